Background: an optimization exercise with open tools, aiming at small area. Do not read the settings as production practice.
At most, simulation tests tie the RTL to the original design; equivalence was not proved.
The runs stand in the order in which they began. Some may have run side by side, so a run need not build on the results above it, and the first need not be the original design.
The series may have gaps, and a smaller design here may also do less where the tests do not look.
The RTL of runs 2 and 3 was laid out without a check of its function.
Power figures rest on the tool's default switching activity, not on a simulated workload.

## flow/run.sh

```bash
#!/bin/bash
# synth_recipe.tcl (not shown) runs the flow's synth.tcl, then flattens the netlist and writes it again
# the make line also repeats each setting of config.mk as NAME=value (left out here)
make -C /OpenROAD-flow-scripts/flow DESIGN_CONFIG=/design/flow/config.mk WORK_HOME=/design/flow/orfs CLKGATE_MAP_FILE= SYNTH_SCRIPT=/design/flow/synth_recipe.tcl finish
```

## flow/config.mk

```make
export PLATFORM = sky130hd
export DESIGN_NAME = tinycpu
export DESIGN_NICKNAME = tinycpu
export VERILOG_FILES = /design/flow/design.v
export SDC_FILE = /design/flow/constraint.sdc
export NUM_CORES = 8
export LEC_CHECK = 0
export CAP_MARGIN = 20
export CORE_MARGIN = 2
export CORE_UTILIZATION = 25
export SETUP_SLACK_MARGIN = 0.6
export SLEW_MARGIN = 20
```

## flow/constraint.sdc

```tcl
create_clock -name core_clock -period 15.0 [get_ports {clk}]
set_input_delay 3.0000 -clock core_clock [delete_from_list [all_inputs] [get_ports {clk}]]
set_output_delay 3.0000 -clock core_clock [all_outputs]
set_load 0.01 [all_outputs]
```

## flow/design.v

```verilog
`timescale 1ns / 1ps
module decode(
    input [31:0] instruction,   
    output [6:0] op,            
    output [6:0] func7,         
    output [2:0] func3,         
    output [4:0] rs1,           
    output [4:0] rs2,           
    output [4:0] rd,            
    output [11:0] load_immediate,   
    output [11:0] save_immediate    
);
    assign op = instruction[6:0];                          
    assign func7 = instruction[31:25];                    
    assign func3 = instruction[14:12];                    
    assign rs1 = instruction[19:15];                      
    assign rs2 = instruction[24:20];                      
    assign rd = instruction[11:7];                        
    assign load_immediate = instruction[31:20];           
    assign save_immediate = {instruction[31:25], instruction[11:7]};   
endmodule
`timescale 1ns / 1ps
module control(
    input [6:0] Op,
    input [6:0] Funct7,
    input [2:0] Funct3,
    input zero,
    output regWrite,
    output memWrite,
    output [5:0] EXTOp,
    output [4:0] ALUOp,
    output ALUSrc,
    output [2:0] dataMemoryType,
    output writeDataSelection  
);
wire rtype  = ~Op[6]&Op[5]&Op[4]&~Op[3]&~Op[2]&Op[1]&Op[0];  
wire i_add=rtype&~Funct7[6]&~Funct7[5]&~Funct7[4]&~Funct7[3]&~Funct7[2]&~Funct7[1]&~Funct7[0]&~Funct3[2]&~Funct3[1]&~Funct3[0];  
wire i_sub=rtype&~Funct7[6]&Funct7[5]&~Funct7[4]&~Funct7[3]&~Funct7[2]&~Funct7[1]&~Funct7[0]&~Funct3[2]&~Funct3[1]&~Funct3[0];  
wire itype_l  = ~Op[6]&~Op[5]&~Op[4]&~Op[3]&~Op[2]&Op[1]&Op[0];  
wire i_lb=itype_l&~Funct3[2]& ~Funct3[1]& ~Funct3[0];  
wire i_lh=itype_l&~Funct3[2]& ~Funct3[1]& Funct3[0];   
wire i_lw=itype_l&~Funct3[2]& Funct3[1]& ~Funct3[0];   
wire itype_r  = ~Op[6]&~Op[5]&Op[4]&~Op[3]&~Op[2]&Op[1]&Op[0];  
wire i_addi  =  itype_r& ~Funct3[2]& ~Funct3[1]& ~Funct3[0];  
wire stype  = ~Op[6]&Op[5]&~Op[4]&~Op[3]&~Op[2]&Op[1]&Op[0]   ; 
wire i_sw   = stype&~Funct3[2]&Funct3[1]&Funct3[0];  
wire i_sb=stype& ~Funct3[2]& ~Funct3[1]&~Funct3[0];
wire i_sh=stype&& ~Funct3[2]&~Funct3[1]&Funct3[0];
assign regWrite   = rtype | itype_r|itype_l  ;  
assign memWrite   = stype;               
assign ALUSrc     = itype_r | stype | itype_l ;  
assign writeDataSelection = itype_l;   
assign ALUOp[0]= i_add  | i_addi|stype|itype_l ;
assign ALUOp[1]= i_add  | i_addi|stype|itype_l ;
assign ALUOp[2]=0;
assign ALUOp[3]=0;
assign ALUOp[4]=0;
assign EXTOp[0] =  stype;
assign EXTOp[1] =  itype_l | itype_r ; 
assign EXTOp[2]=0;
assign EXTOp[4]=0;
assign EXTOp[5]=0;
assign EXTOp[3]    =    0; 
assign dataMemoryType[2:1]=2'b00;
assign dataMemoryType[0]=i_lh | i_sh | i_lb | i_sb;
endmodule
`timescale 1ns / 1ps
module immediate_generate(
    input [4:0] i_immediate_shift_amount,
    input [11:0] i_immediate,
    input [11:0] s_immediate,
    input [11:0] b_immediate,
    input [19:0] u_immediate,
    input [19:0] j_immediate,
    input [5:0] EXTOp,
    output reg[31:0] immediate
    );
        always @(*) begin
        case (EXTOp)
            6'b000010:  
                immediate <= {{20{i_immediate[11]}}, i_immediate[11:0]};  
            6'b000001:  
                immediate <= {{20{s_immediate[11]}}, s_immediate[11:0]};  
            6'b000100:  
                immediate <= {{19{b_immediate[11]}}, b_immediate[11:0], 1'b0};  
            6'b000101:  
                immediate <= {u_immediate[19:0], 12'b0};  
            6'b000110:  
                immediate <= {{11{j_immediate[19]}}, j_immediate[19:0], 1'b0};  
            default:
                immediate <= 32'b0;  
        endcase
    end
endmodule
module alu(
    input signed [31:0] operandA, operandB,   
    input [4:0] ALUOp,                       
    output reg signed [31:0] result,         
    output reg Zero                          
);
always @(*) begin
    case (ALUOp)
        5'b00011:  begin  
            result = operandA + operandB;
        end
        default: result = 32'b0;  
    endcase
    Zero = (result == 0) ? 1'b1 : 1'b0;
end
endmodule
`timescale 1ns / 1ps
module RegisterFile(
    input clk,
    input reset,
    input enable,
    input RegisterFileWrite,
    input [4:0] rs1, rs2, rd,
    input [31:0] WriteData,
    output [31:0] rs1_data, rs2_data
);
reg [31:0] register[31:0];
genvar ith_register;
generate
    for (ith_register = 0; ith_register < 32; ith_register = ith_register + 1) begin : g_reg
        always @(posedge clk or negedge reset) begin
            if (!reset)
                register[ith_register] <= ith_register;
            else if (enable && RegisterFileWrite && rd == ith_register)
                register[ith_register] <= WriteData;
        end
    end
endgenerate
assign rs1_data = (rs1 == 5'b0) ? 32'b0 : register[rs1];
assign rs2_data = (rs2 == 5'b0) ? 32'b0 : register[rs2];
endmodule
`timescale 1ns / 1ps
module dataMemory    (
    input clk,
    input rstn,
    input dataMemoryWrite,
    input [4:0] address,
    input [31:0] dataIn,
    input [2:0] dataMemoryType,
    output reg[31:0]dataOut
);
reg [7:0]data[31:0];
wire [4:0] address1 = address + 5'd1;
wire [4:0] address2 = address + 5'd2;
wire [4:0] address3 = address + 5'd3;
genvar ith_register;
generate
    for (ith_register = 0; ith_register < 32; ith_register = ith_register + 1) begin : g_byte
        always@ (posedge clk or negedge rstn)begin
            if(!rstn)
                data[ith_register]<=8'b0;
            else if(dataMemoryWrite)
            begin
            case(dataMemoryType)
            3'b011: if (address == ith_register) data[ith_register]<=dataIn[7:0];
            3'b001: begin
                if (address == ith_register) data[ith_register]<=dataIn[7:0];
                else if (address1 == ith_register) data[ith_register]<=dataIn[15:8];
            end
            3'b000: begin
                if (address == ith_register) data[ith_register]<=dataIn[7:0];
                else if (address1 == ith_register) data[ith_register]<=dataIn[15:8];
                else if (address2 == ith_register) data[ith_register]<=dataIn[23:16];
                else if (address3 == ith_register) data[ith_register]<=dataIn[31:24];
            end
            default: ;
            endcase
            end
        end
    end
endgenerate
always@(*)
begin
    case(dataMemoryType)
    3'b011: begin
    dataOut={{24{data[address][7]}}, data[address][7:0]};
    end
    3'b001: begin
        dataOut={16'b0,data[address1][7:0],data[address][7:0]};
    end
    default: begin
        dataOut={data[address3][7:0],data[address2][7:0],data[address1][7:0],data[address][7:0]};
    end
    endcase
end
endmodule
`timescale 1ns / 1ps
module tinycpu(
    input         clk,
    input         rstn,           
    input         stall,          
    input  [31:0] instr,          
    output [5:0]  imem_addr,      
    output        rf_we,          
    output [4:0]  rf_waddr,
    output [31:0] rf_wdata,
    output        dm_we,          
    output        dm_half,        
    output [4:0]  dm_addr,
    output [31:0] dm_wdata
    );
reg [5:0] rom_addr;
always @(posedge clk or negedge rstn) begin
    if (!rstn)
        rom_addr <= 6'd0;
    else if (!stall)
        rom_addr <= rom_addr + 1'b1;
end
wire [6:0] op;
wire [6:0] func7;
wire [2:0] func3;
wire [4:0] rs1;
wire [4:0] rs2;
wire [4:0] rd;
wire [11:0] load_immediate;
wire [11:0] save_immediate;
wire regWrite;
wire memWrite;
wire [5:0] EXTOp;
wire [4:0] ALUOp;
wire ALUSrc;
wire [2:0] dataMemoryType;
wire writeDataSelection;
wire [31:0] immediate;
wire [31:0] rs1_data;
wire [31:0] rs2_data;
wire signed [31:0] aluOutput;
wire Zero;
wire [31:0] dataMemory_dataOut;
wire [31:0] WriteData;
decode decoder(.instruction(instr),.op(op),.func7(func7),.func3(func3),.rs1(rs1),.rs2(rs2),.rd(rd),.load_immediate(load_immediate),.save_immediate(save_immediate));
control control_signal(.Op(op),.Funct7(func7),.Funct3(func3),.zero(Zero),.regWrite(regWrite),.memWrite(memWrite),.EXTOp(EXTOp),.ALUOp(ALUOp),.ALUSrc(ALUSrc),.dataMemoryType(dataMemoryType),.writeDataSelection(writeDataSelection));
immediate_generate gen(.i_immediate_shift_amount(5'b0),.i_immediate(instr[31:20]),.s_immediate({instr[31:25],instr[11:7]}),.b_immediate({instr[31],instr[7],instr[30:25],instr[11:8]}),.u_immediate(20'b0),.j_immediate(20'b0),.EXTOp(EXTOp),.immediate(immediate));
assign WriteData = writeDataSelection ? dataMemory_dataOut : aluOutput;
RegisterFile myRegisterFile(
    .clk(clk),
    .reset(rstn),
    .enable(~stall),
    .RegisterFileWrite(regWrite),
    .rs1(rs1),
    .rs2(rs2),
    .rd(rd),
    .WriteData(WriteData),
    .rs1_data(rs1_data),
    .rs2_data(rs2_data)
);
wire [31:0] operandA, operandB;
assign operandA = rs1_data;
assign operandB = (ALUSrc) ? immediate : rs2_data;
alu myAlu(
    .operandA(operandA),
    .operandB(operandB),
    .ALUOp(ALUOp),
    .result(aluOutput),
    .Zero(Zero)
);
dataMemory myDataMemory(
    .clk(clk),
    .rstn(rstn),
    .dataMemoryWrite(memWrite & ~stall),
    .address(aluOutput[4:0]),
    .dataIn(rs2_data),
    .dataMemoryType(dataMemoryType),
    .dataOut(dataMemory_dataOut)
);
assign imem_addr = rom_addr;
assign rf_we     = regWrite;
assign rf_waddr  = rd;
assign rf_wdata  = WriteData;
assign dm_we     = memWrite;
assign dm_half   = dataMemoryType[0];
assign dm_addr   = aluOutput[4:0];
assign dm_wdata  = rs2_data;
endmodule
```

==> results of run 1 <==
==> cells in the final DEF (no fill, tap or decap), drive strengths merged, types with 107 or more instances in the layout <==
master / count
nand2: 1222
a211oi: 236
buf: 1087
nor2: 939
mux2i: 301
a31oi: 173
nand3: 232
a21oi: 679
a22oi: 745
clkdlybuf4s50: 107
clkbuf: 208
dfrtp: 1174
a221oi: 175
nor3: 165
nand4: 186
a22o: 221
o21ai: 940
==> what timing repair did <==
action	CTS	global route
pin swaps	1	3
endpoints found under the setup margin	16	19
buffers inserted	4	2
resized for setup	9	12
hold buffers	0	0
==> layer usage <==
layer  GRT usage, %  vias up  wire length (um)
met1           54.6    47487            272000
met2           54.0     9178            254000
li1               -    35979                 -
met4           27.9       65             57800
met5          0.915        -               915
met3           19.2     2519             98700
==> cell usage after synthesis, types with 33 or more instances <==
cell and n:
nand2_1 1220, dfrtp_1 1174, nor2_1 937, o21ai_0 814, clkbuf_1 779, a22oi_1 744
a21oi_1 669, mux2i_1 301, a211oi_1 234, nand3_1 231, a22o_1 221, nand4_1 186
a221oi_1 175, a31oi_1 173, nor3_1 163, o21ai_1 126, a222oi_1 96, dfstp_2 80
buf_2 63, mux2_2 59, nor4_1 59, and3_1 53, buf_1 50, inv_1 45
and2_1 38, ha_1 38, o31ai_1 37, o221ai_1 33
==> registers in the layout, summed over array words and instances (netlist names) <==
register / cells
myDataMemory.data: 256
myRegisterFile.register: 992
rom_addr: 6
==> critical path, delay by kind of cell <==
kind,cells,cell delay [ns]
adders and majority gates,3,1.27
AOI/OAI and AO/OA,6,1.28
buffers and inverters,10,2.79
xor gates and xnor gates,2,0.71
and+or+nand+nor,9,2.22
==> cell type report <==
cell class / instances / area, um^2
clock inverter: 61 / 817
timing repair buffer: 1201 / 10700
multi-input combinational: 7075 / 43700
sequential: 1254 / 31500
clock buffer: 207 / 4330
tap: 4120 / 5150
antenna: 102 / 255
inverter: 50 / 190
fill: 32480 / 211000
==> logic make-up (layout without fill, tap and decap cells) <==
family,after synthesis,after routing,synth area share [%]
AND/OR/NAND/NOR,3011,3011,17.0
buffers and inverters,957,1519,4.84
multiplexers,362,362,4.81
adder cells (fa/ha/maj),39,39,0.642
flip-flops,1254,1254,40.8
XOR/XNOR,42,42,0.585
other,0,102,0
AO/OA/AOI/OAI,3621,3621,31.4
==> worst max path at each step <==
stage	endpoint	slack (ns)	cells past startpoint
2_1_floorplan	rf_wdata[15]	0.91	35
3_3_place_gp	rf_wdata[19]	0.18	31
3_5_place_dp	rf_wdata[19]	0.26	31
4_1_cts	rf_wdata[22]	0.61	28
5_1_grt	rf_wdata[15]	0.56	32
6_report	rf_wdata[19]	0.66	30
==> through the flow <==
step	total power [W]	worst slack, ns
6_report	0.00817	0.662
5_1_grt	0.00830	0.564
4_1_cts	0.00812	0.612
3_5_place_dp	0.00419	0.259
3_3_place_gp	0.00419	0.176
2_1_floorplan	0.00374	0.906
==> where the power goes <==
group / internal, W / switching [W] / total [W]
Clock: 0.00232 / 0.00167 / 0.00399
Sequential: 0.00341 / 0.0000466 / 0.00346
Combinational: 0.000178 / 0.000539 / 0.000717
Total: 0.00591 / 0.00226 / 0.00817
==> flow_summary.json, run 1 <==
{
  "antenna_found_initial": 134,
  "setup_violations": 0,
  "clock_sinks": 1254,
  "worstSetupPathType": "in2out",
  "slowest_stage": "dlygate4sd2_1",
  "cap_viol_max_count": 0,
  "ys_dominant_reg_cell": "dfrtp_1",
  "rr_endpoint": "myRegisterFile.register[14][22]$_DFFE_PN0P_",
  "tightest_slew_ns": 1.32,
  "leakage_nw": 40.2,
  "routed_wirelength_um": 683000,
  "final_nets": 9809,
  "clkLatencyLatePin_ns": 0.94,
  "rrSetupSlack_ns": 7.35,
  "top_level_ports": 118,
  "hp-start": "rom_addr[5]$_DFFE_PN0N_",
  "r2r.worst_path.cells": 26,
  "crit_path_max_incr_delay_ns": 0.76,
  "fp.dieW_um": 560,
  "utilization_pct": 31.4,
  "drtAntennaViolNets": 0,
  "worst_ep_required_time_ns": 12.00,
  "post-route-min-period_ns": 14.34,
  "power_density_nw_per_um2": 84.6,
  "overflow": 0,
  "ys_seq_elements": 1254,
  "track_usage_pct": 41.8,
  "critical_path.most_common_cell": "buf_4",
  "placed_cell_area_um2": 91100,
  "finalCritPeriodShare_pct": 95.6,
  "setup.worst_path.start": "instr[21]",
  "async_reset_ff_share_pct": 100,
  "finalHoldViolations": 0,
  "dieArea_um2": 313000,
  "setup.worst_path.end_class": "output port",
  "rsz0062_at_grt": "false",
  "whs_endpoint": "rom_addr[5]$_DFFE_PN0N_",
  "area_growth_pct": 25.1,
  "dpl.cell_count": 13694,
  "synth_fp_nets": 9360,
  "startpoint_type": "primary input",
  "start_util_pct": 25.1,
  "drt-pass1-iter-count": 12,
  "synth_top_cell_area_share_pct": 38.0,
  "wire_per_inst_um": 48.5,
  "gp_congestion": 1.19,
  "fin_cells": 14070,
  "htreeDepth": 4,
  "cts_tree": "yes",
  "finClkSkew_ns": 0.140,
  "synthCells": 9286,
  "drc": 0,
  "min_path_type": "reg2reg",
  "crit_path_max_fanout": 15,
  "setup_tns_ns": 0,
  "clock-root-buffer": "clkbuf_16",
  "reg2reg_from": "myRegisterFile.register[6][0]$_DFFE_PN0P_",
  "cts_buffer_depth": 4,
  "synth_edf_count": 0,
  "cts_buffers": 153,
  "synthTopCellsByArea": "dfrtp_1 (38%), a22oi_1 (7.2%), nand2_1 (5.9%), o21ai_0 (5.3%), nor2_1 (4.6%)",
  "avgSynthCellArea_um2": 8.32,
  "cts.reportedPaths.clkPinSlew_ns": 0.07,
  "synthDistinctLibCells": 108,
  "first_global_vias": 84541,
  "ys_seq_area_share_pct": 40.8,
  "critPathArrivalTime_ns": 11.34,
  "final_cell_area_um2": 96600,
  "layout-drive-gt1-share_pct": 18.4,
  "coreArea_um2": 308000,
  "fmax_ghz": 0.0697,
  "holdWs_ns": 0.476,
  "yosysTopAreaCell": "dfrtp_1",
  "std_cell_rows": 204,
  "grt_pass1_wl_um": 876000,
  "holdPathStages": 1,
  "slew_violations": 0,
  "worst_slew_margin_rel_pct": 11.8,
  "port_buffers": 117,
  "die_height_um": 560,
  "yosysWarnings": 7,
  "num_vias": 95228,
  "dp_hpwl_um": 496000,
  "outcome": "no timing/DRC/antenna violations",
  "first_iter_violations": 18695,
  "routed_via_density": 6.77,
  "grt_max_degree": 155,
  "peakVddDrop_mv": 0.0848,
  "netlist_area_um2": 77200
}
==> inputs of run 2 (changes only) <==
==> flow/design.v (replaced) <==
`timescale 1ns / 1ps
module tinycpu(
    input         clk,
    input         rstn,           
    input         stall,          
    input  [31:0] instr,          
    output [5:0]  imem_addr,      
    output        rf_we,          
    output [4:0]  rf_waddr,
    output [31:0] rf_wdata,
    output        dm_we,          
    output        dm_half,        
    output [4:0]  dm_addr,
    output [31:0] dm_wdata
    );
integer i, j;
reg [5:0] pc;
always @(posedge clk or negedge rstn) begin
    if (!rstn)
        pc <= 6'd0;
    else if (!stall)
        pc <= pc + 1'b1;
end
wire [6:0] op  = instr[6:0];
wire [2:0] f3  = instr[14:12];
wire [6:0] f7  = instr[31:25];
wire [4:0] rd  = instr[11:7];
wire [4:0] rs1 = instr[19:15];
wire [4:0] rs2 = instr[24:20];
wire low_ok = ~op[6] & ~op[3] & ~op[2] & op[1] & op[0];
wire is_r   = low_ok &  op[5] &  op[4];
wire is_i   = low_ok & ~op[5] &  op[4];
wire is_l   = low_ok & ~op[5] & ~op[4];
wire is_s   = low_ok &  op[5] & ~op[4];
wire half   = ~f3[2] & ~f3[1];
reg  [31:0] r [1:31];
reg  [31:1] v;                  
wire [31:0] wdata;
wire        rf_wen = rf_we & ~stall;
genvar g;
generate
    for (g = 1; g < 32; g = g + 1) begin : g_reg
        wire we_g = rf_wen & (rd == g);
        always @(posedge clk)
            if (we_g) r[g] <= wdata;
        always @(posedge clk or negedge rstn)
            if (!rstn)
                v[g] <= 1'b0;
            else if (we_g)
                v[g] <= 1'b1;
    end
endgenerate
reg  [31:0] rs1_data, rs2_data;
reg  [31:1] sel1, sel2;
always @(*) begin
    for (i = 1; i < 32; i = i + 1) begin
        sel1[i] = (rs1 == i) & v[i];
        sel2[i] = (rs2 == i) & v[i];
    end
    rs1_data = 32'b0;
    rs2_data = 32'b0;
    for (i = 1; i < 32; i = i + 1) begin
        rs1_data = rs1_data | ({32{sel1[i]}} & r[i]);
        rs2_data = rs2_data | ({32{sel2[i]}} & r[i]);
    end
    rs1_data[4:0] = rs1_data[4:0] | (rs1 & {5{~|sel1}});
    rs2_data[4:0] = rs2_data[4:0] | (rs2 & {5{~|sel2}});
end
wire [31:0] imm = {{20{instr[31]}}, instr[31:25], op[5] ? instr[11:7] : instr[24:20]};
wire [31:0] opb = (op[5] & op[4]) ? rs2_data : imm;
wire [31:0] sum = rs1_data + opb;
reg  [7:0] m [0:31];
wire [4:0] a  = sum[4:0];
wire [1:0] s  = a[1:0];
wire [2:0] wb = a[4:2];
reg  [2:0] c  [0:3];            
reg  [1:0] k  [0:3];            
reg  [7:0] z  [0:3];            
reg  [7:0] st [0:3];            
reg  [7:0] ld [0:3];            
always @(*) begin
    for (j = 0; j < 4; j = j + 1) begin
        c[j] = wb + (j < s);
        k[j] = j - s;
        z[j] = m[{c[j], j[1:0]}];
        st[j] = rs2_data[8*k[j] +: 8];
    end
    for (j = 0; j < 4; j = j + 1)
        ld[j] = z[(s + j) & 3];
end
wire dm_wen = is_s & ~stall;
generate
    for (g = 0; g < 32; g = g + 1) begin : g_byte
        wire we_g = dm_wen & (c[g % 4] == g / 4) & (~k[g % 4][1] | ~half);
        always @(posedge clk or negedge rstn)
            if (!rstn)
                m[g] <= 8'b0;
            else if (we_g)
                m[g] <= st[g % 4];
    end
endgenerate
wire [31:0] load_data = {half ? 16'b0 : {ld[3], ld[2]}, ld[1], ld[0]};
wire add_ok = (f3 == 3'b000) & (~op[5] | (f7 == 7'b0));
assign wdata = ~op[4] ? load_data : (add_ok ? sum : 32'b0);
assign imem_addr = pc;
assign rf_we     = is_r | is_i | is_l;
assign rf_waddr  = rd;
assign rf_wdata  = wdata;
assign dm_we     = is_s;
assign dm_half   = half;
assign dm_addr   = a;
assign dm_wdata  = rs2_data;
endmodule
==> run 2 against run 1 <==
Core utilization decreased by 1.8 points. Sequential power increased by 16%. Largest power group is now registers. Non-clock buffer count down 832. Hold slack got worse by 0.0086 ns. Critical path type unchanged. Highest routed layer unchanged. Global-route usage fell by 18 points. Largest cell class is now flip-flops and latches.
==> flow_summary.json, run 2 <==
{
  "outcome": "no timing/DRC/antenna violations",
  "wire_per_inst_um": 37.8,
  "setup_tns_ns": 0,
  "worst_ep_required_time_ns": 12.00,
  "setup.worst_path.end_class": "output port",
  "cts.reportedPaths.clkPinSlew_ns": 0.05,
  "largest_reg_flops": 992,
  "dp_hpwl_um": 177000,
  "synth_top_cell_area_share_pct": 49.4,
  "drt-pass1-iter-count": 14,
  "num_vias": 51452,
  "coreArea_um2": 240000,
  "antenna_found_initial": 27,
  "htreeDepth": 4,
  "hp-start": "pc[5]$_DFFE_PN0N_",
  "yosysWarnings": 8,
  "setup_violations": 0,
  "ys_seq_elements": 1285,
  "setup_ws_ns": 0.650,
  "first_iter_violations": 11368,
  "slew_violations": 0,
  "peakVddDrop_mv": 0.118,
  "ys_top_cells_by_count": "edfxtp_1 (992), a22oi_1 (589), clkbuf_1 (302)",
  "worst_slew_margin_rel_pct": 17.0,
  "finClkSkew_ns": 0.0684,
  "die_height_um": 495,
  "rr_endpoint": "r[8][11]$_DFFE_PP_",
  "critPathArrivalTime_ns": 11.35,
  "avgSynthCellArea_um2": 13.4,
  "leakage_nw": 24.8,
  "tightest_slew_ns": 1.24,
  "first_global_vias": 47828,
  "finalHoldViolations": 0,
  "finalCritPeriodShare_pct": 95.7,
  "layout-drive-gt1-share_pct": 20.4,
  "post-route-min-period_ns": 14.35,
  "worstSetupPathType": "in2out",
  "area_growth_pct": 17.6,
  "preCtsSetupSlack_ns": 0.267,
  "synthDistinctLibCells": 84,
  "routed_wirelength_um": 300000,
  "power_w": 0.00891,
  "startpoint_type": "primary input",
  "cap_viol_max_count": 0,
  "start_util_pct": 25.1,
  "drtAntennaViolNets": 0,
  "synth_top_family_by_area": "compound AO/OA/AOI/OAI gates",
  "yosysTopAreaCell": "edfxtp_1",
  "ys_dominant_reg_cell": "edfxtp_1",
  "synthTopCellsByArea": "edfxtp_1 (49%), dfrtp_1 (12%), a22oi_1 (7.3%), mux2_2 (5.3%), a22o_1 (2.4%)",
  "largest_registers": "r x992, m x256, v x31",
  "grt_max_degree": 105,
  "overflow": 0,
  "synthMuxAreaShare_pct": 7.19,
  "drc": 0,
  "cts_buffer_depth": 3,
  "routed_via_density": 6.49,
  "cts_tree": "yes",
  "synth_simple_gate_area_share_pct": 8.45,
  "top_level_ports": 118,
  "r2r.worst_path.cells": 22,
  "crit_path_max_fanout": 10,
  "grt_pass1_wl_um": 402000,
  "port_buffers": 117,
  "synth_fp_nets": 4592,
  "ys_seq_area_share_pct": 61.5,
  "reg2reg_from": "v[3]$_DFFE_PN0P_",
  "clock-root-buffer": "clkbuf_16",
  "top_register": "r",
  "synth_compound_area_share_pct": 18.1,
  "whs_endpoint": "pc[5]$_DFFE_PN0N_",
  "yosysMostFrequentCell": "edfxtp_1",
  "cts_buffers": 137,
  "fmax_ghz": 0.0697,
  "critical_path.most_common_cell": "ha_1",
  "dieArea_um2": 245000,
  "netlist_area_um2": 60300,
  "track_usage_pct": 23.5,
  "std_cell_rows": 180,
  "gp_congestion": 1.04,
  "crit_chain": "clkdlybuf4s50_1 > buf_4 > nor2b_2 > and3_2 > nor4_1 > nand4_1 > nor2_2 > a2111o_1 > mux2i_1 > o21ai_0 > fa_1 > ha_1 > ha_1 > ha_1 > xnor2_1 > xnor2_1 > nor2_1 > a222oi_1 > a31oi_1 > a221oi_1 > o22ai_2 > clkdlybuf4s50_1",
  "rsz0062_at_grt": "false",
  "synthCells": 4510,
  "holdPathStages": 1,
  "cts_hold_buf": 0,
  "synth_xor_area_share_pct": 0.722,
  "crit_path_max_incr_delay_ns": 0.82,
  "rrSetupSlack_ns": 7.18,
  "power_density_nw_per_um2": 126,
  "slowest_stage": "xnor2_1",
  "async_reset_ff_share_pct": 22.8,
  "min_path_type": "reg2reg",
  "fp.dieW_um": 495,
  "final_cell_mix": "edfxtp_1 (992), a22oi_1 (589), dfrtp_1 (293)",
  "clkLatencyLatePin_ns": 0.83,
  "synthAdderAreaFrac_pct": 0.987,
  "final_nets": 4696,
  "clock_sinks": 1285,
  "final_common_cell": "edfxtp_1",
  "synth_edf_count": 992
}
run 2: worst max-delay path, delay by kind of cell:
kind	cells	cell delay, ns
and+or+nand+nor	6	1.67
buffers and inverters	3	1.67
adders and majority gates	4	1.47
AOI/OAI and AO/OA	6	2.43
xor gates and xnor gates	2	1.01
muxes	1	0.09
run 2: repair_timing:
item,in CTS,in global routing
resized for setup,9,16
endpoints found under the setup margin,25,29
gates cloned,0,0
pin swaps,0,1
setup buffers,0,2
run 2: where the power goes:
part	switching, W	internal [W]	total, W
logic	0.000931	0.000374	0.00131
clock network	0.00151	0.00206	0.00358
registers	0.0000157	0.00401	0.00403
total	0.00246	0.00645	0.00891
run 2: cell families after synthesis:
logic type / Yosys count
mux: 356
buf+inv: 436
xor+xnor: 45
flops: 1285
simple gates: 948
compound gates: 1393
fa+ha+maj: 47
run 2: stage by stage:
| stage | area, um^2 | hold slack [ns] | std cells | util [%] |
|---|---|---|---|---|
| after detailed placement | 66100 | 0.467 | 7658 | 27.5 |
| after floorplan | 60300 | 0.446 | 4510 | - |
| after CTS | 70900 | 0.477 | 7911 | 29.5 |
| after global routing | 70900 | 0.512 | 7913 | 29.5 |
| after global placement | 66100 | 0.461 | 7658 | 27.5 |
| final | 71000 | 0.468 | 7927 | 29.5 |
run 2: worst max-delay path by stage:
stage               startpoint  slack (ns)      endpoint
floorplan            instr[24]        0.98  rf_wdata[21]
global placement     instr[24]        0.24  rf_wdata[21]
detailed placement   instr[24]        0.27  rf_wdata[29]
CTS                  instr[20]        0.62  rf_wdata[14]
global route         instr[23]        0.61  rf_wdata[19]
finish               instr[23]        0.65  rf_wdata[11]
run 2: metal layers:
metal	wire length (um)	global-route usage [%]
met4	25300	14.6
met1	99900	28.1
met3	53200	11.5
met2	121000	33.4
met5	384	0.548
run 2: layout make-up:
class | count | area [um^2]
antenna | 14 | 35.0
inverter | 32 | 120
tap | 3185 | 3990
sequential | 1285 | 37100
clock buffer | 172 | 3740
clock inverter | 81 | 960
timing repair buffer | 369 | 3090
fill | 23918 | 169000
multi-input combinational | 2789 | 21900
==> inputs of run 3 (changes only) <==
--- a/flow/design.v
+++ b/flow/design.v
@@ -70,6 +70,7 @@
 wire [31:0] opb = (op[5] & op[4]) ? rs2_data : imm;
 wire [31:0] sum = rs1_data + opb;
 reg  [7:0] m [0:31];
+reg  [31:0] mv;                 
 wire [4:0] a  = sum[4:0];
 wire [1:0] s  = a[1:0];
 wire [2:0] wb = a[4:2];
@@ -82,7 +83,9 @@
     for (j = 0; j < 4; j = j + 1) begin
         c[j] = wb + (j < s);
         k[j] = j - s;
-        z[j] = m[{c[j], j[1:0]}];
+        z[j] = 8'b0;
+        for (i = 0; i < 8; i = i + 1)
+            z[j] = z[j] | ({8{(c[j] == i) & mv[4*i+j]}} & m[4*i+j]);
         st[j] = rs2_data[8*k[j] +: 8];
     end
     for (j = 0; j < 4; j = j + 1)
@@ -92,11 +95,14 @@
 generate
     for (g = 0; g < 32; g = g + 1) begin : g_byte
         wire we_g = dm_wen & (c[g % 4] == g / 4) & (~k[g % 4][1] | ~half);
+        always @(posedge clk)
+            if (we_g)
+                m[g] <= st[g % 4];
         always @(posedge clk or negedge rstn)
             if (!rstn)
-                m[g] <= 8'b0;
+                mv[g] <= 1'b0;
             else if (we_g)
-                m[g] <= st[g % 4];
+                mv[g] <= 1'b1;
     end
 endgenerate
 wire [31:0] load_data = {half ? 16'b0 : {ld[3], ld[2]}, ld[1], ld[0]};
--- a/flow/config.mk
+++ b/flow/config.mk
@@ -7,6 +7,6 @@
 export LEC_CHECK = 0
 export CAP_MARGIN = 20
 export CORE_MARGIN = 2
-export CORE_UTILIZATION = 25
-export SETUP_SLACK_MARGIN = 0.6
+export CORE_UTILIZATION = 50
+export SETUP_SLACK_MARGIN = 0.2
 export SLEW_MARGIN = 20
==> run 3 against run 2 <==
Clock power shrank 2%. Combinational power shrank 36%. Total power shrank 4.8%. Highest routed layer unchanged.
==> flow_summary.json, run 3 <==
{
  "htreeDepth": 4,
  "setup_ws_ns": 0.231,
  "die_height_um": 345,
  "fp.dieW_um": 345,
  "avgSynthCellArea_um2": 14.3,
  "ys_dominant_reg_cell": "edfxtp_1",
  "synth_fp_nets": 4148,
  "dp_hpwl_um": 165000,
  "drtAntennaViolNets": 0,
  "first_iter_violations": 11100,
  "p_clk_share_pct": 41.5,
  "grt_pass1_wl_um": 372000,
  "leakage_nw": 21.6,
  "yosysTopAreaCell": "edfxtp_1",
  "ys_seq_area_share_pct": 67.3,
  "p_int_w": 0.00640,
  "worst_slew_margin_rel_pct": 20.2,
  "clkLatencyLatePin_ns": 0.80,
  "track_usage_pct": 45.5,
  "setup.worst_path.end_class": "output port",
  "std_cell_rows": 125,
  "finalCritPeriodShare_pct": 98.5,
  "p_comb_share_pct": 9.8,
  "start_util_pct": 50.3,
  "clock-root-buffer": "clkbuf_16",
  "layout-drive-gt1-share_pct": 15.7,
  "largest_registers": "r x992, m x256, mv x32",
  "peakVddDrop_mv": 0.136,
  "final_nets": 4305,
  "outcome": "no timing/DRC/antenna violations",
  "synthDistinctLibCells": 93,
  "final_cell_mix": "edfxtp_1 (1248), a22oi_1 (579), buf_4 (234)",
  "antenna_found_initial": 16,
  "top_register": "r",
  "use_met1_pct": 54.2,
  "finClkSkew_ns": 0.0429,
  "overflow": 0,
  "top_level_ports": 118,
  "routed_via_density": 8.12,
  "preCtsSetupSlack_ns": 0.496,
  "setup_tns_ns": 0,
  "cts_buffers": 140,
  "synth_top_cell_area_share_pct": 64.3,
  "use_met2_pct": 64.6,
  "power.switching_w": 0.00209,
  "largest_reg_flops": 992,
  "area_growth_pct": 14.7,
  "setup_violations": 0,
  "ys_seq_elements": 1317,
  "cts_buffer_depth": 3,
  "post-route-min-period_ns": 14.77,
  "met3_usage_pct": 22.0,
  "power_density_nw_per_um2": 127,
  "ys_top_cells_by_count": "edfxtp_1 (1248), a22oi_1 (580), clkbuf_1 (276)",
  "coreArea_um2": 116000,
  "num_vias": 47651,
  "rsz0062_at_grt": "false",
  "wire_per_inst_um": 47.3,
  "slew_violations": 0,
  "cts_tree": "yes",
  "finalHoldViolations": 0,
  "yosysWarnings": 8,
  "cts.reportedPaths.clkPinSlew_ns": 0.06,
  "routed_wirelength_um": 278000,
  "critPathArrivalTime_ns": 11.77,
  "synth_edf_count": 1248,
  "yosysMostFrequentCell": "edfxtp_1",
  "async_reset_ff_share_pct": 5.24,
  "final_common_cell": "edfxtp_1",
  "first_global_vias": 44447,
  "switching_share_pct": 24.6,
  "tightest_slew_ns": 1.20,
  "cap_viol_max_count": 0,
  "power_frac_seq_pct": 48.7,
  "gp_congestion": 1.04,
  "grt_busiest_layer": "met2",
  "min_path_type": "reg2reg",
  "grt_max_degree": 47,
  "netlist_area_um2": 58300,
  "drc": 0,
  "startpoint_type": "primary input",
  "clock_sinks": 1317,
  "drt-pass1-iter-count": 12,
  "worst_ep_required_time_ns": 12.00,
  "synthTopCellsByArea": "edfxtp_1 (64%), a22oi_1 (7.5%), a221oi_1 (3.0%), dfrtp_1 (3.0%), a22o_1 (2.7%)",
  "synthCells": 4067,
  "dieArea_um2": 119000,
  "fmax_ghz": 0.0677,
  "port_buffers": 117,
  "worstSetupPathType": "in2out",
  "crit_path_max_fanout": 12
}
[run 3: cell count changes in the layout (fill, tap and decap cells not counted), sizes merged, moves of 25 or more]
cell / previous run / this run
a221oi: 163 / 202
a32oi: 6 / 33
dfrtp: 293 / 69
edfxtp: 992 / 1248
mux2: 282 / 17
mux4: 34 / 8
nand2: 123 / 95
nor2: 152 / 97
o21ai: 49 / 24
or2: 41 / 71
[run 3: kinds of logic (layout without fill, tap and decap cells)]
kind of cell	count (synthesis)	count (layout)	synth area share, %
DFF	1317	1317	67.3
and+or+nand+nor	872	872	8.39
AOI/OAI and AO/OA	1356	1356	18.6
other	0	12	0
adders and majority gates	46	46	1.00
buffers and inverters	354	622	2.36
xor gates and xnor gates	35	35	0.646
muxes	87	87	1.70
[run 3: stage by stage]
stage | power, W | area (um^2) | utilization (%) | cells | hold WS (ns)
2_1_floorplan | 0.00464 | 58300 | - | 4067 | 0.430
3_3_place_gp | 0.00500 | 62200 | 53.7 | 5606 | 0.442
3_5_place_dp | 0.00501 | 62200 | 53.7 | 5606 | 0.445
4_1_cts | 0.00845 | 66800 | 57.7 | 5859 | 0.462
5_1_grt | 0.00866 | 66900 | 57.7 | 5860 | 0.477
6_report | 0.00849 | 66900 | 57.7 | 5871 | 0.457
[run 3: final cells by class]
cell class / count / area [um^2]
Fill cell: 8994 / 49000
Sequential cell: 1317 / 39200
Multi-Input combinational cell: 2396 / 18100
Clock buffer: 174 / 3740
Timing Repair Buffer: 352 / 2960
Tap cell: 1524 / 1910
Clock inverter: 79 / 830
Inverter: 17 / 63.8
Antenna cell: 12 / 30.0
[run 3: final timing paths]
path / from / slack, ns / cells after the start / endpoint
min in group asynchronous: rstn / 2.15 / 1 / mv[20]$_DFFE_PN0P_
hold reg to reg: mv[21]$_DFFE_PN0P_ / 0.46 / 1 / mv[21]$_DFFE_PN0P_
setup / recovery: instr[23] / 0.23 / 26 / rf_wdata[15]
max in group asynchronous: rstn / 11.79 / 2 / v[9]$_DFFE_PN0P_
setup reg to reg: v[25]$_DFFE_PN0P_ / 7.13 / 24 / r[1][15]$_DFFE_PP_
hold / removal: mv[21]$_DFFE_PN0P_ / 0.46 / 1 / mv[21]$_DFFE_PN0P_
[run 3: power groups by stage]
stage               combinational (W)  clock, W  sequential [W]
detailed placement           0.000801         0         0.00421
floorplan                    0.000430         0         0.00421
global route                 0.000867   0.00366         0.00413
CTS                          0.000803   0.00351         0.00413
global placement             0.000795         0         0.00421
finish                       0.000836   0.00352         0.00413
[run 3: metal layers]
layer / up-vias / part of all wire, %
li1: 17538 / -
met1: 23100 / 32
met2: 5387 / 41
met3: 1606 / 17
met4: 20 / 9.3
met5: - / 0.059
[run 3: worst max-delay path, stage by stage]
cell             delay, ns
clkdlybuf4s50_1       0.77
nor2b_1               0.46
and3_2                0.33
buf_4                 0.22
a22o_1                0.21
a221oi_1              0.43
nand4_1               0.17
a2111o_1              0.35
mux2_2                0.27
mux2_2                0.31
ha_1                  0.27
fa_1                  0.58
xnor2_1               0.19
buf_4                 0.22
inv_1                 0.08
ha_1                  0.31
nor2b_1               0.17
o22ai_1               0.36
and2_1                0.25
nor3b_1               0.06
buf_4                 0.17
a221o_1               0.34
or4_4                 0.48
a221o_1               0.38
a221o_1               0.71
clkdlybuf4s50_1       0.62
[run 3: repair_timing]
item,4_1_cts,5_1_grt
resized for setup,0,4
hold buffers,0,0
setup buffers,0,0
endpoints found under the setup margin,0,2
==> inputs of run 4 (changes only) <==
==> flow/design.v (replaced) <==
`timescale 1ns / 1ps
module alu_add(input [31:0] a, input [31:0] b, output [31:0] s);
    wire [31:0] g0 = a & b;
    wire [31:0] p0 = a ^ b;
    reg  [31:0] G, P;
    integer i, d;
    always @(*) begin
        G = g0;
        P = p0;
        for (d = 1; d < 32; d = d * 2)
            for (i = 2 * d - 1; i < 32; i = i + 2 * d) begin
                G[i] = G[i] | (P[i] & G[i - d]);
                P[i] = P[i] & P[i - d];
            end
        for (d = 8; d >= 1; d = d / 2)
            for (i = 3 * d - 1; i < 32; i = i + 2 * d) begin
                G[i] = G[i] | (P[i] & G[i - d]);
                P[i] = P[i] & P[i - d];
            end
    end
    assign s = p0 ^ {G[30:0], 1'b0};
endmodule
`timescale 1ns / 1ps
module sel31(input [31:1] s, input [31:1] d, output y);
    wire [10:0] n;
    genvar i;
    generate
        for (i = 0; i < 10; i = i + 1) begin : g_a
            c_a222oi u (.a1(s[3*i+1]), .a2(d[3*i+1]), .b1(s[3*i+2]), .b2(d[3*i+2]),
                        .c1(s[3*i+3]), .c2(d[3*i+3]), .y(n[i]));
        end
    endgenerate
    c_nand2 u10 (.a(s[31]), .b(d[31]), .y(n[10]));
    wire p0, p1, p2;
    c_nand4 w0 (.a(n[0]), .b(n[1]), .c(n[2]), .d(n[3]), .y(p0));
    c_nand4 w1 (.a(n[4]), .b(n[5]), .c(n[6]), .d(n[7]), .y(p1));
    c_nand3 w2 (.a(n[8]), .b(n[9]), .c(n[10]), .y(p2));
    c_or3   w3 (.a(p0), .b(p1), .c(p2), .y(y));
endmodule
module sel32(input [31:0] s, input [31:0] d, output y);
    wire [10:0] n;
    genvar i;
    generate
        for (i = 0; i < 10; i = i + 1) begin : g_a
            c_a222oi u (.a1(s[3*i]), .a2(d[3*i]), .b1(s[3*i+1]), .b2(d[3*i+1]),
                        .c1(s[3*i+2]), .c2(d[3*i+2]), .y(n[i]));
        end
    endgenerate
    wire n11;
    c_nand2 u10 (.a(s[30]), .b(d[30]), .y(n[10]));
    c_nand2 u11 (.a(s[31]), .b(d[31]), .y(n11));
    wire p0, p1, p2;
    c_nand4 w0 (.a(n[0]), .b(n[1]), .c(n[2]), .d(n[3]), .y(p0));
    c_nand4 w1 (.a(n[4]), .b(n[5]), .c(n[6]), .d(n[7]), .y(p1));
    c_nand4 w2 (.a(n[8]), .b(n[9]), .c(n[10]), .d(n11), .y(p2));
    c_or3   w3 (.a(p0), .b(p1), .c(p2), .y(y));
endmodule
module sel8(input [7:0] s, input [7:0] d, output y);
    wire n0, n1, n2, n3;
    c_a222oi u0 (.a1(s[0]), .a2(d[0]), .b1(s[1]), .b2(d[1]), .c1(s[2]), .c2(d[2]), .y(n0));
    c_a222oi u1 (.a1(s[3]), .a2(d[3]), .b1(s[4]), .b2(d[4]), .c1(s[5]), .c2(d[5]), .y(n1));
    c_nand2  u2 (.a(s[6]), .b(d[6]), .y(n2));
    c_nand2  u3 (.a(s[7]), .b(d[7]), .y(n3));
    c_nand4  w  (.a(n0), .b(n1), .c(n2), .d(n3), .y(y));
endmodule
module sel4(input [3:0] s, input [3:0] d, output y);
    assign y = |(s & d);
endmodule
module wb_bit(input [3:0] rs, input [3:0] rd, input as, input ad, output y);
    assign y = |(rs & rd) | (as & ad);
endmodule
module c_a222oi(input a1, a2, b1, b2, c1, c2, output y);
    assign y = ~((a1 & a2) | (b1 & b2) | (c1 & c2));
endmodule
module c_nand2(input a, b, output y);
    assign y = ~(a & b);
endmodule
module c_nand3(input a, b, c, output y);
    assign y = ~(a & b & c);
endmodule
module c_nand4(input a, b, c, d, output y);
    assign y = ~(a & b & c & d);
endmodule
module c_or3(input a, b, c, output y);
    assign y = a | b | c;
endmodule
`timescale 1ns / 1ps
module tinycpu(
    input         clk,
    input         rstn,           
    input         stall,          
    input  [31:0] instr,          
    output [5:0]  imem_addr,      
    output        rf_we,          
    output [4:0]  rf_waddr,
    output [31:0] rf_wdata,
    output        dm_we,          
    output        dm_half,        
    output [4:0]  dm_addr,
    output [31:0] dm_wdata
    );
integer i, j;
genvar g, b;
reg [5:0] pc;
always @(posedge clk or negedge rstn) begin
    if (!rstn)
        pc <= 6'd0;
    else if (!stall)
        pc <= pc + 1'b1;
end
wire [6:0] op  = instr[6:0];
wire [2:0] f3  = instr[14:12];
wire [6:0] f7  = instr[31:25];
wire [4:0] rd  = instr[11:7];
wire [4:0] rs1 = instr[19:15];
wire [4:0] rs2 = instr[24:20];
wire low_ok = ~op[6] & ~op[3] & ~op[2] & op[1] & op[0];
wire is_r   = low_ok &  op[5] &  op[4];
wire is_i   = low_ok & ~op[5] &  op[4];
wire is_l   = low_ok & ~op[5] & ~op[4];
wire is_s   = low_ok &  op[5] & ~op[4];
wire half   = ~f3[2] & ~f3[1];
reg  [31:0] r [1:31];
reg  [31:1] v;                  
wire [31:0] wdata;
wire        rf_wen = rf_we & ~stall;
generate
    for (g = 1; g < 32; g = g + 1) begin : g_reg
        wire we_g = rf_wen & (rd == g);
        always @(posedge clk)
            if (we_g) r[g] <= wdata;
        always @(posedge clk or negedge rstn)
            if (!rstn)
                v[g] <= 1'b0;
            else if (we_g)
                v[g] <= 1'b1;
    end
endgenerate
reg  [31:1] sel1, sel2;
always @(*)
    for (i = 1; i < 32; i = i + 1) begin
        sel1[i] = (rs1 == i) & v[i];
        sel2[i] = (rs2 == i) & v[i];
    end
wire none1 = ~|sel1;
wire none2 = ~|sel2;
wire [31:0] rs1_data, rs2_data;
generate
    for (b = 0; b < 32; b = b + 1) begin : g_rp
        wire [31:1] col;
        for (g = 1; g < 32; g = g + 1) begin : g_c
            assign col[g] = r[g][b];
        end
        if (b < 5) begin : g_lo
            sel32 p1 (.s({sel1, none1}), .d({col, rs1[b]}), .y(rs1_data[b]));
            sel32 p2 (.s({sel2, none2}), .d({col, rs2[b]}), .y(rs2_data[b]));
        end else begin : g_hi
            sel31 p1 (.s(sel1), .d(col), .y(rs1_data[b]));
            sel31 p2 (.s(sel2), .d(col), .y(rs2_data[b]));
        end
    end
endgenerate
wire [31:0] imm = {{20{instr[31]}}, instr[31:25], op[5] ? instr[11:7] : instr[24:20]};
wire [31:0] opb = (op[5] & op[4]) ? rs2_data : imm;
wire [31:0] sum;
alu_add adder (.a(rs1_data), .b(opb), .s(sum));
reg  [7:0] m [0:31];
reg  [31:0] mv;                 
wire [4:0] a  = sum[4:0];
wire [1:0] s  = a[1:0];
wire [2:0] wb = a[4:2];
reg  [7:0] wsel;                
reg  [7:0] cs [0:3];            
reg  [3:0] kk [0:3];            
always @(*) begin
    for (i = 0; i < 8; i = i + 1)
        wsel[i] = (wb == i);
    for (j = 0; j < 4; j = j + 1) begin
        cs[j] = (j < s) ? {wsel[6:0], wsel[7]} : wsel;
        for (i = 0; i < 4; i = i + 1)
            kk[j][i] = (((j - s) & 3) == i);
    end
end
reg  [7:0] zs [0:3];
always @(*)
    for (j = 0; j < 4; j = j + 1)
        for (i = 0; i < 8; i = i + 1)
            zs[j][i] = cs[j][i] & mv[4*i+j];
wire [7:0] z [0:3];
generate
    for (g = 0; g < 4; g = g + 1) begin : g_z
        for (b = 0; b < 8; b = b + 1) begin : g_zb
            sel8 u (.s(zs[g]),
                    .d({m[28+g][b], m[24+g][b], m[20+g][b], m[16+g][b],
                        m[12+g][b], m[8+g][b], m[4+g][b], m[g][b]}),
                    .y(z[g][b]));
        end
    end
endgenerate
wire [7:0] st [0:3];
generate
    for (g = 0; g < 4; g = g + 1) begin : g_st
        for (b = 0; b < 8; b = b + 1) begin : g_stb
            sel4 u (.s(kk[g]),
                    .d({rs2_data[24+b], rs2_data[16+b], rs2_data[8+b], rs2_data[b]}),
                    .y(st[g][b]));
        end
    end
endgenerate
wire dm_wen = is_s & ~stall;
generate
    for (g = 0; g < 32; g = g + 1) begin : g_byte
        wire we_g = dm_wen & cs[g % 4][g / 4] & (kk[g % 4][0] | kk[g % 4][1] | ~half);
        always @(posedge clk)
            if (we_g)
                m[g] <= st[g % 4];
        always @(posedge clk or negedge rstn)
            if (!rstn)
                mv[g] <= 1'b0;
            else if (we_g)
                mv[g] <= 1'b1;
    end
endgenerate
wire add_ok = op[4] & (f3 == 3'b000) & (~op[5] | (f7 == 7'b0));
reg  [3:0] rot [0:3];
always @(*)
    for (i = 0; i < 4; i = i + 1)
        for (j = 0; j < 4; j = j + 1)
            rot[i][j] = ~op[4] & kk[j][i] & (i < 2 | ~half);
generate
    for (b = 0; b < 32; b = b + 1) begin : g_wb
        wb_bit u (.rs(rot[b / 8]),
                  .rd({z[3][b % 8], z[2][b % 8], z[1][b % 8], z[0][b % 8]}),
                  .as(add_ok), .ad(sum[b]), .y(wdata[b]));
    end
endgenerate
assign imem_addr = pc;
assign rf_we     = is_r | is_i | is_l;
assign rf_waddr  = rd;
assign rf_wdata  = wdata;
assign dm_we     = is_s;
assign dm_half   = half;
assign dm_addr   = a;
assign dm_wdata  = rs2_data;
endmodule
--- a/flow/config.mk
+++ b/flow/config.mk
@@ -8,5 +8,10 @@
 export CAP_MARGIN = 20
 export CORE_MARGIN = 2
 export CORE_UTILIZATION = 50
+export CTS_BUF_LIST = sky130_fd_sc_hd__clkbuf_4 sky130_fd_sc_hd__clkbuf_8
+export CTS_CLUSTER_DIAMETER = 40
+export CTS_CLUSTER_SIZE = 10
 export SETUP_SLACK_MARGIN = 0.2
 export SLEW_MARGIN = 20
+export SYNTH_HIERARCHICAL = 1
+export SYNTH_MINIMUM_KEEP_SIZE = 0
==> run 4 against run 3 <==
Sequential cell count unchanged. Sequential power is 2% lower. Still clean on timing, DRC and antenna. Clock-buffer cell count grew 41. Cell count down 11%. Global-route usage is 5.4 points lower. Sequential share of layout area grew 4.4 points. Highest routed layer unchanged.
==> flow_summary.json, run 4 <==
{
  "outcome": "no timing/DRC/antenna violations",
  "drc": 0,
  "reg2reg_from": "v[26]$_DFFE_PN0P_",
  "clock-root-buffer": "clkbuf_8",
  "critPathArrivalTime_ns": 11.49,
  "ys_dominant_reg_cell": "edfxtp_1",
  "rrSetupSlack_ns": 7.23,
  "port_buffers": 117,
  "rr_endpoint": "r[10][25]$_DFFE_PP_",
  "coreArea_um2": 107000,
  "ys_seq_elements": 1317,
  "synth_edf_count": 1248,
  "synth_fp_nets": 3377,
  "yosysMostFrequentCell": "edfxtp_1",
  "holdPathStages": 1,
  "routed_via_density": 8.01,
  "avgSynthCellArea_um2": 16.5,
  "finalHoldViolations": 0,
  "synthTopCellsByArea": "edfxtp_1 (69%), a222oi_1 (14%), dfrtp_1 (3.2%), nand4_1 (2.0%), nand2_1 (1.6%)",
  "grt_pass1_wl_um": 310000,
  "startpoint_type": "primary input",
  "final_common_cell": "edfxtp_1",
  "wire_per_inst_um": 43.3,
  "layout-drive-gt1-share_pct": 14.6,
  "netlist_area_um2": 54200,
  "synthDistinctLibCells": 65,
  "routed_wirelength_um": 228000,
  "setup.worst_path.end_class": "output port",
  "gp_congestion": 1.01,
  "postCtsSetupBuffers": 0,
  "power_density_nw_per_um2": 118,
  "worst_slew_margin_rel_pct": 15.3,
  "rsz0062_at_grt": "false",
  "power_w": 0.00731,
  "final_cell_mix": "edfxtp_1 (1248), a222oi_1 (736), nand2_1 (238)",
  "tightest_slew_ns": 1.27,
  "setup_tns_ns": 0,
  "cts_buffer_depth": 3,
  "setup.worst_path.start": "instr[21]",
  "std_cell_rows": 120,
  "dp_hpwl_um": 139000,
  "crit_path_max_fanout": 28,
  "setup_violations": 0,
  "hp-start": "mv[18]$_DFFE_PN0P_",
  "top_register": "r",
  "yosysTopAreaCell": "edfxtp_1",
  "antenna_found_initial": 14,
  "cap_viol_max_count": 0,
  "crit_path_max_incr_delay_ns": 0.81,
  "async_reset_ff_share_pct": 5.24,
  "post-route-min-period_ns": 14.49,
  "seqCellArea_um2": 39200,
  "r2r.worst_path.cells": 25,
  "htreeDepth": 4,
  "dieArea_um2": 111000,
  "grt_max_degree": 70,
  "dpl.cell_count": 4952,
  "fmax_ghz": 0.0690,
  "overflow": 0,
  "multi_input_area_um2": 15000,
  "cts.reportedPaths.clkPinSlew_ns": 0.07,
  "n_fill_cell": 8259,
  "yosysWarnings": 20,
  "peakVddDrop_mv": 0.0811,
  "worstSetupPathType": "in2out",
  "cts_buffers": 178,
  "synth_top_cell_area_share_pct": 69.1,
  "fp.dieW_um": 333,
  "leakage_nw": 22.1,
  "crit_end": "rf_wdata[25]",
  "ys_top_cells_by_count": "edfxtp_1 (1248), a222oi_1 (736), nand2_1 (238)",
  "synthCells": 3292,
  "area_growth_pct": 14.6,
  "largest_reg_flops": 992,
  "min_path_type": "reg2reg",
  "first_iter_violations": 11391,
  "die_height_um": 333,
  "clock_sinks": 1317,
  "first_global_vias": 40588,
  "slew_violations": 0,
  "worst_ep_required_time_ns": 12.00,
  "cts_tree": "yes",
  "slowest_stage": "clkdlybuf4s50_1",
  "ys_seq_area_share_pct": 72.3,
  "drt-pass1-iter-count": 15,
  "fin_cells": 5253,
  "top_level_ports": 118,
  "track_usage_pct": 40.0,
  "holdWs_ns": 0.454,
  "clkLatencyLatePin_ns": 0.90,
  "finClkSkew_ns": 0.0661,
  "largest_registers": "r x992, m x256, mv x32",
  "finalCritPeriodShare_pct": 96.6,
  "drtAntennaViolNets": 0,
  "final_nets": 3814,
  "num_vias": 42074,
  "start_util_pct": 50.5
}
[run 4: changes by cell type after synthesis, moves of 90 or more]
cell,previous run,this run
nand2_1,93,238
a221oi_1,202,3
nand4_1,87,177
nand3_1,221,59
clkbuf_1,276,24
a222oi_1,64,736
a22o_1,179,6
a22oi_1,580,98
[run 4: kinds of logic after synthesis]
kind of cell / Yosys count / share of synthesized area (%)
flops: 1317 / 72.3
compound gates: 966 / 16.7
simple gates: 837 / 8.29
buf+inv: 79 / 0.620
fa+ha+maj: 50 / 1.37
xor+xnor: 24 / 0.388
mux: 19 / 0.369
[run 4: per-layer routing]
| layer | global-route usage (%) | part of all wire [%] |
|---|---|---|
| met2 | 58.2 | 43 |
| met1 | 51.8 | 33 |
| met3 | 13.3 | 16 |
| met4 | 25.8 | 7.2 |
| met5 | 0 | 0.035 |
[run 4: power breakdown]
group | total, W | internal (W) | switching (W)
combinational | 0.000465 | 0.000134 | 0.000331
sequential | 0.00406 | 0.00404 | 0.0000155
clock | 0.00279 | 0.00139 | 0.00140
total | 0.00731 | 0.00557 | 0.00174
[run 4: per-stage QoR]
stage	setup slack [ns]	cell area [um^2]	utilization [%]
after CTS	0.582	62100	57.9
after global placement	0.721	58600	54.6
after floorplan	2.53	54200	-
final	0.510	62200	57.9
after detailed placement	0.611	58600	54.6
after global routing	0.230	62200	57.9
[run 4: how the worst min path moves through the flow]
stage / to
5_1_grt: mv[17]$_DFFE_PN0P_
4_1_cts: mv[18]$_DFFE_PN0P_
6_report: mv[18]$_DFFE_PN0P_
2_1_floorplan: mv[17]$_DFFE_PN0P_
3_5_place_dp: mv[18]$_DFFE_PN0P_
3_3_place_gp: mv[17]$_DFFE_PN0P_
[run 4: worst max-delay path: cells and delay by family]
family / cells / cell delay (ns)
simple gates: 9 / 3.47
compound gates: 9 / 2.11
buf+inv: 5 / 1.93
fa+ha+maj: 2 / 0.79
mux: 1 / 0.16
[run 4: final cells by class]
| cell class | instances | share of cell area, % |
|---|---|---|
| Sequential cell | 1317 | 63.1 |
| Multi-Input combinational cell | 1896 | 24.1 |
| Clock buffer | 215 | 4.47 |
| Timing Repair Buffer | 298 | 4.09 |
| Tap cell | 1403 | 2.82 |
| Clock inverter | 80 | 1.20 |
| Inverter | 38 | 0.229 |
| Antenna cell | 6 | 0.0242 |
[run 4: Yosys stat by module, one instance, submodules excluded, a selection]
module | copies in the design | area [um^2] | flops+latches | cells
alu_add | 1 | 1380 | 0 | 160
c_a222oi | 704 | 10.0 | 0 | 1
c_nand2 | 138 | 3.75 | 0 | 1
c_nand3 | 54 | 5.00 | 0 | 1
c_nand4 | 170 | 6.26 | 0 | 1
c_or3 | 64 | 6.26 | 0 | 1
sel4 | 32 | 18.8 | 0 | 3
tinycpu | 1 | 42300 | 1317 | 1810
wb_bit | 32 | 21.3 | 0 | 3
[run 4: repair_timing]
action,in CTS,in global routing
hold buffers,0,0
setup endpoints to repair,0,5
resized for setup,0,1
==> inputs of run 5 (changes only) <==
--- a/flow/config.mk
+++ b/flow/config.mk
@@ -8,9 +8,9 @@
 export CAP_MARGIN = 20
 export CORE_MARGIN = 2
 export CORE_UTILIZATION = 50
-export CTS_BUF_LIST = sky130_fd_sc_hd__clkbuf_4 sky130_fd_sc_hd__clkbuf_8
-export CTS_CLUSTER_DIAMETER = 40
-export CTS_CLUSTER_SIZE = 10
+export CTS_BUF_LIST = sky130_fd_sc_hd__clkbuf_8
+export CTS_CLUSTER_DIAMETER = 50
+export CTS_CLUSTER_SIZE = 14
 export SETUP_SLACK_MARGIN = 0.2
 export SLEW_MARGIN = 20
 export SYNTH_HIERARCHICAL = 1
==> run 5 against run 4 <==
Still clean. Area after synthesis is the same. Clock-buffer cell count shrank 71. Hold slack gained 0.0014 ns. Critical endpoint unchanged.
==> flow_summary.json, run 5 <==
{
  "setup.worst_path.start": "instr[21]",
  "top_level_ports": 118,
  "rsz0062_at_grt": "false",
  "startpoint_type": "primary input",
  "grt_max_degree": 70,
  "synthMuxAreaShare_pct": 0.369,
  "dp_hpwl_um": 139000,
  "ys_seq_elements": 1317,
  "crit_path_max_fanout": 28,
  "drtAntennaViolNets": 0,
  "cts_buffer_depth": 3,
  "die_height_um": 333,
  "outcome": "no timing/DRC/antenna violations",
  "leakage_nw": 21.8,
  "setup.worst_path.end_class": "output port",
  "cts_tree": "yes",
  "cap_viol_max_count": 0,
  "netlist_area_um2": 54200,
  "slew_violations": 0,
  "cts.reportedPaths.clkPinSlew_ns": 0.08,
  "synth_top_cell_area_share_pct": 69.1,
  "synth_top_family_by_area": "compound AO/OA/AOI/OAI gates",
  "yosysTopAreaCell": "edfxtp_1",
  "worst_ep_required_time_ns": 12.00,
  "cts_buffers": 136,
  "routed_via_density": 8.10,
  "synth_simple_gate_area_share_pct": 8.29,
  "ys_top_cells_by_count": "edfxtp_1 (1248), a222oi_1 (736), nand2_1 (238)",
  "wire_per_inst_um": 43.6,
  "dpl.cell_count": 4952,
  "cts_hold_buf": 0,
  "yosysWarnings": 20,
  "peakVddDrop_mv": 0.100,
  "overflow": 0,
  "first_iter_violations": 11101,
  "yosysMostFrequentCell": "edfxtp_1",
  "synth_compound_area_share_pct": 16.7,
  "synthTopCellsByArea": "edfxtp_1 (69%), a222oi_1 (14%), dfrtp_1 (3.2%), nand4_1 (2.0%), nand2_1 (1.6%)",
  "tightest_slew_ns": 1.27,
  "critPathArrivalTime_ns": 11.44,
  "finalHoldViolations": 0,
  "gp_congestion": 1.01,
  "std_cell_rows": 120,
  "post-route-min-period_ns": 14.44,
  "ys_seq_area_share_pct": 72.3,
  "clock_sinks": 1317,
  "wl_met2_um": 96500,
  "power_density_nw_per_um2": 114,
  "clkLatencyLatePin_ns": 0.88,
  "async_reset_ff_share_pct": 5.24,
  "synthDistinctLibCells": 65,
  "setup_violations": 0,
  "synthCells": 3292,
  "layout-drive-gt1-share_pct": 12.9,
  "fmax_ghz": 0.0693,
  "first_global_vias": 40106,
  "finalCritPeriodShare_pct": 96.3,
  "start_util_pct": 50.5,
  "htreeDepth": 4,
  "met3_length_um": 35300,
  "final_common_cell": "edfxtp_1",
  "setup_tns_ns": 0,
  "drc": 0,
  "met1Wirelength_um": 77500,
  "largest_registers": "r x992, m x256, mv x32",
  "largest_reg_flops": 992,
  "drt-pass1-iter-count": 13,
  "num_vias": 42046,
  "dieArea_um2": 111000,
  "final_nets": 3772,
  "min_path_type": "reg2reg",
  "synthAdderAreaFrac_pct": 1.37,
  "avgSynthCellArea_um2": 16.5,
  "top_register": "r",
  "synth_xor_area_share_pct": 0.388,
  "worstSetupPathType": "in2out",
  "coreArea_um2": 107000,
  "hp-start": "mv[18]$_DFFE_PN0P_",
  "area_growth_pct": 13.4,
  "routed_wirelength_um": 226000,
  "highest_layer": "met5",
  "clock-root-buffer": "clkbuf_8",
  "ys_dominant_reg_cell": "edfxtp_1",
  "antenna_found_initial": 10,
  "fin_cells": 5189,
  "synth_fp_nets": 3377,
  "grt_pass1_wl_um": 308000,
  "reg2reg_from": "v[26]$_DFFE_PN0P_",
  "worst_slew_margin_rel_pct": 15.6,
  "synth_edf_count": 1248,
  "track_usage_pct": 39.8,
  "fp.dieW_um": 333,
  "finClkSkew_ns": 0.0506,
  "final_cell_mix": "edfxtp_1 (1248), a222oi_1 (736), nand2_1 (238)",
  "port_buffers": 117
}
==> run 5: cell counts after synthesis <==
No cell type changed its count.
==> run 5: cell type report <==
type / count / area [um^2]
Inverter: 38 / 143
Multi-Input combinational cell: 1896 / 15000
Sequential cell: 1317 / 39200
Fill cell: 8305 / 45800
Timing Repair Buffer: 298 / 2540
Tap cell: 1403 / 1760
Clock buffer: 144 / 1980
Clock inverter: 86 / 883
Antenna cell: 7 / 17.5
==> run 5: worst max-delay path, stage by stage <==
cell and delay, ns:
clkdlybuf4s50_1 0.84, nor2b_1 0.62, nor4bb_1 0.38, a211o_1 0.15, a211o_1 0.11, nor4_2 0.09, a222oi_1 0.41, nand4_1 0.20
or3_1 0.41, mux2i_1 0.14, a21oi_1 0.10, ha_1 0.21, fa_1 0.41, a21o_1 0.20, a21oi_1 0.18, fa_1 0.47
inv_1 0.14, buf_12 0.19, or3_1 0.17, o21ai_0 0.17, and2_1 0.32, a222oi_1 0.41, nand4_1 0.53, a22oi_1 0.37
nand2_1 0.37, buf_4 0.28, clkdlybuf4s50_1 0.50
==> run 5: metrics by stage <==
stage | area [um^2] | total power [W] | hold slack [ns] | worst slack, ns | utilization, %
after floorplan | 54200 | 0.00435 | 0.420 | 2.53 | -
after global placement | 58600 | 0.00458 | 0.438 | 0.721 | 54.6
after detailed placement | 58600 | 0.00459 | 0.440 | 0.611 | 54.6
after CTS | 61500 | 0.00700 | 0.458 | 0.582 | 57.3
after global routing | 61500 | 0.00718 | 0.476 | 0.229 | 57.3
final | 61500 | 0.00700 | 0.455 | 0.561 | 57.3
==> run 5: path summary, 6_finish.rpt <==
path	slack (ns)	endpoint	cells past startpoint
setup reg to reg	7.24	r[26][20]$_DFFE_PP_	25
setup / recovery	0.56	rf_wdata[25]	27
min in group asynchronous	2.24	mv[16]$_DFFE_PN0P_	1
max in group asynchronous	12.02	v[8]$_DFFE_PN0P_	1
hold / removal	0.46	mv[18]$_DFFE_PN0P_	1
hold reg to reg	0.46	mv[18]$_DFFE_PN0P_	1
==> run 5: report_power, final <==
group          switching (W)  internal [W]  leakage (nW)
Combinational       0.000332      0.000134          6.60
Clock                0.00132       0.00116          1.50
Sequential         0.0000153       0.00404          13.7
==> run 5: per-layer routing <==
metal	up-vias	global-route usage, %
li1	15994	-
met5	-	0
met1	20942	52.4
met3	811	11.9
met4	6	25.6
met2	4293	57.8
==> run 5: timing repair <==
item / 4_1_cts / 5_1_grt
endpoints found under the setup margin: 0 / 6
gates resized for setup: 0 / 1
setup buffers: 0 / 0
==> run 5: cells by family after synthesis <==
group                      after synthesis
and+or+nand+nor                        837
muxes                                   19
adders and majority gates               50
buffers and inverters                   79
xor gates and xnor gates                24
AOI/OAI and AO/OA                      966
DFF                                   1317
==> run 5: modules after synthesis (local to each module, per instance), excerpt <==
module    cells  area [um^2]
c_nand3       1         5.00
c_nand4       1         6.26
c_nand2       1         3.75
wb_bit        3         21.3
c_a222oi      1         10.0
alu_add     160         1380
tinycpu    1810        42300
c_or3         1         6.26
sel4          3         18.8
==> inputs of run 6 (changes only) <==
--- a/flow/design.v
+++ b/flow/design.v
@@ -221,17 +221,17 @@
                 mv[g] <= 1'b1;
     end
 endgenerate
-wire add_ok = op[4] & (f3 == 3'b000) & (~op[5] | (f7 == 7'b0));
+wire alu_ok = (is_r & (f3 == 3'b000) & (f7 == 7'b0)) | (is_i & (f3 == 3'b000)) | is_s;
 reg  [3:0] rot [0:3];
 always @(*)
     for (i = 0; i < 4; i = i + 1)
         for (j = 0; j < 4; j = j + 1)
-            rot[i][j] = ~op[4] & kk[j][i] & (i < 2 | ~half);
+            rot[i][j] = is_l & kk[j][i] & (i < 2 | ~half);
 generate
     for (b = 0; b < 32; b = b + 1) begin : g_wb
         wb_bit u (.rs(rot[b / 8]),
                   .rd({z[3][b % 8], z[2][b % 8], z[1][b % 8], z[0][b % 8]}),
-                  .as(add_ok), .ad(sum[b]), .y(wdata[b]));
+                  .as(alu_ok), .ad(sum[b]), .y(wdata[b]));
     end
 endgenerate
 assign imem_addr = pc;
@@ -239,7 +239,7 @@
 assign rf_waddr  = rd;
 assign rf_wdata  = wdata;
 assign dm_we     = is_s;
-assign dm_half   = half;
-assign dm_addr   = a;
+assign dm_half   = (is_l | is_s) & half;
+assign dm_addr   = a & {5{alu_ok | is_l}};
 assign dm_wdata  = rs2_data;
 endmodule
==> flow/flow/run.sh (new file) <==
#!/bin/bash
# Own layout flow: the standard ORFS layout (standard.sh, which runs the
# standard synthesis unchanged) with a leaner clock tree (no dummy loads, sink
# clusters of up to 25 flip-flops on clkbuf_16) and the smallest buffer on the
# ports. The full output of the flow goes to flow.log in this folder; ORFS keeps
# each step's own log under orfs/logs/.
set -euo pipefail
export CTS_ARGS="-sink_clustering_enable -repair_clock_nets -dont_use_dummy_load -buf_list sky130_fd_sc_hd__clkbuf_16 -sink_clustering_size 25 -sink_clustering_max_diameter 80"
export BUFFER_PORTS_ARGS="-buffer_cell sky130_fd_sc_hd__buf_1"
bash standard.sh > flow.log 2>&1
==> flow/standard.sh (new file) <==
#!/bin/bash
# synth_recipe.tcl (not shown) runs the flow's synth.tcl, then flattens the netlist and writes it again
# the make line also repeats each setting of config.mk as NAME=value (left out here)
make -C /OpenROAD-flow-scripts/flow DESIGN_CONFIG=/design/flow/config.mk WORK_HOME=/design/flow/orfs CLKGATE_MAP_FILE= SYNTH_SCRIPT=/design/flow/synth_recipe.tcl "${@:-finish}"
--- a/flow/config.mk
+++ b/flow/config.mk
@@ -7,10 +7,7 @@
 export LEC_CHECK = 0
 export CAP_MARGIN = 20
 export CORE_MARGIN = 2
-export CORE_UTILIZATION = 50
-export CTS_BUF_LIST = sky130_fd_sc_hd__clkbuf_8
-export CTS_CLUSTER_DIAMETER = 50
-export CTS_CLUSTER_SIZE = 14
+export CORE_UTILIZATION = 60
 export SETUP_SLACK_MARGIN = 0.2
 export SLEW_MARGIN = 20
 export SYNTH_HIERARCHICAL = 1
removed: flow/run.sh
==> run 6 against run 5 <==
First-iteration DRC count increased by 2.3%. Via count about the same. Combinational power decreased by 36%. Routed wire length decreased by 3.5%. Synthesized cell count increased by 0.82%. Cell count decreased by 7.3%. Total power decreased by 13%. Hold slack improved by 0.010 ns. Largest cell class unchanged.
==> flow_summary.json, run 6 <==
{
  "rrSetupSlack_ns": 6.87,
  "leakage_nw": 20.9,
  "cts_hold_buf": 0,
  "cts_tree": "yes",
  "yosysWarnings": 20,
  "yosysTopAreaCell": "edfxtp_1",
  "multi_input_area_um2": 15200,
  "power_density_nw_per_um2": 103,
  "final_nets": 3710,
  "antenna_found_initial": 16,
  "largest_reg_flops": 992,
  "cts.reportedPaths.clkPinSlew_ns": 0.08,
  "ys_top_cells_by_count": "edfxtp_1 (1248), a222oi_1 (737), nand2_1 (242)",
  "post_cts_resized": 0,
  "dp_hpwl_um": 134000,
  "rsz0062_at_grt": "false",
  "clkLatencyLatePin_ns": 0.75,
  "tightest_slew_ns": 1.25,
  "synth_edf_count": 1248,
  "std_cell_rows": 110,
  "gp_congestion": 1.08,
  "startpoint_type": "primary input",
  "min_path_type": "reg2reg",
  "synthDistinctLibCells": 66,
  "holdPathStages": 1,
  "dieArea_um2": 93200,
  "layout-drive-gt1-share_pct": 9.27,
  "worst_ep_required_time_ns": 12.00,
  "post-route-min-period_ns": 14.19,
  "setup_violations": 0,
  "finalCritPeriodShare_pct": 94.6,
  "port_buffers": 117,
  "synth_top_cell_area_share_pct": 68.8,
  "num_vias": 42051,
  "track_usage_pct": 46.0,
  "setup.worst_path.end_class": "output port",
  "critPathArrivalTime_ns": 11.19,
  "final_cell_mix": "edfxtp_1 (1248), a222oi_1 (737), nand2_1 (242)",
  "cts_buffers": 61,
  "ys_seq_elements": 1317,
  "reg2reg_from": "v[18]$_DFFE_PN0P_",
  "finalHoldViolations": 0,
  "top_register": "r",
  "cap_viol_max_count": 0,
  "top_level_ports": 118,
  "ys_dominant_reg_cell": "edfxtp_1",
  "fmax_ghz": 0.0705,
  "coreArea_um2": 90000,
  "worst_slew_margin_rel_pct": 16.5,
  "crit_path_max_fanout": 22,
  "synth_fp_nets": 3404,
  "clock_sinks": 1317,
  "setup_tns_ns": 0,
  "outcome": "no timing/DRC/antenna violations",
  "grt_pass1_wl_um": 300000,
  "grt_max_degree": 70,
  "yosysMostFrequentCell": "edfxtp_1",
  "routed_wirelength_um": 218000,
  "start_util_pct": 60.5,
  "overflow": 0,
  "ys_seq_area_share_pct": 72.0,
  "netlist_area_um2": 54400,
  "first_global_vias": 39909,
  "whs_endpoint": "mv[1]$_DFFE_PN0P_",
  "htreeDepth": 2,
  "slew_violations": 0,
  "async_reset_ff_share_pct": 5.24,
  "drt-pass1-iter-count": 15,
  "drc": 0,
  "avgSynthCellArea_um2": 16.4,
  "power_w": 0.00611,
  "drtAntennaViolNets": 0,
  "seqCellArea_um2": 39200,
  "finClkSkew_ns": 0.0800,
  "routed_via_density": 8.75,
  "first_iter_violations": 11360,
  "setup.worst_path.start": "instr[20]",
  "die_height_um": 305,
  "synthCells": 3319,
  "wire_per_inst_um": 45.4,
  "fp.dieW_um": 305,
  "final_common_cell": "edfxtp_1",
  "cts_buffer_depth": 3,
  "n_fill_cell": 6295,
  "worstSetupPathType": "in2out",
  "r2r.worst_path.cells": 20,
  "peakVddDrop_mv": 0.107,
  "rr_endpoint": "r[13][21]$_DFFE_PP_",
  "synthTopCellsByArea": "edfxtp_1 (69%), a222oi_1 (14%), dfrtp_1 (3.2%), nand4_1 (2.0%), nand2_1 (1.7%)",
  "area_growth_pct": 8.96,
  "postCtsSetupBuffers": 0,
  "clock-root-buffer": "clkbuf_16",
  "largest_registers": "r x992, m x256, mv x32",
  "hp-start": "mv[1]$_DFFE_PN0P_"
}
run 6: changes by cell type in the layout (fill, tap and decap cells not counted), sizes merged, moves of 6 or more:
cell | before | now
and2 | 34 | 28
clkinvlp | 8 | 0
bufinv | 14 | 0
nor2 | 70 | 77
buf | 182 | 295
or2 | 31 | 14
o21bai | 33 | 52
clkinv | 34 | 0
clkbuf | 144 | 61
inv | 68 | 33
nand3 | 59 | 67
clkdlybuf4s50 | 116 | 0
run 6: how the worst max path moves through the flow:
stage / to / slack (ns)
2_1_floorplan: rf_wdata[0] / 2.62
3_3_place_gp: rf_wdata[21] / 1.39
3_5_place_dp: rf_wdata[21] / 1.23
4_1_cts: rf_wdata[29] / 1.25
5_1_grt: rf_wdata[31] / 0.74
6_report: rf_wdata[21] / 0.81
run 6: layout make-up:
class | instances | area share [%]
diodes | 9 | 0.0380
flip-flops and latches | 1317 | 66.1
well taps | 1176 | 2.48
repair buffers | 295 | 3.02
inverters | 33 | 0.209
clock buffers | 61 | 2.57
multi-input cells | 1917 | 25.6
run 6: layer usage:
layer | wire (um) | vias up | GRT usage (%)
met5 | 57 | - | 0.258
met4 | 19700 | 6 | 31.8
met3 | 38900 | 1045 | 16.8
met2 | 91900 | 4723 | 66.6
met1 | 67800 | 20431 | 58.1
li1 | - | 15846 | -
run 6: critical path, stage by stage:
cell and delay, ns:
buf_1 0.70, nor3_1 0.23, and3_2 0.39, a2111oi_4 0.30, nand3_1 0.14, a2111oi_2 0.73
a222oi_1 0.28, nand4_1 0.24, or3_1 0.48, mux2i_1 0.14, a21oi_1 0.22, fa_1 0.26
inv_1 0.07, fa_1 0.46, inv_1 0.71, xnor2_1 0.30, and3_1 0.37, a222oi_1 0.52
nand4_1 0.47, a222oi_1 0.49, nand2_1 0.40, buf_1 0.25
run 6: cell families after synthesis:
family,count (synthesis),synth area share [%]
AO/OA/AOI/OAI,994,17.1
XOR/XNOR,24,0.386
adder cells (fa/ha/maj),50,1.37
buffers and inverters,85,0.692
flip-flops,1317,72.0
multiplexers,19,0.370
AND/OR/NAND/NOR,830,8.11
run 6: through the flow:
stage               std cells  setup WS (ns)  util (%)  hold WS (ns)  instance area (um^2)
floorplan                3319           2.62         -         0.420                 54400
global placement         4738           1.39      64.2         0.433                 57800
detailed placement       4738           1.23      64.2         0.436                 57800
CTS                      4799           1.25      65.9         0.458                 59300
global route             4799          0.739      65.9         0.475                 59300
finish                   4808          0.809      65.9         0.466                 59300
run 6: Yosys stat by module (local to each module, per instance), a selection:
module,area (um^2),times used,cells
sel4,18.8,32,3
wb_bit,21.3,32,3
c_nand4,6.26,170,1
alu_add,1380,1,157
tinycpu,42500,1,1840
c_or3,6.26,64,1
c_a222oi,10.0,704,1
run 6: where the power goes:
group | leakage (nW) | switching (W) | total, W | internal, W
sequential | 13.9 | 0.0000143 | 0.00401 | 0.00399
clock | 0.752 | 0.00108 | 0.00181 | 0.000722
combinational | 6.24 | 0.000217 | 0.000299 | 0.0000813
==> inputs of run 7 (changes only) <==
--- a/flow/design.v
+++ b/flow/design.v
@@ -68,6 +68,18 @@
 endmodule
 module wb_bit(input [3:0] rs, input [3:0] rd, input as, input ad, output y);
     assign y = |(rs & rd) | (as & ad);
+endmodule
+module hold #(parameter W = 32) (input [W-1:0] q, input we, input wen, input [W-1:0] w,
+                                 output [W-1:0] d);
+    genvar i;
+    generate
+        for (i = 0; i < W; i = i + 1) begin : g_b
+            c_a22o u (.a1(q[i]), .a2(wen), .b1(w[i]), .b2(we), .y(d[i]));
+        end
+    endgenerate
+endmodule
+module c_a22o(input a1, a2, b1, b2, output y);
+    assign y = (a1 & a2) | (b1 & b2);
 endmodule
 module c_a222oi(input a1, a2, b1, b2, c1, c2, output y);
     assign y = ~((a1 & a2) | (b1 & b2) | (c1 & c2));
@@ -127,8 +139,10 @@
 generate
     for (g = 1; g < 32; g = g + 1) begin : g_reg
         wire we_g = rf_wen & (rd == g);
+        wire [31:0] next_g;
+        hold #(32) h (.q(r[g]), .we(we_g), .wen(~we_g), .w(wdata), .d(next_g));
         always @(posedge clk)
-            if (we_g) r[g] <= wdata;
+            r[g] <= next_g;
         always @(posedge clk or negedge rstn)
             if (!rstn)
                 v[g] <= 1'b0;
@@ -211,9 +225,10 @@
 generate
     for (g = 0; g < 32; g = g + 1) begin : g_byte
         wire we_g = dm_wen & cs[g % 4][g / 4] & (kk[g % 4][0] | kk[g % 4][1] | ~half);
+        wire [7:0] next_g;
+        hold #(8) h (.q(m[g]), .we(we_g), .wen(~we_g), .w(st[g % 4]), .d(next_g));
         always @(posedge clk)
-            if (we_g)
-                m[g] <= st[g % 4];
+            m[g] <= next_g;
         always @(posedge clk or negedge rstn)
             if (!rstn)
                 mv[g] <= 1'b0;
==> run 7 against run 6 <==
Register-to-register slack worse by 0.21 ns. Clock-buffer cell count increased by 5. Maximum frequency down 1.4%. Synthesized cell count is 40% higher. Sequential cell count did not move. Cell count grew 28%. Still clean on timing, DRC and antenna.
==> flow_summary.json, run 7 <==
{
  "first_iter_violations": 13498,
  "grt_pass1_wl_um": 351000,
  "routed_wirelength_um": 249000,
  "gp_congestion": 1.05,
  "antenna_found_initial": 26,
  "cap_viol_max_count": 0,
  "num_vias": 53796,
  "reg2reg_from": "v[20]$_DFFE_PN0P_",
  "cts_buffers": 66,
  "crit_path_max_fanout": 25,
  "slew_violations": 0,
  "largest_reg_flops": 992,
  "finalCritPeriodShare_pct": 95.9,
  "die_height_um": 302,
  "overflow": 0,
  "drc": 0,
  "setup.worst_path.start": "instr[21]",
  "worst_ep_required_time_ns": 12.00,
  "final_cell_mix": "a22o_1 (1249), dfxtp_1 (1248), a222oi_1 (736)",
  "top_register": "r",
  "setup_ws_ns": 0.609,
  "first_global_vias": 49180,
  "hp-start": "mv[6]$_DFFE_PN0P_",
  "start_util_pct": 60.4,
  "synthDistinctLibCells": 71,
  "grt_max_degree": 50,
  "rsz0062_at_grt": "false",
  "layout-drive-gt1-share_pct": 6.76,
  "netlist_area_um2": 53200,
  "finClkSkew_ns": 0.0745,
  "holdWs_ns": 0.453,
  "rrSetupSlack_ns": 6.66,
  "avgSynthCellArea_um2": 11.4,
  "yosysWarnings": 20,
  "fmax_ghz": 0.0695,
  "largest_registers": "r x992, m x256, mv x32",
  "ys_dominant_reg_cell": "dfxtp_1",
  "min_path_type": "reg2reg",
  "htreeDepth": 3,
  "setup_violations": 0,
  "drt-pass1-iter-count": 15,
  "area_growth_pct": 9.47,
  "tightest_slew_ns": 1.29,
  "final_nets": 5039,
  "preCtsSetupSlack_ns": 0.707,
  "final_common_cell": "a22o_1",
  "dp_hpwl_um": 158000,
  "fin_cells": 6134,
  "cts_tree": "yes",
  "synthCells": 4649,
  "std_cell_rows": 109,
  "ys_seq_elements": 1317,
  "outcome": "no timing/DRC/antenna violations",
  "drtAntennaViolNets": 0,
  "routed_via_density": 8.77,
  "postCtsSetupBuffers": 0,
  "synthTopCellsByArea": "dfxtp_1 (47%), a22o_1 (21%), a222oi_1 (14%), dfrtp_1 (3.2%), nand4_1 (2.0%)",
  "setup_tns_ns": 0,
  "clock-root-buffer": "clkbuf_16",
  "top_level_ports": 118,
  "synth_fp_nets": 4734,
  "power_density_nw_per_um2": 98.7,
  "yosysTopAreaCell": "dfxtp_1",
  "crit_end": "rf_wdata[29]",
  "synth_top_cell_area_share_pct": 47.0,
  "critPathArrivalTime_ns": 11.39,
  "fp.dieW_um": 302,
  "clkLatencyLatePin_ns": 0.69,
  "cts_hold_buf": 0,
  "startpoint_type": "primary input",
  "coreArea_um2": 88100,
  "synth_edf_count": 0,
  "dpl.cell_count": 6047,
  "r2r.worst_path.cells": 23,
  "post-route-min-period_ns": 14.39,
  "peakVddDrop_mv": 0.127,
  "ys_seq_area_share_pct": 50.2,
  "power_w": 0.00575,
  "dieArea_um2": 91100,
  "track_usage_pct": 52.4,
  "yosysMostFrequentCell": "a22o_1",
  "wire_per_inst_um": 40.6,
  "cts.reportedPaths.clkPinSlew_ns": 0.08,
  "post_cts_resized": 0,
  "worstSetupPathType": "in2out",
  "worst_slew_margin_rel_pct": 14.3,
  "clock_sinks": 1317,
  "finalHoldViolations": 0,
  "leakage_nw": 22.4,
  "rr_endpoint": "r[6][29]$_DFF_P_",
  "cts_buffer_depth": 3,
  "async_reset_ff_share_pct": 5.24,
  "ys_top_cells_by_count": "a22o_1 (1249), dfxtp_1 (1248), a222oi_1 (736)",
  "port_buffers": 117,
  "setup.worst_path.end_class": "output port"
}
[run 7: cell families (layout without fill, tap and decap cells)]
kind of cell	count (synthesis)	count (layout)	synth area share [%]
AO/OA/AOI/OAI	2230	2230	37.7
XOR/XNOR	24	24	0.395
adder cells (fa/ha/maj)	50	50	1.40
buffers and inverters	113	416	0.858
flip-flops	1317	1317	50.2
multiplexers	16	16	0.348
other	0	17	0
AND/OR/NAND/NOR	899	899	9.06
[run 7: modules after synthesis, one instance, submodules excluded, excerpt]
module | times used | cells inside | flops+latches | cell area (um^2)
c_a22o | 1248 | 1 | 0 | 8.76
c_nand4 | 170 | 1 | 0 | 6.26
c_a222oi | 704 | 1 | 0 | 10.0
c_nand3 | 54 | 1 | 0 | 5.00
c_or3 | 64 | 1 | 0 | 6.26
tinycpu | 1 | 1922 | 1317 | 30300
alu_add | 1 | 157 | 0 | 1380
wb_bit | 32 | 3 | 0 | 21.3
sel4 | 32 | 3 | 0 | 18.8
c_nand2 | 138 | 1 | 0 | 3.75
[run 7: per-stage QoR]
step           util (%)  cell area (um^2)
6_report           66.1             58200
5_1_grt            66.1             58200
4_1_cts            65.9             58100
3_5_place_dp       64.1             56400
3_3_place_gp       64.0             56400
2_1_floorplan         -             53200
[run 7: power by group]
part,leakage (nW),switching (W),internal [W]
logic,10.6,0.000210,0.0000771
clock network,0.813,0.00114,0.000791
registers,11.0,0.0000177,0.00352
total,22.4,0.00137,0.00438
[run 7: routing by layer]
| metal | wire length (um) | track usage [%] | share of wire (%) |
|---|---|---|---|
| met3 | 44000 | 21.5 | 18 |
| met4 | 25100 | 41.2 | 10 |
| met5 | 357 | 2.48 | 0.14 |
| met2 | 96200 | 70.6 | 39 |
| met1 | 83500 | 65.6 | 34 |
[run 7: area by class of cell]
class	instances	area [um^2]
Inverter	60	229
Tap cell	1165	1460
Clock buffer	66	1650
Sequential cell	1317	26700
Antenna cell	17	42.5
Fill cell	7028	29900
Multi-Input combinational cell	3219	26300
Timing Repair Buffer	290	1840
[run 7: worst min-delay path by stage]
stage	to	slack (ns)	depth (start not counted)
floorplan	mv[12]$_DFFE_PN0P_	0.42	1
global placement	mv[21]$_DFFE_PN0P_	0.43	1
detailed placement	mv[4]$_DFFE_PN0P_	0.44	1
CTS	mv[4]$_DFFE_PN0P_	0.45	1
global route	mv[4]$_DFFE_PN0P_	0.47	1
finish	mv[6]$_DFFE_PN0P_	0.45	1
[run 7: worst max-delay path, stage by stage]
cell and delay [ns]:
buf_1 0.60, and2_1 0.30, and2_1 0.22, and3_2 0.69
or4b_1 0.26, nor4_2 0.09, a222oi_1 0.38, nand4_1 0.20
or3_1 0.51, mux2i_1 0.18, a21oi_1 0.09, ha_1 0.24
fa_1 0.41, a21o_1 0.20, a21oi_1 0.20, fa_1 0.48
clkinvlp_4 0.33, nor2b_1 0.11, buf_4 0.21, nand3_1 0.10
o21ai_0 0.20, and2_1 0.31, a222oi_1 0.40, nand4_1 0.55
a22oi_1 0.34, nand2_1 0.48, buf_1 0.28
==> inputs of run 8 (changes only) <==
--- a/flow/design.v
+++ b/flow/design.v
@@ -1,12 +1,23 @@
 `timescale 1ns / 1ps
 module alu_add(input [31:0] a, input [31:0] b, output [31:0] s);
-    wire [31:0] g0 = a & b;
-    wire [31:0] p0 = a ^ b;
+    wire [31:0] p, g, c;
+    alu_pg    pg (.a(a), .b(b), .p(p), .g(g));
+    alu_carry cy (.p(p), .g(g), .c(c));
+    alu_sum   sm (.p(p), .c(c), .s(s));
+endmodule
+module alu_pg(input [31:0] a, input [31:0] b, output [31:0] p, output [31:0] g);
+    assign p = a ^ b;
+    assign g = a & b;
+endmodule
+module alu_sum(input [31:0] p, input [31:0] c, output [31:0] s);
+    assign s = p ^ {c[30:0], 1'b0};
+endmodule
+module alu_carry(input [31:0] p, input [31:0] g, output [31:0] c);
     reg  [31:0] G, P;
     integer i, d;
     always @(*) begin
-        G = g0;
-        P = p0;
+        G = g;
+        P = p;
         for (d = 1; d < 32; d = d * 2)
             for (i = 2 * d - 1; i < 32; i = i + 2 * d) begin
                 G[i] = G[i] | (P[i] & G[i - d]);
@@ -18,7 +29,7 @@
                 P[i] = P[i] & P[i - d];
             end
     end
-    assign s = p0 ^ {G[30:0], 1'b0};
+    assign c = G;
 endmodule
 `timescale 1ns / 1ps
 module sel31(input [31:1] s, input [31:1] d, output y);
==> run 8 against run 7 <==
Register-to-register slack better by 0.06 ns. Via count down 0.33%. Non-clock buffer count is 9 higher. Highest routed layer unchanged.
==> flow_summary.json, run 8 <==
{
  "outcome": "no timing/DRC/antenna violations",
  "crit_path_max_fanout": 24,
  "cts_hold_buf": 0,
  "setup_tns_ns": 0,
  "clkLatencyLatePin_ns": 0.69,
  "finClkSkew_ns": 0.0853,
  "wire_per_inst_um": 40.9,
  "avgSynthCellArea_um2": 11.5,
  "leakage_nw": 22.6,
  "r2r.worst_path.cells": 25,
  "cap_viol_max_count": 0,
  "overflow": 0,
  "drt-pass1-iter-count": 15,
  "die_height_um": 301,
  "layout-drive-gt1-share_pct": 6.74,
  "first_iter_violations": 13105,
  "slowest_stage": "xor2_2",
  "start_util_pct": 60.7,
  "slew_violations": 0,
  "peakVddDrop_mv": 0.119,
  "reg2reg_from": "v[7]$_DFFE_PN0P_",
  "finalCritPeriodShare_pct": 94.8,
  "grt_pass1_wl_um": 352000,
  "critical_path.most_common_cell": "a21o_1",
  "dpl.cell_count": 6030,
  "grt_max_degree": 56,
  "rsz0062_at_grt": "false",
  "tightest_slew_ns": 1.32,
  "cts.reportedPaths.clkPinSlew_ns": 0.07,
  "finalHoldViolations": 0,
  "post_cts_resized": 0,
  "yosysWarnings": 20,
  "crit_path_max_incr_delay_ns": 0.79,
  "drc": 0,
  "dieArea_um2": 90600,
  "final_cell_mix": "a22o_1 (1249), dfxtp_1 (1248), a222oi_1 (736)",
  "hp-start": "mv[20]$_DFFE_PN0P_",
  "holdPathStages": 1,
  "first_global_vias": 49277,
  "multi_input_area_um2": 25900,
  "min_path_type": "reg2reg",
  "clock_sinks": 1317,
  "dp_hpwl_um": 154000,
  "worst_ep_required_time_ns": 12.00,
  "cts_buffer_depth": 3,
  "routed_wirelength_um": 250000,
  "clock-root-buffer": "clkbuf_16",
  "track_usage_pct": 52.9,
  "htreeDepth": 3,
  "std_cell_rows": 108,
  "synthCells": 4620,
  "post-route-min-period_ns": 14.22,
  "cts_buffers": 66,
  "antenna_found_initial": 25,
  "gp_congestion": 1.12,
  "area_growth_pct": 9.15,
  "worst_slew_margin_rel_pct": 12.2,
  "num_vias": 53620,
  "drtAntennaViolNets": 0,
  "coreArea_um2": 87200,
  "cts_tree": "yes",
  "fin_cells": 6111,
  "final_common_cell": "a22o_1",
  "worstSetupPathType": "in2out",
  "n_fill_cell": 7009,
  "postCtsSetupBuffers": 0,
  "critPathArrivalTime_ns": 11.22,
  "synth_fp_nets": 4692,
  "power_w": 0.00577,
  "port_buffers": 117,
  "top_register": "r",
  "routed_via_density": 8.77,
  "utilization_pct": 66.3,
  "top_level_ports": 118,
  "fmax_ghz": 0.0703,
  "setup.worst_path.start": "instr[21]",
  "seqCellArea_um2": 26700,
  "largest_registers": "r x992, m x256, mv x32",
  "fp.dieW_um": 301,
  "holdWs_ns": 0.451,
  "largest_reg_flops": 992,
  "setup_violations": 0,
  "power_density_nw_per_um2": 99.8,
  "startpoint_type": "primary input",
  "setup.worst_path.end_class": "output port",
  "final_nets": 5016,
  "netlist_area_um2": 52900
}
-- run 8: path summary, 6_finish.rpt --
path	to	slack (ns)
worst max-delay path	rf_wdata[9]	0.78
worst min-delay path	mv[20]$_DFFE_PN0P_	0.45
worst max register to register	r[10][9]$_DFF_P_	6.72
worst min register to register	mv[20]$_DFFE_PN0P_	0.45
max in group asynchronous	v[21]$_DFFE_PN0P_	11.58
min in group asynchronous	mv[2]$_DFFE_PN0P_	2.22
-- run 8: report_power, final --
part	switching, W	internal [W]
Clock	0.00114	0.000791
Combinational	0.000219	0.0000782
Sequential	0.0000190	0.00352
Total	0.00138	0.00439
-- run 8: area by class of cell --
class | instances | share of cell area, %
Multi-Input combinational cell | 3210 | 44.9
Timing Repair Buffer | 299 | 3.13
Inverter | 50 | 0.325
Tap cell | 1155 | 2.50
Sequential cell | 1317 | 46.2
Antenna cell | 14 | 0.0606
Clock buffer | 66 | 2.86
-- run 8: layer usage --
| metal | vias up | track usage [%] | wire [um] |
|---|---|---|---|
| met3 | 1453 | 24.1 | 45200 |
| met2 | 5348 | 70.3 | 95300 |
| met1 | 25707 | 66.1 | 84200 |
| li1 | 21082 | - | - |
| met4 | 30 | 40.2 | 24500 |
| met5 | - | 3.92 | 821 |
-- run 8: worst max-delay path: cells and delay by family --
kind / cells / cell delay (ns)
buffers and inverters: 3 / 1.01
adder cells (fa/ha/maj): 1 / 0.31
AO/OA/AOI/OAI: 8 / 2.18
multiplexers: 1 / 0.20
XOR/XNOR: 1 / 0.79
AND/OR/NAND/NOR: 12 / 3.69
-- run 8: metrics by stage --
step / setup WS (ns) / cell area [um^2]
6_report: 0.779 / 57800
2_1_floorplan: 2.74 / 52900
3_5_place_dp: 1.28 / 56100
3_3_place_gp: 1.52 / 56100
5_1_grt: 0.626 / 57700
4_1_cts: 1.25 / 57700
==> inputs of run 9 (changes only) <==
==> flow/design.v (replaced) <==
`timescale 1ns / 1ps
module alu_add(input [31:0] a, input [31:0] b, input ci, output [31:0] s);
    wire [31:0] p, g, c;
    alu_pg    pg (.a(a), .b(b), .ci(ci), .p(p), .g(g));
    alu_carry cy (.p(p), .g(g), .c(c));
    alu_sum   sm (.p(p), .c(c), .ci(ci), .s(s));
endmodule
module alu_pg(input [31:0] a, input [31:0] b, input ci, output [31:0] p, output [31:0] g);
    assign p = a ^ b;
    assign g = {a[31:1] & b[31:1], (a[0] & b[0]) | (ci & (a[0] ^ b[0]))};
endmodule
module alu_sum(input [31:0] p, input [31:0] c, input ci, output [31:0] s);
    assign s = p ^ {c[30:0], ci};
endmodule
module alu_carry(input [31:0] p, input [31:0] g, output [31:0] c);
    reg  [31:0] G, P;
    integer i, d;
    always @(*) begin
        G = g;
        P = p;
        for (d = 1; d < 32; d = d * 2)
            for (i = 2 * d - 1; i < 32; i = i + 2 * d) begin
                G[i] = G[i] | (P[i] & G[i - d]);
                P[i] = P[i] & P[i - d];
            end
        for (d = 8; d >= 1; d = d / 2)
            for (i = 3 * d - 1; i < 32; i = i + 2 * d) begin
                G[i] = G[i] | (P[i] & G[i - d]);
                P[i] = P[i] & P[i - d];
            end
    end
    assign c = G;
endmodule
`timescale 1ns / 1ps
module sel31(input [31:1] s, input [31:1] d, input x, output y);
    wire [10:0] n;
    genvar i;
    generate
        for (i = 0; i < 10; i = i + 1) begin : g_a
            c_a222oi u (.a1(s[3*i+1]), .a2(d[3*i+1]), .b1(s[3*i+2]), .b2(d[3*i+2]),
                        .c1(s[3*i+3]), .c2(d[3*i+3]), .y(n[i]));
        end
    endgenerate
    c_nand2 u10 (.a(s[31]), .b(d[31]), .y(n[10]));
    wire p0, p1, p2;
    c_nand4 w0 (.a(n[0]), .b(n[1]), .c(n[2]), .d(n[3]), .y(p0));
    c_nand4 w1 (.a(n[4]), .b(n[5]), .c(n[6]), .d(n[7]), .y(p1));
    c_nand3 w2 (.a(n[8]), .b(n[9]), .c(n[10]), .y(p2));
    c_or4   w3 (.a(p0), .b(p1), .c(p2), .d(x), .y(y));
endmodule
module sel9(input [8:0] s, input [8:0] d, output y);
    wire n0, n1, n2;
    c_a222oi u0 (.a1(s[0]), .a2(d[0]), .b1(s[1]), .b2(d[1]), .c1(s[2]), .c2(d[2]), .y(n0));
    c_a222oi u1 (.a1(s[3]), .a2(d[3]), .b1(s[4]), .b2(d[4]), .c1(s[5]), .c2(d[5]), .y(n1));
    c_a222oi u2 (.a1(s[6]), .a2(d[6]), .b1(s[7]), .b2(d[7]), .c1(s[8]), .c2(d[8]), .y(n2));
    c_nand3  w  (.a(n0), .b(n1), .c(n2), .y(y));
endmodule
module sel4(input [3:0] s, input [3:0] d, output y);
    assign y = |(s & d);
endmodule
module wb_bit(input [3:0] rs, input [3:0] rd, input as, input ad, input zs, input zd,
              output y);
    wire n0, n1;
    c_a222oi u0 (.a1(rs[0]), .a2(rd[0]), .b1(rs[1]), .b2(rd[1]), .c1(rs[2]), .c2(rd[2]), .y(n0));
    c_a222oi u1 (.a1(rs[3]), .a2(rd[3]), .b1(as), .b2(ad), .c1(zs), .c2(zd), .y(n1));
    c_nand2  w  (.a(n0), .b(n1), .y(y));
endmodule
module hold #(parameter W = 32) (input [W-1:0] q, input we, input wen, input [W-1:0] w,
                                 output [W-1:0] d);
    genvar i;
    generate
        for (i = 0; i < W; i = i + 1) begin : g_b
            c_o22ai u (.a1(q[i]), .a2(we), .b1(w[i]), .b2(wen), .y(d[i]));
        end
    endgenerate
endmodule
module c_o22ai(input a1, a2, b1, b2, output y);
    assign y = ~((a1 | a2) & (b1 | b2));
endmodule
module c_a222oi(input a1, a2, b1, b2, c1, c2, output y);
    assign y = ~((a1 & a2) | (b1 & b2) | (c1 & c2));
endmodule
module c_nand2(input a, b, output y);
    assign y = ~(a & b);
endmodule
module c_nand3(input a, b, c, output y);
    assign y = ~(a & b & c);
endmodule
module c_nand4(input a, b, c, d, output y);
    assign y = ~(a & b & c & d);
endmodule
module c_or4(input a, b, c, d, output y);
    assign y = a | b | c | d;
endmodule
`timescale 1ns / 1ps
module tinycpu(
    input         clk,
    input         rstn,           
    input         stall,          
    input  [31:0] instr,          
    output [5:0]  imem_addr,      
    output        rf_we,          
    output [4:0]  rf_waddr,
    output [31:0] rf_wdata,
    output        dm_we,          
    output        dm_half,        
    output [4:0]  dm_addr,
    output [31:0] dm_wdata
    );
integer i, j;
genvar g, b;
reg [5:0] pc;
always @(posedge clk or negedge rstn) begin
    if (!rstn)
        pc <= 6'd0;
    else if (!stall)
        pc <= pc + 1'b1;
end
reg ph;
always @(posedge clk or negedge rstn) begin
    if (!rstn)
        ph <= 1'b0;
    else
        ph <= ~ph;
end
wire [6:0] op  = instr[6:0];
wire [2:0] f3  = instr[14:12];
wire [6:0] f7  = instr[31:25];
wire [4:0] rd  = instr[11:7];
wire [4:0] rs1 = instr[19:15];
wire [4:0] rs2 = instr[24:20];
wire low_ok = ~op[6] & ~op[3] & ~op[2] & op[1] & op[0];
wire is_r   = low_ok &  op[5] &  op[4];
wire is_i   = low_ok & ~op[5] &  op[4];
wire is_l   = low_ok & ~op[5] & ~op[4];
wire is_s   = low_ok &  op[5] & ~op[4];
wire half   = ~f3[2] & ~f3[1];
reg  [31:0] r [1:31];           
reg  [31:1] v;                  
wire [31:0] wdata_e;            
wire        rf_wen = rf_we & ~stall;
generate
    for (g = 1; g < 32; g = g + 1) begin : g_reg
        wire we_g = rf_wen & (rd == g);
        wire [31:0] next_g;
        hold #(32) h (.q(r[g]), .we(we_g), .wen(~we_g), .w(wdata_e), .d(next_g));
        always @(posedge clk)
            r[g] <= next_g;
        always @(posedge clk or negedge rstn)
            if (!rstn)
                v[g] <= 1'b0;
            else if (we_g)
                v[g] <= 1'b1;
    end
endgenerate
reg  [31:1] sel1, sel2;
always @(*)
    for (i = 1; i < 32; i = i + 1) begin
        sel1[i] = (rs1 == i) & v[i];
        sel2[i] = (rs2 == i) & v[i];
    end
wire none1 = ~|sel1;
wire none2 = ~|sel2;
wire [31:0] idx1_e = {27'b0, rs1} ^ {32{ph}};
wire [31:0] idx2_e = {27'b0, rs2} ^ {32{ph}};
wire [31:0] ix1 = {{27{none1 & ph}}, {5{none1}} & idx1_e[4:0]};
wire [31:0] ix2 = {{27{none2 & ph}}, {5{none2}} & idx2_e[4:0]};
wire [31:0] rs1_e, rs2_e;       
generate
    for (b = 0; b < 32; b = b + 1) begin : g_rp
        wire [31:1] col;
        for (g = 1; g < 32; g = g + 1) begin : g_c
            assign col[g] = r[g][b];
        end
        sel31 p1 (.s(sel1), .d(col), .x(ix1[b]), .y(rs1_e[b]));
        sel31 p2 (.s(sel2), .d(col), .x(ix2[b]), .y(rs2_e[b]));
    end
endgenerate
wire [31:0] imm   = {{20{instr[31]}}, instr[31:25], op[5] ? instr[11:7] : instr[24:20]};
wire [31:0] opb_e = (op[5] & op[4]) ? rs2_e : (imm ^ {32{ph}});
wire [31:0] sum_e;
alu_add adder (.a(rs1_e), .b(opb_e), .ci(ph), .s(sum_e));
reg  [7:0] m [0:31];            
reg  [31:0] mv;                 
wire [4:0] a  = sum_e[4:0] ^ {5{ph}};
wire [1:0] s  = a[1:0];
wire [2:0] wb = a[4:2];
reg  [7:0] wsel;                
reg  [7:0] cs [0:3];            
reg  [3:0] kk [0:3];            
always @(*) begin
    for (i = 0; i < 8; i = i + 1)
        wsel[i] = (wb == i);
    for (j = 0; j < 4; j = j + 1) begin
        cs[j] = (j < s) ? {wsel[6:0], wsel[7]} : wsel;
        for (i = 0; i < 4; i = i + 1)
            kk[j][i] = (((j - s) & 3) == i);
    end
end
reg  [7:0] zs [0:3];
reg  [3:0] znone;
always @(*)
    for (j = 0; j < 4; j = j + 1) begin
        for (i = 0; i < 8; i = i + 1)
            zs[j][i] = cs[j][i] & mv[4*i+j];
        znone[j] = ~|zs[j];
    end
wire [7:0] z_e [0:3];
generate
    for (g = 0; g < 4; g = g + 1) begin : g_z
        for (b = 0; b < 8; b = b + 1) begin : g_zb
            sel9 u (.s({znone[g], zs[g]}),
                    .d({ph, m[28+g][b], m[24+g][b], m[20+g][b], m[16+g][b],
                        m[12+g][b], m[8+g][b], m[4+g][b], m[g][b]}),
                    .y(z_e[g][b]));
        end
    end
endgenerate
wire [7:0] st_e [0:3];
generate
    for (g = 0; g < 4; g = g + 1) begin : g_st
        for (b = 0; b < 8; b = b + 1) begin : g_stb
            sel4 u (.s(kk[g]),
                    .d({rs2_e[24+b], rs2_e[16+b], rs2_e[8+b], rs2_e[b]}),
                    .y(st_e[g][b]));
        end
    end
endgenerate
wire dm_wen = is_s & ~stall;
generate
    for (g = 0; g < 32; g = g + 1) begin : g_byte
        wire we_g = dm_wen & cs[g % 4][g / 4] & (kk[g % 4][0] | kk[g % 4][1] | ~half);
        wire [7:0] next_g;
        hold #(8) h (.q(m[g]), .we(we_g), .wen(~we_g), .w(st_e[g % 4]), .d(next_g));
        always @(posedge clk)
            m[g] <= next_g;
        always @(posedge clk or negedge rstn)
            if (!rstn)
                mv[g] <= 1'b0;
            else if (we_g)
                mv[g] <= 1'b1;
    end
endgenerate
wire alu_ok = (is_r & (f3 == 3'b000) & (f7 == 7'b0)) | (is_i & (f3 == 3'b000)) | is_s;
reg  [3:0] rot [0:3];
reg  [3:0] zero;
always @(*)
    for (i = 0; i < 4; i = i + 1) begin
        for (j = 0; j < 4; j = j + 1)
            rot[i][j] = is_l & kk[j][i] & (i < 2 | ~half);
        zero[i] = is_l ? (i >= 2 & half) : ~alu_ok;
    end
generate
    for (b = 0; b < 32; b = b + 1) begin : g_wb
        wb_bit u (.rs(rot[b / 8]),
                  .rd({z_e[3][b % 8], z_e[2][b % 8], z_e[1][b % 8], z_e[0][b % 8]}),
                  .as(alu_ok), .ad(sum_e[b]), .zs(zero[b / 8]), .zd(ph), .y(wdata_e[b]));
    end
endgenerate
assign imem_addr = pc;
assign rf_we     = is_r | is_i | is_l;
assign rf_waddr  = rd;
assign rf_wdata  = wdata_e ^ {32{ph}};
assign dm_we     = is_s;
assign dm_half   = (is_l | is_s) & half;
assign dm_addr   = a & {5{alu_ok | is_l}};
assign dm_wdata  = rs2_e ^ {32{ph}};
endmodule
==> run 9 against run 8 <==
Sequential power increased by 5%. Hold slack got worse by 0.0034 ns. Critical endpoint is now rf_wdata[0]. Combinational power increased to 2.5 times the previous value. Still clean. Via count increased by 0.65%. Largest cell class unchanged. Synthesized cell count increased by 2.6%. Highest routed layer unchanged. Sequential cell count increased by 1.
==> flow_summary.json, run 9 <==
{
  "routed_wirelength_um": 240000,
  "netlist_area_um2": 51200,
  "crit_path_max_fanout": 28,
  "finalCritPeriodShare_pct": 96.5,
  "leakage_nw": 20.3,
  "avgSynthCellArea_um2": 10.8,
  "cts_buffers": 60,
  "yosysWarnings": 20,
  "first_global_vias": 48258,
  "gp_congestion": 1.05,
  "grt_pass1_wl_um": 337000,
  "fin_cells": 6215,
  "worst_slew_margin_rel_pct": 31.2,
  "final_nets": 5120,
  "synthCells": 4741,
  "min_path_type": "reg2reg",
  "wire_per_inst_um": 38.6,
  "largest_registers": "r x992, m x256, mv x32",
  "cts_hold_buf": 0,
  "clkLatencyLatePin_ns": 0.72,
  "port_buffers": 117,
  "seqCellArea_um2": 26700,
  "layout-drive-gt1-share_pct": 6.60,
  "drt-pass1-iter-count": 17,
  "tightest_slew_ns": 1.03,
  "synth_fp_nets": 4813,
  "drc": 0,
  "post_cts_resized": 0,
  "grt_max_degree": 75,
  "dieArea_um2": 87600,
  "power_w": 0.00629,
  "clock-root-buffer": "clkbuf_16",
  "die_height_um": 296,
  "finClkSkew_ns": 0.0901,
  "rsz0062_at_grt": "false",
  "cts_tree": "yes",
  "first_iter_violations": 13376,
  "setup.worst_path.end_class": "output port",
  "antenna_found_initial": 31,
  "outcome": "no timing/DRC/antenna violations",
  "top_register": "r",
  "cts.reportedPaths.clkPinSlew_ns": 0.09,
  "track_usage_pct": 52.3,
  "peakVddDrop_mv": 0.0971,
  "top_level_ports": 118,
  "critPathArrivalTime_ns": 11.47,
  "routed_via_density": 8.68,
  "clock_sinks": 1318,
  "dp_hpwl_um": 154000,
  "coreArea_um2": 84900,
  "fmax_ghz": 0.0691,
  "overflow": 0,
  "cts_buffer_depth": 3,
  "htreeDepth": 2,
  "final_cell_mix": "o22ai_1 (1263), dfxtp_1 (1248), a222oi_1 (800)",
  "holdWs_ns": 0.447,
  "drtAntennaViolNets": 0,
  "worst_ep_required_time_ns": 12.00,
  "setup_tns_ns": 0,
  "setup_violations": 0,
  "std_cell_rows": 107,
  "num_vias": 53968,
  "post-route-min-period_ns": 14.47,
  "cap_viol_max_count": 0,
  "final_common_cell": "o22ai_1",
  "n_fill_cell": 6964,
  "fp.dieW_um": 296,
  "largest_reg_flops": 992,
  "startpoint_type": "primary input",
  "multi_input_area_um2": 24000,
  "start_util_pct": 60.3,
  "dpl.cell_count": 6130,
  "power_density_nw_per_um2": 113,
  "slew_violations": 0,
  "finalHoldViolations": 0,
  "area_growth_pct": 9.09,
  "worstSetupPathType": "in2out",
  "postCtsSetupBuffers": 0
}
run 9: cell type report:
type | count | share of cell area [%]
multi-input combinational | 3292 | 43.0
sequential | 1318 | 47.9
inverter | 76 | 0.511
timing repair buffer | 300 | 3.26
tap | 1144 | 2.56
clock buffer | 60 | 2.69
antenna | 25 | 0.112
run 9: critical path, stage by stage:
cell and delay, ns:
buf_1 0.44, nor2b_1 0.33, and3_2 0.44, buf_4 0.35, a222oi_1 0.38, nand4_1 0.21, or4_1 0.63, buf_4 0.22
o22ai_1 0.17, a21oi_1 0.06, ha_1 0.33, a21o_1 0.19, a21o_1 0.21, a21o_1 0.23, xor2_2 0.70, nand2b_1 0.32
o22a_1 0.36, nor2b_1 0.21, or4_1 0.57, nor4b_2 0.66, a222oi_1 0.19, nand3_1 0.28, a222oi_1 0.16, nand2_1 0.32
xor2_1 0.28, buf_1 0.19
run 9: path summary, 6_finish.rpt:
path                              startpoint                 to  slack (ns)  cells past startpoint
setup / recovery                   instr[21]        rf_wdata[0]        0.53                     26
hold / removal              m[28][1]$_DFF_P_   m[28][1]$_DFF_P_        0.45                      1
setup reg to reg           v[13]$_DFFE_PN0P_  r[24][31]$_DFF_P_        6.38                     24
hold reg to reg             m[28][1]$_DFF_P_   m[28][1]$_DFF_P_        0.45                      1
max in group asynchronous               rstn       ph$_DFF_PN0_       11.53                      2
min in group asynchronous               rstn  pc[4]$_DFFE_PN0N_        2.30                      1
run 9: stage by stage:
stage | worst slack, ns | utilization, % | instance area (um^2)
2_1_floorplan | 1.49 | - | 51200
4_1_cts | 0.956 | 65.7 | 55700
3_5_place_dp | 0.978 | 63.9 | 54200
6_report | 0.532 | 65.8 | 55800
3_3_place_gp | 1.21 | 63.9 | 54200
5_1_grt | 0.455 | 65.7 | 55800
run 9: routing by layer:
metal | GRT usage [%] | up-vias | routed length (um)
met3 | 22.7 | 1245 | 42600
met2 | 71.9 | 5128 | 93200
met4 | 37.5 | 22 | 22500
li1 | - | 21721 | -
met5 | 2.11 | - | 349
met1 | 65.1 | 25852 | 80900
run 9: report_power, final:
part / internal [W] / leakage [nW] / switching [W] / total [W]
Sequential: 0.00362 / 12.4 / 0.0000923 / 0.00372
Clock: 0.000712 / 0.739 / 0.00110 / 0.00181
Combinational: 0.000242 / 7.19 / 0.000515 / 0.000757
==> inputs of run 10 (changes only) <==
==> flow/flow/run.sh (replaced) <==
#!/bin/bash
# Own layout flow: the standard ORFS layout (standard.sh, which runs the
# standard synthesis unchanged) with a leaner clock tree (no dummy loads, sink
# clusters of up to 30 flip-flops on clkbuf_16) and the smallest buffer on the
# ports. The full output of the flow goes to flow.log in this folder; ORFS keeps
# each step's own log under orfs/logs/.
set -euo pipefail
export CTS_ARGS="-sink_clustering_enable -repair_clock_nets -dont_use_dummy_load -buf_list sky130_fd_sc_hd__clkbuf_16 -sink_clustering_size 30 -sink_clustering_max_diameter 70"
export BUFFER_PORTS_ARGS="-buffer_cell sky130_fd_sc_hd__buf_1"
bash standard.sh > flow.log 2>&1
==> run 10 against run 9 <==
Largest power group unchanged. Area after synthesis unchanged. Critical endpoint unchanged. Largest cell class unchanged. Worst setup slack improved by 0.040 ns. Sequential share of layout area up 0.11 points. Critical path type unchanged. Final area decreased by 0.22%. Cell count down 0.21%.
==> flow_summary.json, run 10 <==
{
  "rsz0062_at_grt": "false",
  "first_iter_violations": 13471,
  "drt-pass1-iter-count": 17,
  "p_comb_share_pct": 12.2,
  "switching_share_pct": 27.4,
  "crit_path_max_fanout": 28,
  "layout-drive-gt1-share_pct": 6.53,
  "final_common_cell": "o22ai_1",
  "power_frac_seq_pct": 59.5,
  "tightest_slew_ns": 1.04,
  "min_path_type": "reg2reg",
  "avgSynthCellArea_um2": 10.8,
  "multi_input_area_um2": 24000,
  "gp_congestion": 1.05,
  "fmax_ghz": 0.0693,
  "finalCritPeriodShare_pct": 96.2,
  "power.switching_w": 0.00171,
  "leakage_nw": 20.2,
  "cts_buffers": 56,
  "finalHoldViolations": 0,
  "top_level_ports": 118,
  "drtAntennaViolNets": 0,
  "n_fill_cell": 6979,
  "coreArea_um2": 84900,
  "top_register": "r",
  "grt_max_degree": 75,
  "largest_registers": "r x992, m x256, mv x32",
  "largest_reg_flops": 992,
  "peakVddDrop_mv": 0.149,
  "clock_sinks": 1318,
  "postCtsSetupBuffers": 0,
  "final_nets": 5116,
  "setup_tns_ns": 0,
  "cts_buffer_depth": 3,
  "drc": 0,
  "fp.dieW_um": 296,
  "overflow": 0,
  "synthCells": 4741,
  "clkLatencyLatePin_ns": 0.72,
  "power_density_nw_per_um2": 112,
  "setup_ws_ns": 0.573,
  "cts_tree": "yes",
  "worst_slew_margin_rel_pct": 30.9,
  "netlist_area_um2": 51200,
  "p_int_w": 0.00453,
  "preCtsSetupSlack_ns": 0.978,
  "final_cell_mix": "o22ai_1 (1263), dfxtp_1 (1248), a222oi_1 (800)",
  "setup_violations": 0,
  "startpoint_type": "primary input",
  "fin_cells": 6202,
  "dpl.cell_count": 6130,
  "slew_violations": 0,
  "num_vias": 54043,
  "first_global_vias": 48114,
  "worst_ep_required_time_ns": 12.00,
  "outcome": "no timing/DRC/antenna violations",
  "critPathArrivalTime_ns": 11.43,
  "die_height_um": 296,
  "dieArea_um2": 87600,
  "start_util_pct": 60.3,
  "wire_per_inst_um": 38.7,
  "track_usage_pct": 52.5,
  "cap_viol_max_count": 0,
  "utilization_pct": 65.6,
  "htreeDepth": 2,
  "routed_wirelength_um": 240000,
  "finClkSkew_ns": 0.0617,
  "dp_hpwl_um": 154000,
  "grt_pass1_wl_um": 338000,
  "worstSetupPathType": "in2out",
  "cts.reportedPaths.clkPinSlew_ns": 0.10,
  "post-route-min-period_ns": 14.43,
  "p_clk_share_pct": 28.3,
  "seqCellArea_um2": 26700,
  "antenna_found_initial": 29,
  "std_cell_rows": 107,
  "post_cts_resized": 0,
  "cts_hold_buf": 0,
  "area_growth_pct": 8.85,
  "setup.worst_path.end_class": "output port",
  "routed_via_density": 8.71,
  "port_buffers": 117,
  "clock-root-buffer": "clkbuf_16",
  "yosysWarnings": 20,
  "synth_fp_nets": 4813
}
==> run 10: cell types whose count changed in the layout (fill, tap and decap cells not counted), sizes merged <==
cell / previous run / this run
diode: 25 / 16
clkbuf: 61 / 57
==> run 10: critical path, cell delays in order <==
cell,delay (ns)
buf_1,0.44
nor2b_1,0.33
and3_2,0.43
buf_4,0.33
a222oi_1,0.38
nand4_1,0.20
or4_1,0.62
buf_4,0.22
o22ai_1,0.17
a21oi_1,0.06
ha_1,0.32
a21o_1,0.19
a21o_1,0.21
a21o_1,0.23
xor2_2,0.69
nand2b_1,0.32
o22a_1,0.37
nor2b_1,0.21
or4_1,0.57
nor4b_2,0.66
a222oi_1,0.19
nand3_1,0.28
a222oi_1,0.16
nand2_1,0.34
xor2_1,0.26
buf_1,0.19
==> run 10: path summary, 6_finish.rpt <==
| path | startpoint | endpoint | slack [ns] | cells past startpoint |
|---|---|---|---|---|
| worst max-delay path | instr[21] | rf_wdata[0] | 0.57 | 26 |
| worst min-delay path | m[9][0]$_DFF_P_ | m[9][0]$_DFF_P_ | 0.45 | 1 |
| worst max register to register | v[13]$_DFFE_PN0P_ | r[5][31]$_DFF_P_ | 6.39 | 24 |
| worst min register to register | m[9][0]$_DFF_P_ | m[9][0]$_DFF_P_ | 0.45 | 1 |
| max in group asynchronous | rstn | v[25]$_DFFE_PN0P_ | 11.55 | 2 |
| min in group asynchronous | rstn | pc[2]$_DFFE_PN0N_ | 2.24 | 1 |
==> run 10: routing by layer <==
| metal | part of all wire, % | track usage, % |
|---|---|---|
| met1 | 33 | 65.0 |
| met2 | 38 | 71.4 |
| met3 | 18 | 23.8 |
| met4 | 10 | 38.9 |
| met5 | 0.10 | 0 |
==> run 10: power groups by stage <==
stage	registers (W)	clock network [W]	logic, W
global placement	0.00379	0	0.000708
finish	0.00372	0.00176	0.000763
CTS	0.00371	0.00175	0.000717
floorplan	0.00377	0	0.000450
detailed placement	0.00379	0	0.000716
global route	0.00373	0.00186	0.000787
==> run 10: cell type report <==
| type | count | share of cell area [%] |
|---|---|---|
| flip-flops and latches | 1318 | 48.0 |
| multi-input cells | 3292 | 43.1 |
| repair buffers | 300 | 3.26 |
| well taps | 1144 | 2.57 |
| clock buffers | 56 | 2.52 |
| inverters | 76 | 0.512 |
| diodes | 16 | 0.0719 |
==> run 10: metrics by stage <==
step                      total power [W]  hold WS [ns]  instance area (um^2)
after global routing              0.00637         0.459                 55700
after detailed placement          0.00451         0.436                 54200
after global placement            0.00450         0.428                 54200
after CTS                         0.00617         0.448                 55600
after floorplan                   0.00422         0.421                 51200
final                             0.00624         0.450                 55700

-- port drivers added, routing unchanged --
The flow's constraints put no driver on any port. The routed layouts listed below were extracted and timed again, unchanged, in two steps. Step 1 assumes that a clkbuf_16 drives the clock port and a buf_2 every other input. Step 2 times the ports against the registers' clock, not the clock port: input delays grow and output delays shrink by t, the midpoint of the rising clock arrivals with the driver on. Slacks: ideal ports / drivers / drivers and shift; pairs: ideal ports / drivers.
| run | t, ns | setup WS [ns] | latest minus earliest clock arrival (ns) | slew at the worst register clock pin (ns) | worst slew at a driven data input, ns |
|---|---|---|---|---|---|
| run 1 | 0.964 | 0.662 / 0.561 / 0.561 | 0.141 / 0.141 | 0.07 / 0.07 | 0.14 |
| run 2 | 0.874 | 0.650 / 0.622 / 0.622 | 0.068 / 0.068 | 0.07 / 0.07 | 0.20 |
| run 3 | 0.851 | 0.231 / 0.205 / 0.205 | 0.043 / 0.043 | 0.07 / 0.07 | 0.05 |
| run 4 | 0.937 | 0.510 / 0.472 / 0.472 | 0.066 / 0.066 | 0.08 / 0.08 | 0.06 |
| run 5 | 0.928 | 0.561 / 0.529 / 0.529 | 0.051 / 0.051 | 0.09 / 0.09 | 0.06 |
| run 6 | 0.784 | 0.809 / 0.763 / 0.763 | 0.080 / 0.080 | 0.10 / 0.10 | 0.04 |
| run 7 | 0.728 | 0.609 / 0.503 / 0.503 | 0.074 / 0.075 | 0.11 / 0.11 | 0.10 |
| run 8 | 0.734 | 0.779 / 0.711 / 0.711 | 0.085 / 0.085 | 0.11 / 0.11 | 0.09 |
| run 9 | 0.754 | 0.532 / 0.474 / 0.474 | 0.090 / 0.090 | 0.10 / 0.10 | 0.07 |
| run 10 | 0.769 | 0.573 / 0.516 / 0.516 | 0.062 / 0.062 | 0.12 / 0.12 | 0.07 |
After both steps every run listed still meets setup and hold. For run 7, which loses most, drivers alone change the setup slack by -0.106 ns; drivers and shift together by -0.106 ns.
